This design comes from an exercise in tuning for a short achievable clock period and few clock cycles on the open sky130 flow, not from production work. Function was checked by simulation only, so behaviour that the tests miss may differ from the original. Order is by start time. A run may have started before the one above it ended, and the first run may already hold edits. The series may have gaps, and a smaller design here may also do less where the tests do not look. Power and IR drop assume default switching activity.

==> flow/config.mk <==
export PLATFORM = sky130hd
export DESIGN_NAME = mips
export DESIGN_NICKNAME = mips
export VERILOG_FILES = /design/flow/design.v
export SDC_FILE = /design/flow/constraint.sdc
export NUM_CORES = 4
export LEC_CHECK = 0
export CAP_MARGIN = 20
export CORE_MARGIN = 2
export CORE_UTILIZATION = 40
export SLEW_MARGIN = 20
==> flow/design.v <==
module PC_four_adder(input [31:0] PC, output [31:0] incremented_PC);
wire cin = 1'b0;
wire cout;
thirty_two_bit_adder adder1(cout, incremented_PC[31:0], PC[31:0], 32'b00000000000000000000000000000100,cin);
endmodule
module PC_immediate_adder(input [31:0] shift_left_result, 
								  input [31:0] PC_4_add_result, 
								  output [31:0] PC_shift_left_add_result);
wire cin = 1'b0;
wire cout;
thirty_two_bit_adder adder2(cout, PC_shift_left_add_result[31:0], shift_left_result[31:0], PC_4_add_result[31:0], cin);
endmodule
module PC_mux(input [31:0] PC_4_add_result, 
				  input [31:0] PC_shift_left_add_result, 
				  input zero_and_branch, 
				  output [31:0] PC);
  wire [31:0] temp_res1;
  wire [31:0] temp_res2;
  wire zero_and_branch_;
  not not1(zero_and_branch_, zero_and_branch);
  and and1(temp_res1[31], PC_4_add_result[31], zero_and_branch_);
  and and2(temp_res1[30], PC_4_add_result[30], zero_and_branch_);
  and and3(temp_res1[29], PC_4_add_result[29], zero_and_branch_);
  and and4(temp_res1[28], PC_4_add_result[28], zero_and_branch_);
  and and5(temp_res1[27], PC_4_add_result[27], zero_and_branch_);
  and and6(temp_res1[26], PC_4_add_result[26], zero_and_branch_);
  and and7(temp_res1[25], PC_4_add_result[25], zero_and_branch_);
  and and8(temp_res1[24], PC_4_add_result[24], zero_and_branch_);
  and and9(temp_res1[23], PC_4_add_result[23], zero_and_branch_);
  and and10(temp_res1[22], PC_4_add_result[22], zero_and_branch_);
  and and11(temp_res1[21], PC_4_add_result[21], zero_and_branch_);
  and and12(temp_res1[20], PC_4_add_result[20], zero_and_branch_);
  and and13(temp_res1[19], PC_4_add_result[19], zero_and_branch_);
  and and14(temp_res1[18], PC_4_add_result[18], zero_and_branch_);
  and and15(temp_res1[17], PC_4_add_result[17], zero_and_branch_);
  and and16(temp_res1[16], PC_4_add_result[16], zero_and_branch_);
  and and17(temp_res1[15], PC_4_add_result[15], zero_and_branch_);
  and and18(temp_res1[14], PC_4_add_result[14], zero_and_branch_);
  and and19(temp_res1[13], PC_4_add_result[13], zero_and_branch_);
  and and20(temp_res1[12], PC_4_add_result[12], zero_and_branch_);
  and and21(temp_res1[11], PC_4_add_result[11], zero_and_branch_);
  and and22(temp_res1[10], PC_4_add_result[10], zero_and_branch_);
  and and23(temp_res1[9], PC_4_add_result[9], zero_and_branch_);
  and and24(temp_res1[8], PC_4_add_result[8], zero_and_branch_);
  and and25(temp_res1[7], PC_4_add_result[7], zero_and_branch_);
  and and26(temp_res1[6], PC_4_add_result[6], zero_and_branch_);
  and and27(temp_res1[5], PC_4_add_result[5], zero_and_branch_);
  and and28(temp_res1[4], PC_4_add_result[4], zero_and_branch_);
  and and29(temp_res1[3], PC_4_add_result[3], zero_and_branch_);
  and and30(temp_res1[2], PC_4_add_result[2], zero_and_branch_);
  and and31(temp_res1[1], PC_4_add_result[1], zero_and_branch_);
  and and32(temp_res1[0], PC_4_add_result[0], zero_and_branch_);
  and and33(temp_res2[31], PC_shift_left_add_result[31], zero_and_branch);
  and and34(temp_res2[30], PC_shift_left_add_result[30], zero_and_branch);
  and and35(temp_res2[29], PC_shift_left_add_result[29], zero_and_branch);
  and and36(temp_res2[28], PC_shift_left_add_result[28], zero_and_branch);
  and and37(temp_res2[27], PC_shift_left_add_result[27], zero_and_branch);
  and and38(temp_res2[26], PC_shift_left_add_result[26], zero_and_branch);
  and and39(temp_res2[25], PC_shift_left_add_result[25], zero_and_branch);
  and and40(temp_res2[24], PC_shift_left_add_result[24], zero_and_branch);
  and and41(temp_res2[23], PC_shift_left_add_result[23], zero_and_branch);
  and and42(temp_res2[22], PC_shift_left_add_result[22], zero_and_branch);
  and and43(temp_res2[21], PC_shift_left_add_result[21], zero_and_branch);
  and and44(temp_res2[20], PC_shift_left_add_result[20], zero_and_branch);
  and and45(temp_res2[19], PC_shift_left_add_result[19], zero_and_branch);
  and and46(temp_res2[18], PC_shift_left_add_result[18], zero_and_branch);
  and and47(temp_res2[17], PC_shift_left_add_result[17], zero_and_branch);
  and and48(temp_res2[16], PC_shift_left_add_result[16], zero_and_branch);
  and and49(temp_res2[15], PC_shift_left_add_result[15], zero_and_branch);
  and and50(temp_res2[14], PC_shift_left_add_result[14], zero_and_branch);
  and and51(temp_res2[13], PC_shift_left_add_result[13], zero_and_branch);
  and and52(temp_res2[12], PC_shift_left_add_result[12], zero_and_branch);
  and and53(temp_res2[11], PC_shift_left_add_result[11], zero_and_branch);
  and and54(temp_res2[10], PC_shift_left_add_result[10], zero_and_branch);
  and and55(temp_res2[9], PC_shift_left_add_result[9], zero_and_branch);
  and and56(temp_res2[8], PC_shift_left_add_result[8], zero_and_branch);
  and and57(temp_res2[7], PC_shift_left_add_result[7], zero_and_branch);
  and and58(temp_res2[6], PC_shift_left_add_result[6], zero_and_branch);
  and and59(temp_res2[5], PC_shift_left_add_result[5], zero_and_branch);
  and and60(temp_res2[4], PC_shift_left_add_result[4], zero_and_branch);
  and and61(temp_res2[3], PC_shift_left_add_result[3], zero_and_branch);
  and and62(temp_res2[2], PC_shift_left_add_result[2], zero_and_branch);
  and and63(temp_res2[1], PC_shift_left_add_result[1], zero_and_branch);
  and and64(temp_res2[0], PC_shift_left_add_result[0], zero_and_branch);
  or or1(PC[31], temp_res1[31], temp_res2[31]);
  or or2(PC[30], temp_res1[30], temp_res2[30]);
  or or3(PC[29], temp_res1[29], temp_res2[29]);
  or or4(PC[28], temp_res1[28], temp_res2[28]);
  or or5(PC[27], temp_res1[27], temp_res2[27]);
  or or6(PC[26], temp_res1[26], temp_res2[26]);
  or or7(PC[25], temp_res1[25], temp_res2[25]);
  or or8(PC[24], temp_res1[24], temp_res2[24]);
  or or9(PC[23], temp_res1[23], temp_res2[23]);
  or or10(PC[22], temp_res1[22], temp_res2[22]);
  or or11(PC[21], temp_res1[21], temp_res2[21]);
  or or12(PC[20], temp_res1[20], temp_res2[20]);
  or or13(PC[19], temp_res1[19], temp_res2[19]);
  or or14(PC[18], temp_res1[18], temp_res2[18]);
  or or15(PC[17], temp_res1[17], temp_res2[17]);
  or or16(PC[16], temp_res1[16], temp_res2[16]);
  or or17(PC[15], temp_res1[15], temp_res2[15]);
  or or18(PC[14], temp_res1[14], temp_res2[14]);
  or or19(PC[13], temp_res1[13], temp_res2[13]);
  or or20(PC[12], temp_res1[12], temp_res2[12]);
  or or21(PC[11], temp_res1[11], temp_res2[11]);
  or or22(PC[10], temp_res1[10], temp_res2[10]);
  or or23(PC[9], temp_res1[9], temp_res2[9]);
  or or24(PC[8], temp_res1[8], temp_res2[8]);
  or or25(PC[7], temp_res1[7], temp_res2[7]);
  or or26(PC[6], temp_res1[6], temp_res2[6]);
  or or27(PC[5], temp_res1[5], temp_res2[5]);
  or or28(PC[4], temp_res1[4], temp_res2[4]);
  or or29(PC[3], temp_res1[3], temp_res2[3]);
  or or30(PC[2], temp_res1[2], temp_res2[2]);
  or or31(PC[1], temp_res1[1], temp_res2[1]);
  or or32(PC[0], temp_res1[0], temp_res2[0]);
endmodule
module _8x1Mux(res, a, b, c, d, e, f, g, h, s0, s1, s2);
input a, b, c, d, e, f, g, h, s0,s1,s2;
output res;
wire temp0, temp1, temp2, temp3, temp4, temp5, temp6, temp7, s0_, s1_, s2_;
not not1(s0_, s0);
not not2(s1_, s1);
not not3(s2_, s2);
and and1(temp0, s2_, s1_, s0_, a);
and and2(temp1, s2_, s1_, s0, b);
and and3(temp2, s2_, s1, s0_, c);
and and4(temp3, s2_, s1, s0, d);
and and5(temp4, s2, s1_, s0_, e);
and and6(temp5, s2, s1_, s0, f);
and and7(temp6, s2, s1, s0_, g);
and and8(temp7, s2, s1, s0, h);
or or1(res, temp0, temp1, temp2, temp3, temp4, temp5, temp6, temp7);
endmodule
module alu(output [31:0]alu_result, 
				output zero_bit, 
				input [31:0]alu_src1, 
				input [31:0]alu_src2, 
				input [2:0]alu_ctr);
	wire lt,sign,carry_out_sum;
	wire [31:0]R_and, R_or, R_lt, R_xor, R_nor, R_add, R_sub, R_move;
	wire [31:0] alu_result_;
	my_and myand1(R_and[31:0], alu_src1[31:0], alu_src2[31:0]);
	my_or myor1(R_or[31:0], alu_src1[31:0], alu_src2[31:0]);
	is_less_than lt_1(R_lt[0], alu_src1[31:0], alu_src2[31:0]);
	assign R_lt[31:1] = 31'b0;
	my_xor myxor1(R_xor[31:0], alu_src1[31:0], alu_src2[31:0]);
	my_nor mynor1(R_nor[31:0], alu_src1[31:0], alu_src2[31:0]);
	thirty_two_bit_adder adder1(carry_out_sum, R_add[31:0], alu_src1[31:0], alu_src2[31:0], 1'b0);
	thirty_two_bit_subtractor sub1(R_sub[31:0], sign, alu_src1[31:0], alu_src2[31:0]);
	move move1(R_move[31:0], alu_src1[31:0]);
	_8x1Mux mux0 (alu_result[0], R_and[0], R_or[0], R_xor[0], R_nor[0], R_lt[0], R_add[0], R_sub[0], R_move[0], alu_ctr[0], alu_ctr[1], alu_ctr[2]);
	_8x1Mux mux1 (alu_result[1], R_and[1], R_or[1], R_xor[1], R_nor[1], R_lt[1], R_add[1], R_sub[1], R_move[1], alu_ctr[0], alu_ctr[1], alu_ctr[2]);
	_8x1Mux mux2 (alu_result[2], R_and[2], R_or[2], R_xor[2], R_nor[2], R_lt[2], R_add[2], R_sub[2], R_move[2], alu_ctr[0], alu_ctr[1], alu_ctr[2]);
	_8x1Mux mux3 (alu_result[3], R_and[3], R_or[3], R_xor[3], R_nor[3], R_lt[3], R_add[3], R_sub[3], R_move[3], alu_ctr[0], alu_ctr[1], alu_ctr[2]);
	_8x1Mux mux4 (alu_result[4], R_and[4], R_or[4], R_xor[4], R_nor[4], R_lt[4], R_add[4], R_sub[4], R_move[4], alu_ctr[0], alu_ctr[1], alu_ctr[2]);
	_8x1Mux mux5 (alu_result[5], R_and[5], R_or[5], R_xor[5], R_nor[5], R_lt[5], R_add[5], R_sub[5], R_move[5], alu_ctr[0], alu_ctr[1], alu_ctr[2]);
	_8x1Mux mux6 (alu_result[6], R_and[6], R_or[6], R_xor[6], R_nor[6], R_lt[6], R_add[6], R_sub[6], R_move[6], alu_ctr[0], alu_ctr[1], alu_ctr[2]);
	_8x1Mux mux7 (alu_result[7], R_and[7], R_or[7], R_xor[7], R_nor[7], R_lt[7], R_add[7], R_sub[7], R_move[7], alu_ctr[0], alu_ctr[1], alu_ctr[2]);
	_8x1Mux mux8 (alu_result[8], R_and[8], R_or[8], R_xor[8], R_nor[8], R_lt[8], R_add[8], R_sub[8], R_move[8], alu_ctr[0], alu_ctr[1], alu_ctr[2]);
	_8x1Mux mux9 (alu_result[9], R_and[9], R_or[9], R_xor[9], R_nor[9], R_lt[9], R_add[9], R_sub[9], R_move[9], alu_ctr[0], alu_ctr[1], alu_ctr[2]);
	_8x1Mux mux10 (alu_result[10], R_and[10], R_or[10], R_xor[10], R_nor[10], R_lt[10], R_add[10], R_sub[10], R_move[10], alu_ctr[0], alu_ctr[1], alu_ctr[2]);
	_8x1Mux mux11 (alu_result[11], R_and[11], R_or[11], R_xor[11], R_nor[11], R_lt[11], R_add[11], R_sub[11], R_move[11], alu_ctr[0], alu_ctr[1], alu_ctr[2]);
	_8x1Mux mux12 (alu_result[12], R_and[12], R_or[12], R_xor[12], R_nor[12], R_lt[12], R_add[12], R_sub[12], R_move[12], alu_ctr[0], alu_ctr[1], alu_ctr[2]);
	_8x1Mux mux13 (alu_result[13], R_and[13], R_or[13], R_xor[13], R_nor[13], R_lt[13], R_add[13], R_sub[13], R_move[13], alu_ctr[0], alu_ctr[1], alu_ctr[2]);
	_8x1Mux mux14 (alu_result[14], R_and[14], R_or[14], R_xor[14], R_nor[14], R_lt[14], R_add[14], R_sub[14], R_move[14], alu_ctr[0], alu_ctr[1], alu_ctr[2]);
	_8x1Mux mux15 (alu_result[15], R_and[15], R_or[15], R_xor[15], R_nor[15], R_lt[15], R_add[15], R_sub[15], R_move[15], alu_ctr[0], alu_ctr[1], alu_ctr[2]);
	_8x1Mux mux16 (alu_result[16], R_and[16], R_or[16], R_xor[16], R_nor[16], R_lt[16], R_add[16], R_sub[16], R_move[16], alu_ctr[0], alu_ctr[1], alu_ctr[2]);
	_8x1Mux mux17 (alu_result[17], R_and[17], R_or[17], R_xor[17], R_nor[17], R_lt[17], R_add[17], R_sub[17], R_move[17], alu_ctr[0], alu_ctr[1], alu_ctr[2]);
	_8x1Mux mux18 (alu_result[18], R_and[18], R_or[18], R_xor[18], R_nor[18], R_lt[18], R_add[18], R_sub[18], R_move[18], alu_ctr[0], alu_ctr[1], alu_ctr[2]);
	_8x1Mux mux19 (alu_result[19], R_and[19], R_or[19], R_xor[19], R_nor[19], R_lt[19], R_add[19], R_sub[19], R_move[19], alu_ctr[0], alu_ctr[1], alu_ctr[2]);
	_8x1Mux mux20 (alu_result[20], R_and[20], R_or[20], R_xor[20], R_nor[20], R_lt[20], R_add[20], R_sub[20], R_move[20], alu_ctr[0], alu_ctr[1], alu_ctr[2]);
	_8x1Mux mux21 (alu_result[21], R_and[21], R_or[21], R_xor[21], R_nor[21], R_lt[21], R_add[21], R_sub[21], R_move[21], alu_ctr[0], alu_ctr[1], alu_ctr[2]);
	_8x1Mux mux22 (alu_result[22], R_and[22], R_or[22], R_xor[22], R_nor[22], R_lt[22], R_add[22], R_sub[22], R_move[22], alu_ctr[0], alu_ctr[1], alu_ctr[2]);
	_8x1Mux mux23 (alu_result[23], R_and[23], R_or[23], R_xor[23], R_nor[23], R_lt[23], R_add[23], R_sub[23], R_move[23], alu_ctr[0], alu_ctr[1], alu_ctr[2]);
	_8x1Mux mux24 (alu_result[24], R_and[24], R_or[24], R_xor[24], R_nor[24], R_lt[24], R_add[24], R_sub[24], R_move[24], alu_ctr[0], alu_ctr[1], alu_ctr[2]);
	_8x1Mux mux25 (alu_result[25], R_and[25], R_or[25], R_xor[25], R_nor[25], R_lt[25], R_add[25], R_sub[25], R_move[25], alu_ctr[0], alu_ctr[1], alu_ctr[2]);
	_8x1Mux mux26 (alu_result[26], R_and[26], R_or[26], R_xor[26], R_nor[26], R_lt[26], R_add[26], R_sub[26], R_move[26], alu_ctr[0], alu_ctr[1], alu_ctr[2]);
	_8x1Mux mux27 (alu_result[27], R_and[27], R_or[27], R_xor[27], R_nor[27], R_lt[27], R_add[27], R_sub[27], R_move[27], alu_ctr[0], alu_ctr[1], alu_ctr[2]);
	_8x1Mux mux28 (alu_result[28], R_and[28], R_or[28], R_xor[28], R_nor[28], R_lt[28], R_add[28], R_sub[28], R_move[28], alu_ctr[0], alu_ctr[1], alu_ctr[2]);
	_8x1Mux mux29 (alu_result[29], R_and[29], R_or[29], R_xor[29], R_nor[29], R_lt[29], R_add[29], R_sub[29], R_move[29], alu_ctr[0], alu_ctr[1], alu_ctr[2]);
	_8x1Mux mux30 (alu_result[30], R_and[30], R_or[30], R_xor[30], R_nor[30], R_lt[30], R_add[30], R_sub[30], R_move[30], alu_ctr[0], alu_ctr[1], alu_ctr[2]);
	_8x1Mux mux31 (alu_result[31], R_and[31], R_or[31], R_xor[31], R_nor[31], R_lt[31], R_add[31], R_sub[31], R_move[31], alu_ctr[0], alu_ctr[1], alu_ctr[2]);
  not not1(alu_result_[31], alu_result[31]);
  not not2(alu_result_[30], alu_result[30]);
  not not3(alu_result_[29], alu_result[29]);
  not not4(alu_result_[28], alu_result[28]);
  not not5(alu_result_[27], alu_result[27]);
  not not6(alu_result_[26], alu_result[26]);
  not not7(alu_result_[25], alu_result[25]);
  not not8(alu_result_[24], alu_result[24]);
  not not9(alu_result_[23], alu_result[23]);
  not not10(alu_result_[22], alu_result[22]);
  not not11(alu_result_[21], alu_result[21]);
  not not12(alu_result_[20], alu_result[20]);
  not not13(alu_result_[19], alu_result[19]);
  not not14(alu_result_[18], alu_result[18]);
  not not15(alu_result_[17], alu_result[17]);
  not not16(alu_result_[16], alu_result[16]);
  not not17(alu_result_[15], alu_result[15]);
  not not18(alu_result_[14], alu_result[14]);
  not not19(alu_result_[13], alu_result[13]);
  not not20(alu_result_[12], alu_result[12]);
  not not21(alu_result_[11], alu_result[11]);
  not not22(alu_result_[10], alu_result[10]);
  not not23(alu_result_[9], alu_result[9]);
  not not24(alu_result_[8], alu_result[8]);
  not not25(alu_result_[7], alu_result[7]);
  not not26(alu_result_[6], alu_result[6]);
  not not27(alu_result_[5], alu_result[5]);
  not not28(alu_result_[4], alu_result[4]);
  not not29(alu_result_[3], alu_result[3]);
  not not30(alu_result_[2], alu_result[2]);
  not not31(alu_result_[1], alu_result[1]);
  not not32(alu_result_[0], alu_result[0]);
  and and1(zero_bit, alu_result_[31], alu_result_[30], alu_result_[29], alu_result_[28], alu_result_[27], alu_result_[26], alu_result_[25], alu_result_[24], alu_result_[23], alu_result_[22], alu_result_[21], alu_result_[20], alu_result_[19], alu_result_[18], alu_result_[17], alu_result_[16], alu_result_[15], alu_result_[14], alu_result_[13], alu_result_[12], alu_result_[11], alu_result_[10], alu_result_[9], alu_result_[8], alu_result_[7], alu_result_[6], alu_result_[5], alu_result_[4], alu_result_[3], alu_result_[2], alu_result_[1], alu_result_[0]);
endmodule
module alu_control(
output [2:0] alu_ctr,
input [5:0] function_code,
input [2:0] ALUop);
wire is_R_type;
wire is_not_R_type;
wire is_move;
wire [5:0] function_code_;
wire [5:0] res;
wire [2:0] can_I_type_op;
not not1(function_code_[5], function_code[5]);
not not2(function_code_[4], function_code[4]);
not not3(function_code_[3], function_code[3]);
not not4(function_code_[2], function_code[2]);
not not5(function_code_[1], function_code[1]);
not not6(function_code_[0], function_code[0]);
not not7(is_not_R_type, is_R_type);
or ALUctr_2(alu_ctr[2], can_I_type_op[2], res[3], res[2], res[1], is_move);
or ALUctr_1(alu_ctr[1], can_I_type_op[1], res[1], is_move);
or ALUctr_0(alu_ctr[0], can_I_type_op[0], res[4], res[2], is_move);
and find_type(is_R_type, ALUop[2], ALUop[1], ALUop[0]);
and find_move(is_move, function_code_[5], function_code_[4], function_code_[3], function_code_[2], function_code_[1], function_code_[0], ALUop[2], ALUop[1], ALUop[0]);
and is_not_R_type_op1(can_I_type_op[2], ALUop[2], is_not_R_type);
and is_not_R_type_op2(can_I_type_op[1], ALUop[1], is_not_R_type);
and is_not_R_type_op3(can_I_type_op[0], ALUop[0], is_not_R_type);
and is_and(res[5], is_R_type, function_code_[5], function_code_[4], function_code_[3], function_code[2], function_code_[1], function_code_[0]);
and is_or(res[4], is_R_type, function_code_[5], function_code_[4], function_code_[3], function_code[2], function_code_[1], function_code[0]);
and is_slt(res[3], is_R_type, function_code_[5], function_code_[4], function_code_[3], function_code[2], function_code[1], function_code[0]);
and is_add(res[2], is_R_type, function_code_[5], function_code_[4], function_code_[3], function_code_[2], function_code[1], function_code_[0]);
and is_sub(res[1], is_R_type, function_code_[5], function_code_[4], function_code_[3], function_code_[2], function_code[1], function_code[0]);
and is_jr(res[0], is_R_type, function_code_[5], function_code_[4], function_code[3], function_code_[2], function_code_[1], function_code_[0]);
endmodule
module alu_input_mux(
  input [31:0] read_data2,
  input [31:0] sign_extended,
  input ALUsrc,
  output [31:0] res
);
  wire [31:0] temp_res1;
  wire [31:0] temp_res2;
  wire ALUsrc_;
  not not1(ALUsrc_, ALUsrc);
  and and1(temp_res1[31], read_data2[31], ALUsrc_);
  and and2(temp_res1[30], read_data2[30], ALUsrc_);
  and and3(temp_res1[29], read_data2[29], ALUsrc_);
  and and4(temp_res1[28], read_data2[28], ALUsrc_);
  and and5(temp_res1[27], read_data2[27], ALUsrc_);
  and and6(temp_res1[26], read_data2[26], ALUsrc_);
  and and7(temp_res1[25], read_data2[25], ALUsrc_);
  and and8(temp_res1[24], read_data2[24], ALUsrc_);
  and and9(temp_res1[23], read_data2[23], ALUsrc_);
  and and10(temp_res1[22], read_data2[22], ALUsrc_);
  and and11(temp_res1[21], read_data2[21], ALUsrc_);
  and and12(temp_res1[20], read_data2[20], ALUsrc_);
  and and13(temp_res1[19], read_data2[19], ALUsrc_);
  and and14(temp_res1[18], read_data2[18], ALUsrc_);
  and and15(temp_res1[17], read_data2[17], ALUsrc_);
  and and16(temp_res1[16], read_data2[16], ALUsrc_);
  and and17(temp_res1[15], read_data2[15], ALUsrc_);
  and and18(temp_res1[14], read_data2[14], ALUsrc_);
  and and19(temp_res1[13], read_data2[13], ALUsrc_);
  and and20(temp_res1[12], read_data2[12], ALUsrc_);
  and and21(temp_res1[11], read_data2[11], ALUsrc_);
  and and22(temp_res1[10], read_data2[10], ALUsrc_);
  and and23(temp_res1[9], read_data2[9], ALUsrc_);
  and and24(temp_res1[8], read_data2[8], ALUsrc_);
  and and25(temp_res1[7], read_data2[7], ALUsrc_);
  and and26(temp_res1[6], read_data2[6], ALUsrc_);
  and and27(temp_res1[5], read_data2[5], ALUsrc_);
  and and28(temp_res1[4], read_data2[4], ALUsrc_);
  and and29(temp_res1[3], read_data2[3], ALUsrc_);
  and and30(temp_res1[2], read_data2[2], ALUsrc_);
  and and31(temp_res1[1], read_data2[1], ALUsrc_);
  and and32(temp_res1[0], read_data2[0], ALUsrc_);
  and and33(temp_res2[31], sign_extended[31], ALUsrc);
  and and34(temp_res2[30], sign_extended[30], ALUsrc);
  and and35(temp_res2[29], sign_extended[29], ALUsrc);
  and and36(temp_res2[28], sign_extended[28], ALUsrc);
  and and37(temp_res2[27], sign_extended[27], ALUsrc);
  and and38(temp_res2[26], sign_extended[26], ALUsrc);
  and and39(temp_res2[25], sign_extended[25], ALUsrc);
  and and40(temp_res2[24], sign_extended[24], ALUsrc);
  and and41(temp_res2[23], sign_extended[23], ALUsrc);
  and and42(temp_res2[22], sign_extended[22], ALUsrc);
  and and43(temp_res2[21], sign_extended[21], ALUsrc);
  and and44(temp_res2[20], sign_extended[20], ALUsrc);
  and and45(temp_res2[19], sign_extended[19], ALUsrc);
  and and46(temp_res2[18], sign_extended[18], ALUsrc);
  and and47(temp_res2[17], sign_extended[17], ALUsrc);
  and and48(temp_res2[16], sign_extended[16], ALUsrc);
  and and49(temp_res2[15], sign_extended[15], ALUsrc);
  and and50(temp_res2[14], sign_extended[14], ALUsrc);
  and and51(temp_res2[13], sign_extended[13], ALUsrc);
  and and52(temp_res2[12], sign_extended[12], ALUsrc);
  and and53(temp_res2[11], sign_extended[11], ALUsrc);
  and and54(temp_res2[10], sign_extended[10], ALUsrc);
  and and55(temp_res2[9], sign_extended[9], ALUsrc);
  and and56(temp_res2[8], sign_extended[8], ALUsrc);
  and and57(temp_res2[7], sign_extended[7], ALUsrc);
  and and58(temp_res2[6], sign_extended[6], ALUsrc);
  and and59(temp_res2[5], sign_extended[5], ALUsrc);
  and and60(temp_res2[4], sign_extended[4], ALUsrc);
  and and61(temp_res2[3], sign_extended[3], ALUsrc);
  and and62(temp_res2[2], sign_extended[2], ALUsrc);
  and and63(temp_res2[1], sign_extended[1], ALUsrc);
  and and64(temp_res2[0], sign_extended[0], ALUsrc);
  or or1(res[31], temp_res1[31], temp_res2[31]);
  or or2(res[30], temp_res1[30], temp_res2[30]);
  or or3(res[29], temp_res1[29], temp_res2[29]);
  or or4(res[28], temp_res1[28], temp_res2[28]);
  or or5(res[27], temp_res1[27], temp_res2[27]);
  or or6(res[26], temp_res1[26], temp_res2[26]);
  or or7(res[25], temp_res1[25], temp_res2[25]);
  or or8(res[24], temp_res1[24], temp_res2[24]);
  or or9(res[23], temp_res1[23], temp_res2[23]);
  or or10(res[22], temp_res1[22], temp_res2[22]);
  or or11(res[21], temp_res1[21], temp_res2[21]);
  or or12(res[20], temp_res1[20], temp_res2[20]);
  or or13(res[19], temp_res1[19], temp_res2[19]);
  or or14(res[18], temp_res1[18], temp_res2[18]);
  or or15(res[17], temp_res1[17], temp_res2[17]);
  or or16(res[16], temp_res1[16], temp_res2[16]);
  or or17(res[15], temp_res1[15], temp_res2[15]);
  or or18(res[14], temp_res1[14], temp_res2[14]);
  or or19(res[13], temp_res1[13], temp_res2[13]);
  or or20(res[12], temp_res1[12], temp_res2[12]);
  or or21(res[11], temp_res1[11], temp_res2[11]);
  or or22(res[10], temp_res1[10], temp_res2[10]);
  or or23(res[9], temp_res1[9], temp_res2[9]);
  or or24(res[8], temp_res1[8], temp_res2[8]);
  or or25(res[7], temp_res1[7], temp_res2[7]);
  or or26(res[6], temp_res1[6], temp_res2[6]);
  or or27(res[5], temp_res1[5], temp_res2[5]);
  or or28(res[4], temp_res1[4], temp_res2[4]);
  or or29(res[3], temp_res1[3], temp_res2[3]);
  or or30(res[2], temp_res1[2], temp_res2[2]);
  or or31(res[1], temp_res1[1], temp_res2[1]);
  or or32(res[0], temp_res1[0], temp_res2[0]);
endmodule
module control_unit(
output regDst,
output branch,
output memRead,
output memWrite,
output [2:0] ALUop,
output ALUsrc,
output regWrite,
output jump,
output byteOperations,
output move,
input [5:0] opcode
);
wire [5:0] opcode_;
wire [1:0] store_;
wire [6:0] res;
wire [4:0] temp_res_1;
wire [2:0] temp_res_2;
wire [2:0] temp_res_3;
wire is_move_op;
wire temp_regWrite;
not(opcode_[0], opcode[0]);
not(opcode_[1], opcode[1]);
not(opcode_[2], opcode[2]);
not(opcode_[3], opcode[3]);
not(opcode_[4], opcode[4]);
not(opcode_[5], opcode[5]);
wire move_;
not(move_, move);
not(store_[1], temp_res_1[2]);  
not(store_[0], temp_res_1[0]); 
and is_111(res[5], opcode_[5], opcode_[4], opcode_[3], opcode_[2], opcode_[1], opcode_[0]);
and is_000(res[4], opcode_[5], opcode_[4], opcode_[3], opcode[2], opcode_[1], opcode_[0]);
and is_001(res[3], opcode_[5], opcode_[4], opcode_[3], opcode[2], opcode_[1], opcode[0]);
and is_100(res[2], opcode_[5], opcode_[4], opcode_[3], opcode[2], opcode[1], opcode[0]);
or  is_101(res[1], temp_res_1[0], temp_res_1[1], temp_res_1[2], temp_res_1[3], temp_res_1[4]);
or is_110(res[0], temp_res_2[2], temp_res_2[1], temp_res_2[0]);
or is_111_or_move(res[6], res[5], temp_res_3[2]);
or ALUop_2(ALUop[2], res[2], res[1], res[0], res[6]);
or ALUop_1(ALUop[1], res[0], res[6]);
or ALUop_0(ALUop[0], res[3], res[1], res[6]);
and regDst_is(regDst, res[5], move_);  
or branch_is(branch, temp_res_2[1], temp_res_2[0], temp_res_3[1], temp_res_3[0]);  
or memRead_is(memRead, temp_res_1[3], temp_res_1[1]);  
or memWrite_is(memWrite, temp_res_1[2], temp_res_1[0]);  
or ALUsrc_is(ALUsrc, res[1], res[4], res[3], res[2], temp_res_2[2]);  
and temp_regWrite_is(temp_regWrite, store_[0], store_[1]);
or regWrite_is(regWrite, temp_regWrite, temp_res_3[2]);
or jump_is(jump, temp_res_3[1], temp_res_3[0]);
or byteOperation_is(byteOperations, temp_res_1[1], temp_res_1[0]);
and move_is(move, temp_res_3[2], 1'b1);
and is_addi(temp_res_1[4], opcode_[5], opcode_[4], opcode_[3], opcode_[2], opcode[1], opcode_[0]);
and is_lw(temp_res_1[3], opcode_[5], opcode_[4], opcode[3], opcode_[2], opcode_[1], opcode_[0]);
and is_sw(temp_res_1[2], opcode_[5], opcode[4], opcode_[3], opcode_[2], opcode_[1], opcode_[0]);
and is_lb(temp_res_1[1], opcode_[5], opcode_[4], opcode[3], opcode_[2], opcode_[1], opcode[0]);
and is_sb(temp_res_1[0], opcode_[5], opcode[4], opcode_[3], opcode_[2], opcode_[1], opcode[0]);
and is_subi(temp_res_2[2], opcode_[5], opcode_[4], opcode_[3], opcode_[2], opcode[1], opcode[0]);
and is_beq(temp_res_2[1], opcode[5], opcode_[4], opcode_[3], opcode_[2], opcode[1], opcode[0]);
and is_bne(temp_res_2[0], opcode[5], opcode_[4], opcode_[3], opcode[2], opcode[1], opcode[0]);
and is_move(temp_res_3[2], opcode[5], opcode_[4], opcode_[3], opcode_[2], opcode_[1], opcode_[0]);
and is_j(temp_res_3[1], opcode[5], opcode[4], opcode[3], opcode_[2], opcode_[1], opcode_[0]);
and is_jal(temp_res_3[0], opcode[5], opcode[4], opcode[3], opcode_[2], opcode_[1], opcode[0]);
endmodule
module four_bit_CLA(output [3:0]r, output P, output G, input [3:0]a, input [3:0]b, input cin);
	wire [2:0]w;
	wire [3:0]p;
	wire [3:0]g;
	wire [3:0]c;  
	one_bit_adder add1(p[0], g[0], r[0], a[0], b[0], cin);
	one_bit_adder add2(p[1], g[1], r[1], a[1], b[1], c[0]);
	one_bit_adder add3(p[2], g[2], r[2], a[2], b[2], c[1]);
	one_bit_adder add4(p[3], g[3], r[3], a[3], b[3], c[2]);
	four_bit_CLL CLL1(c[3:0], p[3:0], g[3:0], cin);
	and and2(w[0], p[3], g[2]);
	and and3(w[1], p[3], p[2], g[1]);
	and and4(w[2], p[3], p[2], p[1], g[0]);
	or	 or1(G, g[3], w[2], w[1], w[0]);
	and and5(P, p[3], p[2], p[1], p[0]);
endmodule
module four_bit_CLL(output [3:0]cout, input [3:0]p, input [3:0]g, input cin);
	wire [3:0]w;
	and and1(w[0], p[0], cin);
	or or1(cout[0], g[0], w[0]);			 
	and and2(w[1], p[1], cout[0]);
	or or2(cout[1], g[1], w[1]);			 
	and and3(w[2], p[2], cout[1]);
	or or3(cout[2], g[2], w[2]);			 
	and and4(w[3], p[3], cout[2]);
	or or4(cout[3], g[3], w[3]);			 
endmodule
module is_less_than(output lt, input [31:0] A, input [31:0] B);
	wire sign;
	wire [31:0]res;
	thirty_two_bit_subtractor sub(res, sign, A[31:0], B[31:0]);
	not not1(lt, sign);
endmodule
module jump_mux(
			input [25:0] jump_address, 
			input [31:0] PC, 
			input jump, 
			output [31:0] selected_PC);
  wire [31:0] temp_res1;
  wire [31:0] temp_res2;
  wire jump_;
  not not1(jump_, jump);
  and and1(temp_res1[31], 1'b0, jump);
  and and2(temp_res1[30], 1'b0, jump);
  and and3(temp_res1[29], 1'b0, jump);
  and and4(temp_res1[28], 1'b0, jump);
  and and5(temp_res1[27], 1'b0, jump);
  and and6(temp_res1[26], 1'b0, jump);
  and and7(temp_res1[25], jump_address[25], jump);
  and and8(temp_res1[24], jump_address[24], jump);
  and and9(temp_res1[23], jump_address[23], jump);
  and and10(temp_res1[22], jump_address[22], jump);
  and and11(temp_res1[21], jump_address[21], jump);
  and and12(temp_res1[20], jump_address[20], jump);
  and and13(temp_res1[19], jump_address[19], jump);
  and and14(temp_res1[18], jump_address[18], jump);
  and and15(temp_res1[17], jump_address[17], jump);
  and and16(temp_res1[16], jump_address[16], jump);
  and and17(temp_res1[15], jump_address[15], jump);
  and and18(temp_res1[14], jump_address[14], jump);
  and and19(temp_res1[13], jump_address[13], jump);
  and and20(temp_res1[12], jump_address[12], jump);
  and and21(temp_res1[11], jump_address[11], jump);
  and and22(temp_res1[10], jump_address[10], jump);
  and and23(temp_res1[9], jump_address[9], jump);
  and and24(temp_res1[8], jump_address[8], jump);
  and and25(temp_res1[7], jump_address[7], jump);
  and and26(temp_res1[6], jump_address[6], jump);
  and and27(temp_res1[5], jump_address[5], jump);
  and and28(temp_res1[4], jump_address[4], jump);
  and and29(temp_res1[3], jump_address[3], jump);
  and and30(temp_res1[2], jump_address[2], jump);
  and and31(temp_res1[1], jump_address[1], jump);
  and and32(temp_res1[0], jump_address[0], jump);
  and and33(temp_res2[31], PC[31], jump_);
  and and34(temp_res2[30], PC[30], jump_);
  and and35(temp_res2[29], PC[29], jump_);
  and and36(temp_res2[28], PC[28], jump_);
  and and37(temp_res2[27], PC[27], jump_);
  and and38(temp_res2[26], PC[26], jump_);
  and and39(temp_res2[25], PC[25], jump_);
  and and40(temp_res2[24], PC[24], jump_);
  and and41(temp_res2[23], PC[23], jump_);
  and and42(temp_res2[22], PC[22], jump_);
  and and43(temp_res2[21], PC[21], jump_);
  and and44(temp_res2[20], PC[20], jump_);
  and and45(temp_res2[19], PC[19], jump_);
  and and46(temp_res2[18], PC[18], jump_);
  and and47(temp_res2[17], PC[17], jump_);
  and and48(temp_res2[16], PC[16], jump_);
  and and49(temp_res2[15], PC[15], jump_);
  and and50(temp_res2[14], PC[14], jump_);
  and and51(temp_res2[13], PC[13], jump_);
  and and52(temp_res2[12], PC[12], jump_);
  and and53(temp_res2[11], PC[11], jump_);
  and and54(temp_res2[10], PC[10], jump_);
  and and55(temp_res2[9], PC[9], jump_);
  and and56(temp_res2[8], PC[8], jump_);
  and and57(temp_res2[7], PC[7], jump_);
  and and58(temp_res2[6], PC[6], jump_);
  and and59(temp_res2[5], PC[5], jump_);
  and and60(temp_res2[4], PC[4], jump_);
  and and61(temp_res2[3], PC[3], jump_);
  and and62(temp_res2[2], PC[2], jump_);
  and and63(temp_res2[1], PC[1], jump_);
  and and64(temp_res2[0], PC[0], jump_);
  or or1(selected_PC[31], temp_res1[31], temp_res2[31]);
  or or2(selected_PC[30], temp_res1[30], temp_res2[30]);
  or or3(selected_PC[29], temp_res1[29], temp_res2[29]);
  or or4(selected_PC[28], temp_res1[28], temp_res2[28]);
  or or5(selected_PC[27], temp_res1[27], temp_res2[27]);
  or or6(selected_PC[26], temp_res1[26], temp_res2[26]);
  or or7(selected_PC[25], temp_res1[25], temp_res2[25]);
  or or8(selected_PC[24], temp_res1[24], temp_res2[24]);
  or or9(selected_PC[23], temp_res1[23], temp_res2[23]);
  or or10(selected_PC[22], temp_res1[22], temp_res2[22]);
  or or11(selected_PC[21], temp_res1[21], temp_res2[21]);
  or or12(selected_PC[20], temp_res1[20], temp_res2[20]);
  or or13(selected_PC[19], temp_res1[19], temp_res2[19]);
  or or14(selected_PC[18], temp_res1[18], temp_res2[18]);
  or or15(selected_PC[17], temp_res1[17], temp_res2[17]);
  or or16(selected_PC[16], temp_res1[16], temp_res2[16]);
  or or17(selected_PC[15], temp_res1[15], temp_res2[15]);
  or or18(selected_PC[14], temp_res1[14], temp_res2[14]);
  or or19(selected_PC[13], temp_res1[13], temp_res2[13]);
  or or20(selected_PC[12], temp_res1[12], temp_res2[12]);
  or or21(selected_PC[11], temp_res1[11], temp_res2[11]);
  or or22(selected_PC[10], temp_res1[10], temp_res2[10]);
  or or23(selected_PC[9], temp_res1[9], temp_res2[9]);
  or or24(selected_PC[8], temp_res1[8], temp_res2[8]);
  or or25(selected_PC[7], temp_res1[7], temp_res2[7]);
  or or26(selected_PC[6], temp_res1[6], temp_res2[6]);
  or or27(selected_PC[5], temp_res1[5], temp_res2[5]);
  or or28(selected_PC[4], temp_res1[4], temp_res2[4]);
  or or29(selected_PC[3], temp_res1[3], temp_res2[3]);
  or or30(selected_PC[2], temp_res1[2], temp_res2[2]);
  or or31(selected_PC[1], temp_res1[1], temp_res2[1]);
  or or32(selected_PC[0], temp_res1[0], temp_res2[0]);
endmodule
module move(output [31:0] moved_rt, input [31:0] rs);
  and and1(moved_rt[0], rs[0], 1'b1);
  and and2(moved_rt[1], rs[1], 1'b1);
  and and3(moved_rt[2], rs[2], 1'b1);
  and and4(moved_rt[3], rs[3], 1'b1);
  and and5(moved_rt[4], rs[4], 1'b1);
  and and6(moved_rt[5], rs[5], 1'b1);
  and and7(moved_rt[6], rs[6], 1'b1);
  and and8(moved_rt[7], rs[7], 1'b1);
  and and9(moved_rt[8], rs[8], 1'b1);
  and and10(moved_rt[9], rs[9], 1'b1);
  and and11(moved_rt[10], rs[10], 1'b1);
  and and12(moved_rt[11], rs[11], 1'b1);
  and and13(moved_rt[12], rs[12], 1'b1);
  and and14(moved_rt[13], rs[13], 1'b1);
  and and15(moved_rt[14], rs[14], 1'b1);
  and and16(moved_rt[15], rs[15], 1'b1);
  and and17(moved_rt[16], rs[16], 1'b1);
  and and18(moved_rt[17], rs[17], 1'b1);
  and and19(moved_rt[18], rs[18], 1'b1);
  and and20(moved_rt[19], rs[19], 1'b1);
  and and21(moved_rt[20], rs[20], 1'b1);
  and and22(moved_rt[21], rs[21], 1'b1);
  and and23(moved_rt[22], rs[22], 1'b1);
  and and24(moved_rt[23], rs[23], 1'b1);
  and and25(moved_rt[24], rs[24], 1'b1);
  and and26(moved_rt[25], rs[25], 1'b1);
  and and27(moved_rt[26], rs[26], 1'b1);
  and and28(moved_rt[27], rs[27], 1'b1);
  and and29(moved_rt[28], rs[28], 1'b1);
  and and30(moved_rt[29], rs[29], 1'b1);
  and and31(moved_rt[30], rs[30], 1'b1);
  and and32(moved_rt[31], rs[31], 1'b1);
endmodule
module my_and(output [31:0] R, input [31:0] A, input [31:0] B);
    and and1(R[0], A[0], B[0]);
    and and2(R[1], A[1], B[1]);
    and and3(R[2], A[2], B[2]);
    and and4(R[3], A[3], B[3]);
    and and5(R[4], A[4], B[4]);
    and and6(R[5], A[5], B[5]);
    and and7(R[6], A[6], B[6]);
    and and8(R[7], A[7], B[7]);
    and and9(R[8], A[8], B[8]);
    and and10(R[9], A[9], B[9]);
    and and11(R[10], A[10], B[10]);
    and and12(R[11], A[11], B[11]);
    and and13(R[12], A[12], B[12]);
    and and14(R[13], A[13], B[13]);
    and and15(R[14], A[14], B[14]);
    and and16(R[15], A[15], B[15]);
    and and17(R[16], A[16], B[16]);
    and and18(R[17], A[17], B[17]);
    and and19(R[18], A[18], B[18]);
    and and20(R[19], A[19], B[19]);
    and and21(R[20], A[20], B[20]);
    and and22(R[21], A[21], B[21]);
    and and23(R[22], A[22], B[22]);
    and and24(R[23], A[23], B[23]);
    and and25(R[24], A[24], B[24]);
    and and26(R[25], A[25], B[25]);
    and and27(R[26], A[26], B[26]);
    and and28(R[27], A[27], B[27]);
    and and29(R[28], A[28], B[28]);
    and and30(R[29], A[29], B[29]);
    and and31(R[30], A[30], B[30]);
    and and32(R[31], A[31], B[31]);
endmodule
module my_nor(output [31:0] R, input [31:0] A, input [31:0] B);
    nor nor1(R[0], A[0], B[0]);
    nor nor2(R[1], A[1], B[1]);
    nor nor3(R[2], A[2], B[2]);
    nor nor4(R[3], A[3], B[3]);
    nor nor5(R[4], A[4], B[4]);
    nor nor6(R[5], A[5], B[5]);
    nor nor7(R[6], A[6], B[6]);
    nor nor8(R[7], A[7], B[7]);
    nor nor9(R[8], A[8], B[8]);
    nor nor10(R[9], A[9], B[9]);
    nor nor11(R[10], A[10], B[10]);
    nor nor12(R[11], A[11], B[11]);
    nor nor13(R[12], A[12], B[12]);
    nor nor14(R[13], A[13], B[13]);
    nor nor15(R[14], A[14], B[14]);
    nor nor16(R[15], A[15], B[15]);
    nor nor17(R[16], A[16], B[16]);
    nor nor18(R[17], A[17], B[17]);
    nor nor19(R[18], A[18], B[18]);
    nor nor20(R[19], A[19], B[19]);
    nor nor21(R[20], A[20], B[20]);
    nor nor22(R[21], A[21], B[21]);
    nor nor23(R[22], A[22], B[22]);
    nor nor24(R[23], A[23], B[23]);
    nor nor25(R[24], A[24], B[24]);
    nor nor26(R[25], A[25], B[25]);
    nor nor27(R[26], A[26], B[26]);
    nor nor28(R[27], A[27], B[27]);
    nor nor29(R[28], A[28], B[28]);
    nor nor30(R[29], A[29], B[29]);
    nor nor31(R[30], A[30], B[30]);
    nor nor32(R[31], A[31], B[31]);
endmodule
module my_or(output [31:0] R, input [31:0] A, input [31:0] B);
    or or1(R[0], A[0], B[0]);
    or or2(R[1], A[1], B[1]);
    or or3(R[2], A[2], B[2]);
    or or4(R[3], A[3], B[3]);
    or or5(R[4], A[4], B[4]);
    or or6(R[5], A[5], B[5]);
    or or7(R[6], A[6], B[6]);
    or or8(R[7], A[7], B[7]);
    or or9(R[8], A[8], B[8]);
    or or10(R[9], A[9], B[9]);
    or or11(R[10], A[10], B[10]);
    or or12(R[11], A[11], B[11]);
    or or13(R[12], A[12], B[12]);
    or or14(R[13], A[13], B[13]);
    or or15(R[14], A[14], B[14]);
    or or16(R[15], A[15], B[15]);
    or or17(R[16], A[16], B[16]);
    or or18(R[17], A[17], B[17]);
    or or19(R[18], A[18], B[18]);
    or or20(R[19], A[19], B[19]);
    or or21(R[20], A[20], B[20]);
    or or22(R[21], A[21], B[21]);
    or or23(R[22], A[22], B[22]);
    or or24(R[23], A[23], B[23]);
    or or25(R[24], A[24], B[24]);
    or or26(R[25], A[25], B[25]);
    or or27(R[26], A[26], B[26]);
    or or28(R[27], A[27], B[27]);
    or or29(R[28], A[28], B[28]);
    or or30(R[29], A[29], B[29]);
    or or31(R[30], A[30], B[30]);
    or or32(R[31], A[31], B[31]);
endmodule
module my_twos_complement(output [31:0] T, input [31:0] A);
	 wire [31:0]R;
	 wire overflow;
    not not1(R[0], A[0]);
    not not2(R[1], A[1]);
    not not3(R[2], A[2]);
    not not4(R[3], A[3]);
    not not5(R[4], A[4]);
    not not6(R[5], A[5]);
    not not7(R[6], A[6]);
    not not8(R[7], A[7]);
    not not9(R[8], A[8]);
    not not10(R[9], A[9]);
    not not11(R[10], A[10]);
    not not12(R[11], A[11]);
    not not13(R[12], A[12]);
    not not14(R[13], A[13]);
    not not15(R[14], A[14]);
    not not16(R[15], A[15]);
    not not17(R[16], A[16]);
    not not18(R[17], A[17]);
    not not19(R[18], A[18]);
    not not20(R[19], A[19]);
    not not21(R[20], A[20]);
    not not22(R[21], A[21]);
    not not23(R[22], A[22]);
    not not24(R[23], A[23]);
    not not25(R[24], A[24]);
    not not26(R[25], A[25]);
    not not27(R[26], A[26]);
    not not28(R[27], A[27]);
    not not29(R[28], A[28]);
    not not30(R[29], A[29]);
    not not31(R[30], A[30]);
    not not32(R[31], A[31]);
	 thirty_two_bit_adder adder1(overflow, T[31:0], R[31:0], 32'b00000000000000000000000000000001, 1'b0);
endmodule
module my_xor(output [31:0] R, input [31:0] A, input [31:0] B);
    xor xor1(R[0], A[0], B[0]);
    xor xor2(R[1], A[1], B[1]);
    xor xor3(R[2], A[2], B[2]);
    xor xor4(R[3], A[3], B[3]);
    xor xor5(R[4], A[4], B[4]);
    xor xor6(R[5], A[5], B[5]);
    xor xor7(R[6], A[6], B[6]);
    xor xor8(R[7], A[7], B[7]);
    xor xor9(R[8], A[8], B[8]);
    xor xor10(R[9], A[9], B[9]);
    xor xor11(R[10], A[10], B[10]);
    xor xor12(R[11], A[11], B[11]);
    xor xor13(R[12], A[12], B[12]);
    xor xor14(R[13], A[13], B[13]);
    xor xor15(R[14], A[14], B[14]);
    xor xor16(R[15], A[15], B[15]);
    xor xor17(R[16], A[16], B[16]);
    xor xor18(R[17], A[17], B[17]);
    xor xor19(R[18], A[18], B[18]);
    xor xor20(R[19], A[19], B[19]);
    xor xor21(R[20], A[20], B[20]);
    xor xor22(R[21], A[21], B[21]);
    xor xor23(R[22], A[22], B[22]);
    xor xor24(R[23], A[23], B[23]);
    xor xor25(R[24], A[24], B[24]);
    xor xor26(R[25], A[25], B[25]);
    xor xor27(R[26], A[26], B[26]);
    xor xor28(R[27], A[27], B[27]);
    xor xor29(R[28], A[28], B[28]);
    xor xor30(R[29], A[29], B[29]);
    xor xor31(R[30], A[30], B[30]);
    xor xor32(R[31], A[31], B[31]);
endmodule
module one_bit_adder (output p, output g, output r, input a, input b, input cin);
    wire w1, w2;
    and and1(g, a, b);			 
    or or1(p, a, b);				 
    xor xor1(r, a, b, cin);	 
endmodule
module register_block (
    output [31:0] read_data1,
    output [31:0] read_data2,
    input clk,
    input byteOperations,
    input [31:0] write_data,
    input [4:0] read_reg1,
    input [4:0] read_reg2,
    input [4:0] write_reg,
    input regWrite
);
	reg [31:0] registers [31:0];
    assign read_data1 = registers[read_reg1];
    assign read_data2 = registers[read_reg2];
    always @(posedge clk) begin
        if (regWrite) begin
            if (byteOperations) begin
                registers[write_reg] <= {24'b000000000000000000000000, write_data[7:0]};
            end else begin
                registers[write_reg] <= write_data;
            end
        end
    end
endmodule
module second_level_CLL(output [7:0]cout, input [7:0]P, input [7:0]G, input cin);
	wire w[7:0];
	and and1(w[0], P[0], cin);
	or or1(cout[0], G[0], w[0]);			 
	and and2(w[1], P[1], cout[0]);
	or or2(cout[1], G[1], w[1]);			 
	and and3(w[2], P[2], cout[1]);
	or or3(cout[2], G[2], w[2]);			 
	and and4(w[3], P[3], cout[2]);
	or or4(cout[3], G[3], w[3]);			 
	and and5(w[4], P[4], cout[3]);
	or or5(cout[4], G[4], w[4]);			 
	and and6(w[5], P[5], cout[4]);
	or or6(cout[5], G[5], w[5]);			 
	and and7(w[6], P[6], cout[5]);
	or or7(cout[6], G[6], w[6]);			 
	and and8(w[7], P[7], cout[6]);
	or or8(cout[7], G[7], w[7]);			 
endmodule
module shift_left_2 (
    output [31:0] shifted_address,
    input [31:0] address
);
    and and1(shifted_address[31], address[29], 1'b1);
    and and2(shifted_address[30], address[28], 1'b1);
    and and3(shifted_address[29], address[27], 1'b1);
    and and4(shifted_address[28], address[26], 1'b1);
    and and5(shifted_address[27], address[25], 1'b1);
    and and6(shifted_address[26], address[24], 1'b1);
    and and7(shifted_address[25], address[23], 1'b1);
    and and8(shifted_address[24], address[22], 1'b1);
    and and9(shifted_address[23], address[21], 1'b1);
    and and10(shifted_address[22], address[20], 1'b1);
    and and11(shifted_address[21], address[19], 1'b1);
    and and12(shifted_address[20], address[18], 1'b1);
    and and13(shifted_address[19], address[17], 1'b1);
    and and14(shifted_address[18], address[16], 1'b1);
    and and15(shifted_address[17], address[15], 1'b1);
    and and16(shifted_address[16], address[14], 1'b1);
    and and17(shifted_address[15], address[13], 1'b1);
    and and18(shifted_address[14], address[12], 1'b1);
    and and19(shifted_address[13], address[11], 1'b1);
    and and20(shifted_address[12], address[10], 1'b1);
    and and21(shifted_address[11], address[9], 1'b1);
    and and22(shifted_address[10], address[8], 1'b1);
    and and23(shifted_address[9], address[7], 1'b1);
    and and24(shifted_address[8], address[6], 1'b1);
    and and25(shifted_address[7], address[5], 1'b1);
    and and26(shifted_address[6], address[4], 1'b1);
    and and27(shifted_address[5], address[3], 1'b1);
    and and28(shifted_address[4], address[2], 1'b1);
    and and29(shifted_address[3], address[1], 1'b1);
    and and30(shifted_address[2], address[0], 1'b1);
    and and31(shifted_address[1], 1'b0, 1'b1);
    and and32(shifted_address[0], 1'b0, 1'b1);
endmodule
module sign_extend(
output wire [31:0] sign_ext_imm,
input [15:0] imm);
    and and1(sign_ext_imm[31], 1'b1, 1'b0);
    and and2(sign_ext_imm[30], 1'b1, 1'b0);
    and and3(sign_ext_imm[29], 1'b1, 1'b0);
    and and4(sign_ext_imm[28], 1'b1, 1'b0);
    and and5(sign_ext_imm[27], 1'b1, 1'b0);
    and and6(sign_ext_imm[26], 1'b1, 1'b0);
    and and7(sign_ext_imm[25], 1'b1, 1'b0);
    and and8(sign_ext_imm[24], 1'b1, 1'b0);
    and and9(sign_ext_imm[23], 1'b1, 1'b0);
    and and10(sign_ext_imm[22], 1'b1, 1'b0);
    and and11(sign_ext_imm[21], 1'b1, 1'b0);
    and and12(sign_ext_imm[20], 1'b1, 1'b0);
    and and13(sign_ext_imm[19], 1'b1, 1'b0);
    and and14(sign_ext_imm[18], 1'b1, 1'b0);
    and and15(sign_ext_imm[17], 1'b1, 1'b0);
    and and16(sign_ext_imm[16], 1'b1, 1'b0);
    and and17(sign_ext_imm[15], imm[15], 1'b1);
    and and18(sign_ext_imm[14], imm[14], 1'b1);
    and and19(sign_ext_imm[13], imm[13], 1'b1);
    and and20(sign_ext_imm[12], imm[12], 1'b1);
    and and21(sign_ext_imm[11], imm[11], 1'b1);
    and and22(sign_ext_imm[10], imm[10], 1'b1);
    and and23(sign_ext_imm[9], imm[9], 1'b1);
    and and24(sign_ext_imm[8], imm[8], 1'b1);
    and and25(sign_ext_imm[7], imm[7], 1'b1);
    and and26(sign_ext_imm[6], imm[6], 1'b1);
    and and27(sign_ext_imm[5], imm[5], 1'b1);
    and and28(sign_ext_imm[4], imm[4], 1'b1);
    and and29(sign_ext_imm[3], imm[3], 1'b1);
    and and30(sign_ext_imm[2], imm[2], 1'b1);
    and and31(sign_ext_imm[1], imm[1], 1'b1);
    and and32(sign_ext_imm[0], imm[0], 1'b1);
endmodule
module thirty_two_bit_adder(
output cout, 
output [31:0] R, 
input [31:0] A, 
input [31:0] B, 
input cin);
	wire [7:0]P;
	wire [7:0]G;
	wire [7:0]c;
	four_bit_CLA CLA1(R[3:0], P[0], G[0], A[3:0], B[3:0], cin);
	four_bit_CLA CLA2(R[7:4], P[1], G[1], A[7:4], B[7:4], c[0]);
	four_bit_CLA CLA3(R[11:8], P[2], G[2], A[11:8], B[11:8], c[1]);
	four_bit_CLA CLA4(R[15:12], P[3], G[3], A[15:12], B[15:12], c[2]);
	four_bit_CLA CLA5(R[19:16], P[4], G[4], A[19:16], B[19:16], c[3]);
	four_bit_CLA CLA6(R[23:20], P[5], G[5], A[23:20], B[23:20], c[4]);
	four_bit_CLA CLA7(R[27:24], P[6], G[6], A[27:24], B[27:24], c[5]);
	four_bit_CLA CLA8(R[31:28], P[7], G[7], A[31:28], B[31:28], c[6]);
	second_level_CLL CLL1(c[7:0], P[7:0], G[7:0], cin);
	and and1(cout, c[7], 1);
endmodule
module thirty_two_bit_subtractor(output [31:0] R, output sign, input [31:0] A, input [31:0] B);
	wire [31:0] B_TC;
	my_twos_complement tws1(B_TC[31:0], B[31:0]);
	thirty_two_bit_adder adder1(sign, R[31:0], A[31:0], B_TC[31:0], 1'b0);
endmodule
module write_data_mux(input [31:0] read_data, 
                      input [31:0] ALU_result, 
							 input memRead, 
							 output [31:0] write_data);
  wire [31:0] temp_res1;
  wire [31:0] temp_res2;
  wire memRead_;
  not not1(memRead_, memRead);
  and and1(temp_res1[31], ALU_result[31], memRead_);
  and and2(temp_res1[30], ALU_result[30], memRead_);
  and and3(temp_res1[29], ALU_result[29], memRead_);
  and and4(temp_res1[28], ALU_result[28], memRead_);
  and and5(temp_res1[27], ALU_result[27], memRead_);
  and and6(temp_res1[26], ALU_result[26], memRead_);
  and and7(temp_res1[25], ALU_result[25], memRead_);
  and and8(temp_res1[24], ALU_result[24], memRead_);
  and and9(temp_res1[23], ALU_result[23], memRead_);
  and and10(temp_res1[22], ALU_result[22], memRead_);
  and and11(temp_res1[21], ALU_result[21], memRead_);
  and and12(temp_res1[20], ALU_result[20], memRead_);
  and and13(temp_res1[19], ALU_result[19], memRead_);
  and and14(temp_res1[18], ALU_result[18], memRead_);
  and and15(temp_res1[17], ALU_result[17], memRead_);
  and and16(temp_res1[16], ALU_result[16], memRead_);
  and and17(temp_res1[15], ALU_result[15], memRead_);
  and and18(temp_res1[14], ALU_result[14], memRead_);
  and and19(temp_res1[13], ALU_result[13], memRead_);
  and and20(temp_res1[12], ALU_result[12], memRead_);
  and and21(temp_res1[11], ALU_result[11], memRead_);
  and and22(temp_res1[10], ALU_result[10], memRead_);
  and and23(temp_res1[9], ALU_result[9], memRead_);
  and and24(temp_res1[8], ALU_result[8], memRead_);
  and and25(temp_res1[7], ALU_result[7], memRead_);
  and and26(temp_res1[6], ALU_result[6], memRead_);
  and and27(temp_res1[5], ALU_result[5], memRead_);
  and and28(temp_res1[4], ALU_result[4], memRead_);
  and and29(temp_res1[3], ALU_result[3], memRead_);
  and and30(temp_res1[2], ALU_result[2], memRead_);
  and and31(temp_res1[1], ALU_result[1], memRead_);
  and and32(temp_res1[0], ALU_result[0], memRead_);
  and and33(temp_res2[31], read_data[31], memRead);
  and and34(temp_res2[30], read_data[30], memRead);
  and and35(temp_res2[29], read_data[29], memRead);
  and and36(temp_res2[28], read_data[28], memRead);
  and and37(temp_res2[27], read_data[27], memRead);
  and and38(temp_res2[26], read_data[26], memRead);
  and and39(temp_res2[25], read_data[25], memRead);
  and and40(temp_res2[24], read_data[24], memRead);
  and and41(temp_res2[23], read_data[23], memRead);
  and and42(temp_res2[22], read_data[22], memRead);
  and and43(temp_res2[21], read_data[21], memRead);
  and and44(temp_res2[20], read_data[20], memRead);
  and and45(temp_res2[19], read_data[19], memRead);
  and and46(temp_res2[18], read_data[18], memRead);
  and and47(temp_res2[17], read_data[17], memRead);
  and and48(temp_res2[16], read_data[16], memRead);
  and and49(temp_res2[15], read_data[15], memRead);
  and and50(temp_res2[14], read_data[14], memRead);
  and and51(temp_res2[13], read_data[13], memRead);
  and and52(temp_res2[12], read_data[12], memRead);
  and and53(temp_res2[11], read_data[11], memRead);
  and and54(temp_res2[10], read_data[10], memRead);
  and and55(temp_res2[9], read_data[9], memRead);
  and and56(temp_res2[8], read_data[8], memRead);
  and and57(temp_res2[7], read_data[7], memRead);
  and and58(temp_res2[6], read_data[6], memRead);
  and and59(temp_res2[5], read_data[5], memRead);
  and and60(temp_res2[4], read_data[4], memRead);
  and and61(temp_res2[3], read_data[3], memRead);
  and and62(temp_res2[2], read_data[2], memRead);
  and and63(temp_res2[1], read_data[1], memRead);
  and and64(temp_res2[0], read_data[0], memRead);
  or or1(write_data[31], temp_res1[31], temp_res2[31]);
  or or2(write_data[30], temp_res1[30], temp_res2[30]);
  or or3(write_data[29], temp_res1[29], temp_res2[29]);
  or or4(write_data[28], temp_res1[28], temp_res2[28]);
  or or5(write_data[27], temp_res1[27], temp_res2[27]);
  or or6(write_data[26], temp_res1[26], temp_res2[26]);
  or or7(write_data[25], temp_res1[25], temp_res2[25]);
  or or8(write_data[24], temp_res1[24], temp_res2[24]);
  or or9(write_data[23], temp_res1[23], temp_res2[23]);
  or or10(write_data[22], temp_res1[22], temp_res2[22]);
  or or11(write_data[21], temp_res1[21], temp_res2[21]);
  or or12(write_data[20], temp_res1[20], temp_res2[20]);
  or or13(write_data[19], temp_res1[19], temp_res2[19]);
  or or14(write_data[18], temp_res1[18], temp_res2[18]);
  or or15(write_data[17], temp_res1[17], temp_res2[17]);
  or or16(write_data[16], temp_res1[16], temp_res2[16]);
  or or17(write_data[15], temp_res1[15], temp_res2[15]);
  or or18(write_data[14], temp_res1[14], temp_res2[14]);
  or or19(write_data[13], temp_res1[13], temp_res2[13]);
  or or20(write_data[12], temp_res1[12], temp_res2[12]);
  or or21(write_data[11], temp_res1[11], temp_res2[11]);
  or or22(write_data[10], temp_res1[10], temp_res2[10]);
  or or23(write_data[9], temp_res1[9], temp_res2[9]);
  or or24(write_data[8], temp_res1[8], temp_res2[8]);
  or or25(write_data[7], temp_res1[7], temp_res2[7]);
  or or26(write_data[6], temp_res1[6], temp_res2[6]);
  or or27(write_data[5], temp_res1[5], temp_res2[5]);
  or or28(write_data[4], temp_res1[4], temp_res2[4]);
  or or29(write_data[3], temp_res1[3], temp_res2[3]);
  or or30(write_data[2], temp_res1[2], temp_res2[2]);
  or or31(write_data[1], temp_res1[1], temp_res2[1]);
  or or32(write_data[0], temp_res1[0], temp_res2[0]);
endmodule
module write_reg_input_mux(input [4:0] write_reg_1, input [4:0] write_reg_2, input regDst, output [4:0] selected_write_reg);
wire [4:0] temp_res_1;
wire [4:0] temp_res_2;
wire regDst_;
not not1(regDst_, regDst);
and and1(temp_res_1[4], write_reg_1[4], regDst_);
and and2(temp_res_1[3], write_reg_1[3], regDst_);
and and3(temp_res_1[2], write_reg_1[2], regDst_);
and and4(temp_res_1[1], write_reg_1[1], regDst_);
and and5(temp_res_1[0], write_reg_1[0], regDst_);
and and6(temp_res_2[4], write_reg_2[4], regDst);
and and7(temp_res_2[3], write_reg_2[3], regDst);
and and8(temp_res_2[2], write_reg_2[2], regDst);
and and9(temp_res_2[1], write_reg_2[1], regDst);
and and0(temp_res_2[0], write_reg_2[0], regDst);
or or1(selected_write_reg[4], temp_res_1[4], temp_res_2[4]);
or or2(selected_write_reg[3], temp_res_1[3], temp_res_2[3]);
or or3(selected_write_reg[2], temp_res_1[2], temp_res_2[2]);
or or4(selected_write_reg[1], temp_res_1[1], temp_res_2[1]);
or or5(selected_write_reg[0], temp_res_1[0], temp_res_2[0]);
endmodule
module zero_bit_branch_operations(input [5:0] opcode, input zero_bit, input jump, output zero_bit_result);
wire [5:0] opcode_;
wire zero_bit_;
not not7(zero_bit_, zero_bit);
wire [1:0] temp_res;
not not1(opcode_[5], opcode[5]);
not not2(opcode_[4], opcode[4]);
not not3(opcode_[3], opcode[3]);
not not4(opcode_[2], opcode[2]);
not not5(opcode_[1], opcode[1]);
not not6(opcode_[0], opcode[0]);
and and1(temp_res[1], opcode[5], opcode_[4], opcode_[3], opcode_[2], opcode[1], opcode[0], zero_bit);
and and2(temp_res[0], opcode[5], opcode_[4], opcode_[3], opcode[2], opcode[1], opcode[0], zero_bit_);
or(zero_bit_result, temp_res[1], temp_res[0], jump);
endmodule
module mips(
	input clk,
	input rst,
	output [31:0] imem_addr,
	input  [31:0] imem_rdata,
	output [31:0] dmem_addr,
	output [31:0] dmem_wdata,
	output dmem_we,
	output dmem_byte,
	input  [31:0] dmem_rdata
);
reg  [31:0] PC_next;
wire [31:0] PC;
wire [31:0] PC_mux_out;
wire [31:0] instruction;
wire [31:0] sign_extended;
wire [31:0] PC_4_add_result;
wire [31:0] PC_shift_left_add_result;
wire [31:0] shift_left_result;
wire [31:0] ALU_result;
wire [31:0] read_data1;
wire [31:0] read_data2;
wire [31:0] write_data;
wire [4:0]  write_reg;
wire [31:0] mem_read_data;
wire [2:0]  alu_ctr;
wire [31:0] selected_PC_to_jump_or_four_added_pc;
wire regDst;
wire branch;
wire memRead;
wire memWrite;
wire [2:0] ALUop;
wire ALUsrc;
wire regWrite;
wire jump;
wire byteOperations;
wire move;
wire zero_bit;
wire [31:0] alu_input_mux_result;
wire branch_and_zero;
wire zero_bit_result;
  always @(posedge clk) begin
		if (rst)
			PC_next <= 32'b00000000000000000000000000000000;
		else
			PC_next <= selected_PC_to_jump_or_four_added_pc;
  end
  assign PC = PC_next;
  assign imem_addr = PC;
  assign instruction = imem_rdata;
  assign mem_read_data = dmem_rdata;
  assign dmem_addr = ALU_result;
  assign dmem_wdata = read_data2;
  assign dmem_we = memWrite & ~rst;
  assign dmem_byte = byteOperations;
and pc_mux_and(branch_and_zero, branch, zero_bit_result);
control_unit cu(regDst, branch, memRead, memWrite, ALUop[2:0], ALUsrc, regWrite, jump, byteOperations, move, instruction[31:26]);
write_reg_input_mux mux1(instruction[20:16], instruction[15:11], regDst, write_reg[4:0]);
register_block rb(read_data1[31:0], read_data2[31:0], clk, byteOperations, write_data[31:0], instruction[25:21], instruction[20:16], write_reg[4:0], regWrite);
sign_extend se(sign_extended[31:0], instruction[15:0]);
alu_control ac(alu_ctr[2:0], instruction[5:0], ALUop[2:0]);
alu_input_mux mux2(read_data2[31:0], sign_extended[31:0], ALUsrc, alu_input_mux_result[31:0]);
alu alu1(ALU_result[31:0], zero_bit, read_data1[31:0], alu_input_mux_result[31:0], alu_ctr[2:0]);
shift_left_2 sl(shift_left_result[31:0], sign_extended[31:0]);
PC_four_adder pfa(PC[31:0], PC_4_add_result[31:0]);
PC_immediate_adder pia(shift_left_result[31:0], PC_4_add_result[31:0], PC_shift_left_add_result[31:0]);
zero_bit_branch_operations zbb(instruction[31:26], zero_bit, jump, zero_bit_result);
PC_mux pm(PC_4_add_result[31:0], PC_shift_left_add_result[31:0], branch_and_zero, PC_mux_out[31:0]);
jump_mux jm(instruction[25:0], PC_mux_out[31:0], jump, selected_PC_to_jump_or_four_added_pc[31:0]);
write_data_mux wdm(mem_read_data[31:0], ALU_result[31:0], memRead, write_data[31:0]);
endmodule
==> flow/run.sh <==
#!/bin/bash
# synth_recipe.tcl (not shown) runs the flow's synth.tcl, then flattens the netlist and writes it again
# the make line also repeats each setting of config.mk as NAME=value (left out here)
make -C /OpenROAD-flow-scripts/flow DESIGN_CONFIG=/design/flow/config.mk WORK_HOME=/design/flow/orfs CLKGATE_MAP_FILE= SYNTH_SCRIPT=/design/flow/synth_recipe.tcl finish
==> flow/constraint.sdc <==
create_clock -name core_clock -period 18.0 [get_ports {clk}]
set_input_delay 3.6000 -clock core_clock [delete_from_list [all_inputs] [get_ports {clk}]]
set_output_delay 3.6000 -clock core_clock [all_outputs]
set_load 0.01 [all_outputs]
==> flow_metrics.tcl, run 1 <==
set metrics [dict create \
    status "complete, no violations" \
    cp_common_cell "ha_1" \
    setup_viol 0 \
    pwr-share-comb 0.173 \
    clock_skew_ns 0.0282 \
    netlist_area_mm2 0.0573 \
    htree_num_levels 3 \
    r2r_slack_ns 7.77 \
    async_reset_ff_frac 0 \
    ys_warn_count 3 \
    ios 164 \
    yosys.area.top_type_share 0.537 \
    setup_ws_ns 1.82 \
    grt_max_degree 89 \
    vias_per_cell 6.48 \
    cp_slowest_cell "buf_4" \
    cts_buffers 106 \
    wirelength_um 195000 \
    die_h_um 383 \
    grt_overflow 0 \
    dr.first_iter.drc_count 5201 \
    p_leak_nw 22.4 \
    cpPeakStageDelay_ns 0.81 \
    syn_nets 3885 \
    path_max_fanout 88 \
    worst_pin_slew_ns 1.18 \
    syn_to_final_growth_pct 13.1 \
    route.detailed.drc 0 \
    die_width_um 383 \
    maxCapViolCount 0 \
    syn_area_per_cell_um2 16.1 \
    cts_tree "built" \
    drtPass1Iterations 5 \
    port_buffers 163 \
    endpoint_kind "primary output" \
    initial_core_util 0.404 \
    synth.area.top_cells "edfxtp_1 54%, mux4_2 21%, ha_1 4.6%" \
    synth_top_area_cell "edfxtp_1" \
    core.rowCount 138 \
    rsz0062_at_grt "no" \
    clock-sinks 1056 \
    syn_inst 3551 \
    critical_path_class "primary input to primary output" \
    seq_power_share 0.462 \
    max_freq_ghz 0.0618 \
    setup.worst_path.start_class "primary input" \
    ys_top_cells_by_count "1024 x edfxtp_1, 534 x mux4_2, 210 x ha_1, 203 x inv_1, 196 x nand2_1" \
    slew_headroom 0.209 \
    p_switching_w 0.00166 \
    nNetsFinal 3991 \
    n_antenna_cell 0 \
    cts_root_buf "clkbuf_16" \
    synth_seq_cells 1056 \
    min_period_ns 16.18 \
    worst_skew_pair.late_latency_ns 0.74 \
    final.setup.tns_ns 0 \
    hold_path_depth 2 \
    p_clk_frac 0.365 \
    synth_most_common_cell "edfxtp_1" \
    hold_buffers 0 \
    powerDensity_mw_per_mm2 95.7 \
    p_sw_frac 0.267 \
    synth_cell_types 87 \
    vias 36500 \
    path_clk_slew_ns 0.06 \
    hold_path_class "flip-flop to flip-flop" \
    grt_first_pass_wirelength_um 272000 \
    grt_pass1_vias 35400 \
    die_area_mm2 0.146 \
    detail_route.wl_per_cell_um 34.6 \
    synth_ff_type "edfxtp_1" \
    fin_util 0.457 \
    rr_worst_depth 31 \
    cp.required_ns 14.40 \
    finalCritPeriodShare 0.899 \
    core_area_mm2 0.142 \
    synth_edf_count 1024 \
    peakVddDrop_mv 0.0737 \
    power.internal_w 0.00455 \
    cts_resized 0 \
    antenna_found_initial 7 \
    detailedPlace.worstSlack_ns 1.83 \
    ant_nets 0 \
    hold_viol 0 \
    slew_viol_final 0 \
    post_cts_buffers 0 \
    hpwl_um 120000 \
    grt_usage 0.264 \
    clockBufferDepth 3 \
    arrival_ns 12.58 \
    gp_congestion 0.970 \
    yosysSeqAreaShare 0.548 \
    drive_gt1_frac 0.251 \
]
## cell families after synthesis
| kind of cell | after synthesis | share of synthesized area |
|---|---|---|
| AO/OA/AOI/OAI | 424 | 0.0558 |
| XOR/XNOR | 37 | 0.00565 |
| AND/OR/NAND/NOR | 587 | 0.0497 |
| buffers and inverters | 504 | 0.0405 |
| adder cells (fa/ha/maj) | 268 | 0.0661 |
| multiplexers | 675 | 0.235 |
| flip-flops | 1056 | 0.548 |
## registers in the layout, summed over array words and instances (netlist names), named ones only
name and cells:
PC_next 30, rb.registers 1024
## cell usage in the layout, fill, tap and decap left out, types with 10 or more instances in the layout
cell and instances:
nand2_1 195, bufinv_16 12, clkinv_1 20, o21ai_0 38, o2111ai_1 13, nand2b_1 22
nor2_1 130, and4_1 16, clkinv_2 15, and3b_1 10, nor2_4 33, a21oi_1 54
nor3_1 23, a211o_1 12, nor4_1 16, nand3_1 27, a2111oi_0 19, a221oi_1 31
ha_1 210, inv_1 200, xor2_1 21, clkbuf_16 111, a22oi_1 72, edfxtp_1 1024
a31oi_1 14, mux2i_1 138, o211ai_1 40, fa_1 58, buf_4 135, a211oi_1 14
clkdlybuf4s50_1 154, nor2b_1 10, nand4_1 15, xnor2_1 16, nor3_2 18, clkbuf_1 25
dfxtp_1 32, mux4_2 534
## routing by layer
metal  track usage  vias to the layer above  wire [µm]
met2         0.407                     2324      89200
met1         0.371                    19300      77400
met3        0.0555                      387      20700
met5             0                        -         17
li1              -                    14500          -
met4        0.0966                        4       7720
## final cells by class
cell class | instances | area (µm²)
multi-input combinational | 1991 | 24100
clock buffer | 136 | 2870
inverter | 203 | 767
fill | 12300 | 77100
timing repair buffer | 299 | 2700
tap | 1890 | 2360
sequential | 1056 | 31400
clock inverter | 59 | 651
## final timing paths
path | start | end
worst max-delay path | imem_rdata[16] | dmem_addr[31]
worst min-delay path | flip-flop | flip-flop
worst max register to register | rb.registers[30][2] | PC_next[21]
worst min register to register | flip-flop | flip-flop
## through the flow
stage          std cells  instance area (µm²)  power [W]  hold slack, ns
4_1_cts             5634                64800    0.00622           0.456
6_report            5634                64800    0.00620           0.456
3_3_place_gp        5438                61300    0.00397           0.446
2_1_floorplan       3551                57300    0.00357           0.437
5_1_grt             5634                64800    0.00640           0.475
3_5_place_dp        5439                61300    0.00398           0.448
## worst max-delay path, delay by kind of cell
family,cells,cell delay [ns]
buffers and inverters,7,2.87
XOR/XNOR,1,0.17
AND/OR/NAND/NOR,8,1.81
multiplexers,3,1.44
adder cells (fa/ha/maj),7,1.95
AO/OA/AOI/OAI,3,0.52
## power by group through the flow
stage / clock network [W] / registers [W] / logic [W]
floorplan: 0 / 0.00291 / 0.000660
global placement: 0 / 0.00292 / 0.00105
detailed placement: 0 / 0.00292 / 0.00106
CTS: 0.00229 / 0.00286 / 0.00106
global route: 0.00239 / 0.00287 / 0.00115
finish: 0.00226 / 0.00287 / 0.00107
Testbench counts, summed over its fixed seeds: cycles 39,283.
==> inputs of run 2 (changes only) <==
--- a/flow/design.v
+++ b/flow/design.v
@@ -1064,61 +1064,101 @@
 );
-reg  [31:0] PC_next;
-wire [31:0] PC;
-wire [31:0] PC_mux_out;
-wire [31:0] instruction;
-wire [31:0] sign_extended;
-wire [31:0] PC_4_add_result;
-wire [31:0] PC_shift_left_add_result;
-wire [31:0] shift_left_result;
-wire [31:0] ALU_result;
-wire [31:0] read_data1;
-wire [31:0] read_data2;
-wire [31:0] write_data;
-wire [4:0]  write_reg;
-wire [31:0] mem_read_data;
-wire [2:0]  alu_ctr;
-wire [31:0] selected_PC_to_jump_or_four_added_pc;
-wire regDst;
-wire branch;
-wire memRead;
-wire memWrite;
-wire [2:0] ALUop;
-wire ALUsrc;
-wire regWrite;
-wire jump;
-wire byteOperations;
-wire move;
-wire zero_bit;
-wire [31:0] alu_input_mux_result;
-wire branch_and_zero;
-wire zero_bit_result;
-  always @(posedge clk) begin
-		if (rst)
-			PC_next <= 32'b00000000000000000000000000000000;
-		else
-			PC_next <= selected_PC_to_jump_or_four_added_pc;
-  end
-  assign PC = PC_next;
-  assign imem_addr = PC;
-  assign instruction = imem_rdata;
-  assign mem_read_data = dmem_rdata;
-  assign dmem_addr = ALU_result;
-  assign dmem_wdata = read_data2;
-  assign dmem_we = memWrite & ~rst;
-  assign dmem_byte = byteOperations;
-and pc_mux_and(branch_and_zero, branch, zero_bit_result);
-control_unit cu(regDst, branch, memRead, memWrite, ALUop[2:0], ALUsrc, regWrite, jump, byteOperations, move, instruction[31:26]);
-write_reg_input_mux mux1(instruction[20:16], instruction[15:11], regDst, write_reg[4:0]);
-register_block rb(read_data1[31:0], read_data2[31:0], clk, byteOperations, write_data[31:0], instruction[25:21], instruction[20:16], write_reg[4:0], regWrite);
-sign_extend se(sign_extended[31:0], instruction[15:0]);
-alu_control ac(alu_ctr[2:0], instruction[5:0], ALUop[2:0]);
-alu_input_mux mux2(read_data2[31:0], sign_extended[31:0], ALUsrc, alu_input_mux_result[31:0]);
-alu alu1(ALU_result[31:0], zero_bit, read_data1[31:0], alu_input_mux_result[31:0], alu_ctr[2:0]);
-shift_left_2 sl(shift_left_result[31:0], sign_extended[31:0]);
-PC_four_adder pfa(PC[31:0], PC_4_add_result[31:0]);
-PC_immediate_adder pia(shift_left_result[31:0], PC_4_add_result[31:0], PC_shift_left_add_result[31:0]);
-zero_bit_branch_operations zbb(instruction[31:26], zero_bit, jump, zero_bit_result);
-PC_mux pm(PC_4_add_result[31:0], PC_shift_left_add_result[31:0], branch_and_zero, PC_mux_out[31:0]);
-jump_mux jm(instruction[25:0], PC_mux_out[31:0], jump, selected_PC_to_jump_or_four_added_pc[31:0]);
-write_data_mux wdm(mem_read_data[31:0], ALU_result[31:0], memRead, write_data[31:0]);
+localparam [2:0] ALU_AND = 3'd0, ALU_OR = 3'd1, ALU_LT = 3'd4,
+                 ALU_ADD = 3'd5, ALU_SUB = 3'd6, ALU_MOVE = 3'd7;
+reg [31:0] registers [0:31];
+reg [31:0] pc_r;
+reg        vE, wrE, ldE, byE, stE, beqE, bneE;
+reg [4:0]  wdE;
+reg [2:0]  opE;
+reg [31:0] aE, bE, rtE, btE;
+wire eqE    = (aE == bE);
+wire takenE = vE & ((beqE & eqE) | (bneE & ~eqE));
+reg [31:0] alu_res;
+always @(*) begin
+	case (opE)
+		ALU_OR:   alu_res = aE | bE;
+		ALU_LT:   alu_res = {31'b0, (bE == 32'b0) | (aE < bE)};
+		ALU_ADD:  alu_res = aE + bE;
+		ALU_SUB:  alu_res = aE - bE;
+		ALU_MOVE: alu_res = aE;
+		default:  alu_res = aE & bE;
+	endcase
+end
+wire [31:0] resE = ldE ? (byE ? {24'b0, dmem_rdata[7:0]} : dmem_rdata) : alu_res;
+assign dmem_addr  = aE + bE;
+assign dmem_wdata = rtE;
+assign dmem_byte  = byE;
+assign dmem_we    = vE & stE & ~rst;
+always @(posedge clk) begin
+	if (vE & wrE)
+		registers[wdE] <= resE;
+end
+wire [31:0] fa  = takenE ? btE : pc_r;
+wire [31:0] fa4 = takenE ? (btE + 32'd4) : (pc_r + 32'd4);
+assign imem_addr = fa;
+wire [31:0] ins = imem_rdata;
+wire [5:0]  op  = ins[31:26];
+wire [5:0]  fn  = ins[5:0];
+wire [4:0]  rs  = ins[25:21];
+wire [4:0]  rt  = ins[20:16];
+wire [4:0]  rd  = ins[15:11];
+wire [31:0] zimm = {16'b0, ins[15:0]};
+wire is_r     = (op == 6'b000000);
+wire is_move  = (op == 6'b100000);
+wire is_andi  = (op == 6'b000100);
+wire is_ori   = (op == 6'b000101);
+wire is_slti  = (op == 6'b000111);
+wire is_addi  = (op == 6'b000010);
+wire is_subi  = (op == 6'b000011);
+wire is_lw    = (op == 6'b001000);
+wire is_lb    = (op == 6'b001001);
+wire is_sw    = (op == 6'b010000);
+wire is_sb    = (op == 6'b010001);
+wire is_beq   = (op == 6'b100011);
+wire is_bne   = (op == 6'b100111);
+wire is_jump  = (op == 6'b111000) | (op == 6'b111001);
+reg [2:0] fn_op;
+always @(*) begin
+	case (fn)
+		6'b000100: fn_op = ALU_AND;
+		6'b000101: fn_op = ALU_OR;
+		6'b000111: fn_op = ALU_LT;
+		6'b000010: fn_op = ALU_ADD;
+		6'b000011: fn_op = ALU_SUB;
+		6'b000000: fn_op = ALU_MOVE;
+		default:   fn_op = ALU_AND;
+	endcase
+end
+wire mem_op  = is_lw | is_lb | is_sw | is_sb;
+wire use_imm = is_andi | is_ori | is_slti | is_addi | is_subi | mem_op;
+wire [2:0] alu_op = (is_r | is_move)       ? fn_op   :
+                    is_ori                 ? ALU_OR  :
+                    is_slti                ? ALU_LT  :
+                    (is_addi | mem_op)     ? ALU_ADD :
+                    (is_subi | is_beq | is_bne) ? ALU_SUB :
+                                             ALU_AND;
+wire fwd_rs = vE & wrE & (wdE == rs);
+wire fwd_rt = vE & wrE & (wdE == rt);
+wire [31:0] rs_val = fwd_rs ? resE : registers[rs];
+wire [31:0] rt_val = fwd_rt ? resE : registers[rt];
+always @(posedge clk) begin
+	if (rst) begin
+		pc_r <= 32'b0;
+		vE   <= 1'b0;
+	end else begin
+		pc_r <= is_jump ? {6'b0, ins[25:0]} : fa4;
+		vE   <= 1'b1;
+	end
+	wrE  <= ~(is_sw | is_sb);
+	ldE  <= is_lw | is_lb;
+	byE  <= is_lb | is_sb;
+	stE  <= is_sw | is_sb;
+	beqE <= is_beq;
+	bneE <= is_bne;
+	wdE  <= is_r ? rd : rt;
+	opE  <= alu_op;
+	aE   <= rs_val;
+	bE   <= use_imm ? zimm : rt_val;
+	rtE  <= rt_val;
+	btE  <= fa4 + {14'b0, ins[15:0], 2'b00};
+end
 endmodule
==> flow_metrics.tcl, run 2 <==
set metrics [dict create \
    htree_num_levels 3 \
    min_period_ns 12.16 \
    hold_path_class "flip-flop to flip-flop" \
    synth_ff_type "edfxtp_1" \
    detail_route.wl_per_cell_um 32.7 \
    port_buffers 163 \
    setup_viol 0 \
    holdCritStartpoint "btE[0]" \
    core_area_mm2 0.149 \
    die_area_mm2 0.153 \
    worst_skew_pair.late_latency_ns 0.78 \
    fin_util 0.456 \
    async_reset_ff_frac 0 \
    synth.area.top_cells "edfxtp_1 51%, mux4_2 24%, dfxtp_1 4.9%" \
    grt_first_pass_wirelength_um 278000 \
    post_cts_buffers 0 \
    nNetsFinal 4045 \
    vias 37900 \
    cp_common_cell "buf_4" \
    synth_edf_count 1024 \
    detailedPlace.worstSlack_ns 6.58 \
    setup.worst_path.start_class "flip-flop" \
    p_leak_nw 22.4 \
    peakVddDrop_mv 0.0981 \
    cts_resized 0 \
    powerDensity_mw_per_mm2 103 \
    ios 164 \
    cts_buffers 119 \
    critical_path_class "flip-flop to primary output" \
    hold_viol 0 \
    cp_cell_sequence "buf_4 -> buf_4 -> mux4_2 -> mux4_2 -> mux2_2 -> inv_1 -> ha_1 -> or4_4 -> or3_4 -> o31a_1 -> o21ai_4 -> buf_4 -> mux2i_1 -> inv_1 -> clkdlybuf4s50_1" \
    die_h_um 391 \
    worst_pin_slew_ns 1.17 \
    setup_ws_ns 5.84 \
    hold_buffers 0 \
    dp.cells 5755 \
    ant_nets 0 \
    cts_root_buf "clkbuf_16" \
    status "complete, no violations" \
    syn_to_final_growth_pct 13.7 \
    top_register "registers" \
    path_clk_slew_ns 0.06 \
    slew_headroom 0.201 \
    gp_congestion 0.961 \
    clock-sinks 1172 \
    initial_core_util 0.401 \
    wirelength_um 196000 \
    hpwl_um 122000 \
    cpPeakStageDelay_ns 0.83 \
    mostFrequentLayoutCells "1024 x edfxtp_1, 640 x mux4_2, 183 x nand2_1" \
    cts_tree "built" \
    fin_hold_ws_ns 0.520 \
    synth_cell_types 86 \
    grt_max_degree 127 \
    vias_per_cell 6.34 \
    cp_slowest_cell "buf_4" \
    syn_area_per_cell_um2 16.1 \
    grt_pass1_vias 37300 \
    largest_reg_flops 1024 \
    synth_seq_cells 1172 \
    yosys.area.top_type_share 0.513 \
    cp.required_ns 14.40 \
    grt_usage 0.255 \
    stdcell_count 5979 \
    dr.first_iter.drc_count 4981 \
    n_fill_cell 12900 \
    drive_gt1_frac 0.271 \
    yosysSeqAreaShare 0.562 \
    maxCapViolCount 0 \
    n_antenna_cell 0 \
    rsz0062_at_grt "no" \
    slew_viol_final 0 \
    netlist_area_mm2 0.0600 \
    drtPass1Iterations 6 \
    grt_overflow 0 \
    antenna_found_initial 1 \
    max_freq_ghz 0.0823 \
    ys_warn_count 1 \
    ys_top_cells_by_count "1024 x edfxtp_1, 640 x mux4_2, 185 x nand2_1, 177 x nor2_1, 159 x a21oi_1" \
    core.rowCount 142 \
    synth_top_area_cell "edfxtp_1" \
    synth_most_common_cell "edfxtp_1" \
    clockBufferDepth 3 \
    syn_inst 3726 \
    route.detailed.drc 0 \
    die_width_um 391 \
    arrival_ns 8.56 \
    path_max_fanout 76 \
    clock_skew_ns 0.0564 \
    syn_nets 3909 \
    final.setup.tns_ns 0 \
    final_common_cell "edfxtp_1" \
    endpoint_kind "primary output" \
    finalCritPeriodShare 0.675 \
]
run 2: critical path: cells and delay by family (launching register included):
family,cells,cell delay (ns)
AOI/OAI and AO/OA,2,0.62
adders and majority gates,1,0.41
buffers and inverters,6,2.95
muxes,4,1.89
DFF,1,0.76
and+or+nand+nor,2,0.94
run 2: stage by stage:
stage | cell area [µm²] | power [W]
2_1_floorplan | 60000 | 0.00400
3_3_place_gp | 64200 | 0.00453
3_5_place_dp | 64200 | 0.00454
4_1_cts | 68200 | 0.00703
5_1_grt | 68200 | 0.00724
6_report | 68200 | 0.00701
run 2: final timing paths:
| check | endpoint | slack (ns) | cells past startpoint |
|---|---|---|---|
| max | imem_addr[4] | 5.84 | 15 |
| min | btE[0] | 0.52 | 1 |
| max reg2reg | btE[30] | 7.26 | 29 |
| min reg2reg | btE[0] | 0.52 | 1 |
run 2: logic make-up (layout without fill, tap and decap cells):
family | Yosys count | count (layout) | synth area share
flip-flops | 1172 | 1172 | 0.562
multiplexers | 756 | 756 | 0.261
AND/OR/NAND/NOR | 666 | 666 | 0.0540
AO/OA/AOI/OAI | 525 | 525 | 0.0563
buffers and inverters | 384 | 621 | 0.0259
adder cells (fa/ha/maj) | 117 | 117 | 0.0248
XOR/XNOR | 106 | 106 | 0.0156
run 2: cell type report:
class,instances,area (µm²),area share
sequential,1172,33700,0.495
multi-input combinational,2170,25100,0.367
clock buffer,140,3080,0.0451
tap,2016,2520,0.0370
timing repair buffer,264,2440,0.0358
clock inverter,82,861,0.0126
inverter,135,507,0.00743
run 2: routing by layer:
metal	wire length [µm]	track usage	vias up
li1	-	-	15500
met5	0	0	-
met4	7400	0.0954	0
met3	18900	0.0452	327
met2	90700	0.396	2125
met1	78700	0.359	20000
run 2: power by group:
group / internal [W] / total, W / leakage (nW) / switching [W]
registers: 0.00313 / 0.00319 / 10.6 / 0.0000574
clock network: 0.00140 / 0.00251 / 1.89 / 0.00111
logic: 0.000502 / 0.00131 / 9.93 / 0.000813
total: 0.00503 / 0.00701 / 22.4 / 0.00198
Testbench counts for the RTL of run 2, summed over its fixed seeds: cycles 39,411.
==> inputs of run 3 (changes only) <==
--- a/flow/design.v
+++ b/flow/design.v
@@ -1066,10 +1066,9 @@
                  ALU_ADD = 3'd5, ALU_SUB = 3'd6, ALU_MOVE = 3'd7;
-reg [31:0] registers [0:31];
+reg        rst_q;
 reg [31:0] pc_r;
-reg        vE, wrE, ldE, byE, stE, beqE, bneE;
+reg        wrE, ldE, byE, weE;
 reg [4:0]  wdE;
 reg [2:0]  opE;
-reg [31:0] aE, bE, rtE, btE;
-wire eqE    = (aE == bE);
-wire takenE = vE & ((beqE & eqE) | (bneE & ~eqE));
+reg [31:0] aE, bE, rtE, addrE;
+wire vE = ~rst_q;
 reg [31:0] alu_res;
@@ -1086,12 +1085,20 @@
 wire [31:0] resE = ldE ? (byE ? {24'b0, dmem_rdata[7:0]} : dmem_rdata) : alu_res;
-assign dmem_addr  = aE + bE;
+wire        wbE  = vE & wrE;
+assign dmem_addr  = addrE;
 assign dmem_wdata = rtE;
 assign dmem_byte  = byE;
-assign dmem_we    = vE & stE & ~rst;
-always @(posedge clk) begin
-	if (vE & wrE)
-		registers[wdE] <= resE;
-end
-wire [31:0] fa  = takenE ? btE : pc_r;
-wire [31:0] fa4 = takenE ? (btE + 32'd4) : (pc_r + 32'd4);
+assign dmem_we    = weE & ~rst;
+wire [1023:0] rf;
+genvar gi;
+generate
+	for (gi = 0; gi < 32; gi = gi + 1) begin : g_rf
+		reg [31:0] r;
+		always @(posedge clk)
+			if (wbE && wdE == gi)
+				r <= resE;
+		assign rf[gi*32 +: 32] = r;
+	end
+endgenerate
+wire [31:0] fa  = rst_q ? 32'b0 : pc_r;
+wire [31:0] fa4 = fa + 32'd4;
 assign imem_addr = fa;
@@ -1132,32 +1139,28 @@
 wire use_imm = is_andi | is_ori | is_slti | is_addi | is_subi | mem_op;
-wire [2:0] alu_op = (is_r | is_move)       ? fn_op   :
-                    is_ori                 ? ALU_OR  :
-                    is_slti                ? ALU_LT  :
-                    (is_addi | mem_op)     ? ALU_ADD :
+wire [2:0] alu_op = (is_r | is_move)            ? fn_op   :
+                    is_ori                      ? ALU_OR  :
+                    is_slti                     ? ALU_LT  :
+                    (is_addi | mem_op)          ? ALU_ADD :
                     (is_subi | is_beq | is_bne) ? ALU_SUB :
-                                             ALU_AND;
-wire fwd_rs = vE & wrE & (wdE == rs);
-wire fwd_rt = vE & wrE & (wdE == rt);
-wire [31:0] rs_val = fwd_rs ? resE : registers[rs];
-wire [31:0] rt_val = fwd_rt ? resE : registers[rt];
+                                                  ALU_AND;
+wire fwd_rs = wbE & (wdE == rs);
+wire fwd_rt = wbE & (wdE == rt);
+wire [31:0] rs_val = fwd_rs ? resE : rf[rs*32 +: 32];
+wire [31:0] rt_val = fwd_rt ? resE : rf[rt*32 +: 32];
+wire        eq    = (rs_val == rt_val);
+wire        taken = (is_beq & eq) | (is_bne & ~eq);
+wire [31:0] btgt  = fa4 + {14'b0, ins[15:0], 2'b00};
 always @(posedge clk) begin
-	if (rst) begin
-		pc_r <= 32'b0;
-		vE   <= 1'b0;
-	end else begin
-		pc_r <= is_jump ? {6'b0, ins[25:0]} : fa4;
-		vE   <= 1'b1;
-	end
-	wrE  <= ~(is_sw | is_sb);
-	ldE  <= is_lw | is_lb;
-	byE  <= is_lb | is_sb;
-	stE  <= is_sw | is_sb;
-	beqE <= is_beq;
-	bneE <= is_bne;
-	wdE  <= is_r ? rd : rt;
-	opE  <= alu_op;
-	aE   <= rs_val;
-	bE   <= use_imm ? zimm : rt_val;
-	rtE  <= rt_val;
-	btE  <= fa4 + {14'b0, ins[15:0], 2'b00};
+	rst_q <= rst;
+	pc_r  <= is_jump ? {6'b0, ins[25:0]} : taken ? btgt : fa4;
+	wrE   <= ~(is_sw | is_sb);
+	ldE   <= is_lw | is_lb;
+	byE   <= is_lb | is_sb;
+	weE   <= ~rst & (is_sw | is_sb);
+	wdE   <= is_r ? rd : rt;
+	opE   <= alu_op;
+	aE    <= rs_val;
+	bE    <= use_imm ? zimm : rt_val;
+	rtE   <= rt_val;
+	addrE <= rs_val + zimm;
 end
==> flow_metrics.tcl, run 3 <==
set metrics [dict create \
    grt_overflow 0 \
    yosys.area.top_type_share 0.484 \
    grt_usage 0.268 \
    cts_root_buf "clkbuf_16" \
    cts_tree "built" \
    top_layer "met5" \
    grt_max_degree 120 \
    fin_util 0.456 \
    ant_nets 0 \
    worst_pin_slew_ns 1.16 \
    yosysSeqAreaShare 0.538 \
    n_fill_cell 14000 \
    grt_first_pass_wirelength_um 312000 \
    die_area_mm2 0.162 \
    hold_end "pc_r[1]" \
    holdCritStartpoint "pc_r[1]" \
    clock_skew_ns 0.0327 \
    synth_seq_cells 1197 \
    largest_reg_flops 1024 \
    route.detailed.drc 0 \
    gp_congestion 0.962 \
    wl_met1_um 87500 \
    nNetsFinal 4832 \
    worstReg2RegEnd "addrE[28]" \
    synth_cell_types 100 \
    path_clk_slew_ns 0.06 \
    slew_viol_final 0 \
    dr_wl_met3_um 20300 \
    htree_num_levels 4 \
    syn_to_final_growth_pct 13.4 \
    synth_most_common_cell "edfxtp_1" \
    ios 164 \
    final_common_cell "edfxtp_1" \
    critical_path_class "primary input to flip-flop" \
    final.setup.tns_ns 0 \
    drive_gt1_frac 0.201 \
    async_reset_ff_frac 0 \
    multi_input_area_mm2 0.0277 \
    cp_cell_sequence "buf_6 -> buf_4 -> xor2_1 -> nor4_1 -> and2_2 -> buf_4 -> nor2_1 -> a221oi_1 -> o32ai_1 -> or4b_1 -> nor4_1 -> nand4_1 -> or3_1 -> or4_4 -> nor4_4 -> mux2_4 -> or4_1 -> and3_1" \
    cts_resized 0 \
    hold_path_class "flip-flop to flip-flop" \
    crit_start "imem_rdata[23]" \
    cp.required_ns 18.68 \
    top_register "g_rf.r" \
    slew_headroom 0.228 \
    vias 43900 \
    r2r_slack_ns 9.84 \
    seq_area_mm2 0.0342 \
    hold_path_depth 2 \
    netlist_area_mm2 0.0636 \
    route.met2.wl_um 103000 \
    hpwl_um 140000 \
    max_freq_ghz 0.0957 \
    setup_viol 0 \
    dr.first_iter.drc_count 5941 \
    syn_area_per_cell_um2 14.1 \
    detail_route.wl_per_cell_um 32.2 \
    port_buffers 163 \
    drtPass1Iterations 5 \
    synth.area.top_cells "edfxtp_1 48%, mux4_2 17%, dfxtp_1 5.4%" \
    power.total_w 0.00748 \
    antenna_found_initial 9 \
    ys_warn_count 1 \
    min_period_ns 10.45 \
    hold_buffers 0 \
    endpoint_kind "flip-flop" \
    initial_core_util 0.402 \
    rsz0062_at_grt "no" \
    peakVddDrop_mv 0.113 \
    synth_edf_count 1024 \
    cts_buffers 132 \
    finalCritPeriodShare 0.580 \
    synth_ff_type "edfxtp_1" \
    die_h_um 403 \
    maxCapViolCount 0 \
    clockBufferDepth 3 \
    grt_pass1_vias 42500 \
    die_width_um 403 \
    path_max_fanout 56 \
    hold_viol 0 \
    setup_ws_ns 7.55 \
    mostFrequentLayoutCells "1024 x edfxtp_1, 487 x mux4_2, 246 x nand2_1" \
    rr_worst_depth 28 \
    syn_nets 4705 \
    cp_slowest_cell "a221oi_1" \
    clock-sinks 1197 \
    ys_top_cells_by_count "1024 x edfxtp_1, 487 x mux4_2, 251 x nor2_1, 250 x nand2_1, 235 x mux2i_1" \
    critical_path_buf_inv_count 3 \
    vias_per_cell 6.44 \
    synth_top_area_cell "edfxtp_1" \
    status "complete, no violations" \
    r2r-start "bE[7]" \
    arrival_ns 11.12 \
    syn_inst 4503 \
    setup.worst_path.start_class "primary input" \
    crit_family "simple AND/OR/NAND/NOR gates" \
    p_leak_nw 24.5 \
    post_cts_buffers 0 \
    cpPeakStageDelay_ns 0.73 \
    detailedPlace.worstSlack_ns 6.28 \
    powerDensity_mw_per_mm2 104 \
    worst_skew_pair.late_latency_ns 0.80 \
    core_area_mm2 0.158 \
    core.rowCount 146 \
    wirelength_um 220000 \
]
## run 3: per-layer routing
layer / up-vias / GRT usage
met5: - / 0
met4: 2 / 0.107
met3: 473 / 0.0456
met2: 2434 / 0.424
met1: 22700 / 0.367
li1: 18300 / -
## run 3: how the worst max path moves through the flow
stage,slack (ns),depth (start not counted),to
final,7.55,18,pc_r[30]
after global routing,7.13,17,pc_r[30]
after CTS,7.11,18,pc_r[18]
after global placement,6.34,18,pc_r[18]
after detailed placement,6.28,18,pc_r[18]
after floorplan,9.17,24,addrE[28]
## run 3: logic make-up after synthesis
group | Yosys count | share of synthesized area
adder cells (fa/ha/maj) | 136 | 0.0272
AND/OR/NAND/NOR | 1025 | 0.0802
AO/OA/AOI/OAI | 819 | 0.0880
flip-flops | 1197 | 0.538
multiplexers | 764 | 0.217
XOR/XNOR | 123 | 0.0169
buffers and inverters | 439 | 0.0324
## run 3: worst reg2reg max path: cells and delay by family, from the launching register on
family / cells / cell delay, ns
AO/OA/AOI/OAI: 14 / 3.77
AND/OR/NAND/NOR: 7 / 1.88
adder cells (fa/ha/maj): 3 / 1.24
buffers and inverters: 3 / 0.55
flip-flops: 1 / 0.44
XOR/XNOR: 1 / 0.14
## run 3: report_power, final
group          switching [W]  total [W]  leakage [nW]  internal [W]
clock                0.00117    0.00275          2.10       0.00157
combinational       0.000938    0.00144          11.6      0.000504
sequential         0.0000668    0.00329          10.8       0.00322
## run 3: final cells by class
class	instances	area share
Inverter	145	0.00755
Clock inverter	87	0.0132
Clock buffer	155	0.0471
Timing Repair Buffer	287	0.0367
Tap cell	2072	0.0360
Antenna cell	5	0.000174
Multi-Input combinational cell	2867	0.385
Sequential cell	1197	0.475
## run 3: metrics by stage
stage / std cells / area (µm²) / hold slack [ns]
after floorplan: 4503 / 63600 / 0.619
after CTS: 6805 / 72000 / 0.659
after detailed placement: 6563 / 67600 / 0.645
final: 6815 / 72100 / 0.653
after global placement: 6563 / 67600 / 0.608
after global routing: 6813 / 72100 / 0.723
Testbench counts for the RTL of run 3, summed over its fixed seeds: cycles 39,411.
==> inputs of run 4 (changes only) <==
--- a/flow/config.mk
+++ b/flow/config.mk
@@ -7,2 +7,3 @@
 export LEC_CHECK = 0
+export ABC_CLOCK_PERIOD_IN_PS = 3000
 export CAP_MARGIN = 20
@@ -10,2 +11,3 @@
 export CORE_UTILIZATION = 40
+export SETUP_SLACK_MARGIN = 5
 export SLEW_MARGIN = 20
==> flow_metrics.tcl, run 4 <==
set metrics [dict create \
    drive_gt1_frac 0.201 \
    cp_cell_sequence "buf_6 -> buf_4 -> xor2_1 -> nor4_1 -> and2_2 -> buf_4 -> nor2_1 -> a221oi_1 -> o32ai_1 -> or4b_1 -> nor4_1 -> nand4_1 -> or3_1 -> or4_4 -> nor4_4 -> mux2_4 -> or4_1 -> and3_1" \
    htree_num_levels 4 \
    port_buffers 163 \
    syn_inst 4503 \
    hold_path_depth 2 \
    hold_buffers 0 \
    syn_area_per_cell_um2 14.1 \
    holdCritStartpoint "pc_r[1]" \
    setup_viol 0 \
    grt_max_degree 120 \
    antenna_found_initial 9 \
    peakVddDrop_mv 0.113 \
    detailedPlace.worstSlack_ns 6.28 \
    r2r-start "bE[7]" \
    async_reset_ff_frac 0 \
    synth_most_common_cell "edfxtp_1" \
    cts_root_buf "clkbuf_16" \
    route.detailed.drc 0 \
    powerDensity_mw_per_mm2 104 \
    slew_viol_final 0 \
    grt_usage 0.268 \
    dpl_cell_area_mm2 0.0676 \
    clock_skew_ns 0.0327 \
    synth_top_area_cell "edfxtp_1" \
    post_cts_buffers 0 \
    dp.cells 6563 \
    finalCritPeriodShare 0.580 \
    final.setup.tns_ns 0 \
    synth_seq_cells 1197 \
    final_common_cell "edfxtp_1" \
    synth_edf_count 1024 \
    gr-usage-met2 0.424 \
    synth_cell_types 100 \
    clockBufferDepth 3 \
    worst_skew_pair.late_latency_ns 0.80 \
    die_area_mm2 0.162 \
    die_h_um 403 \
    cp_slowest_cell "a221oi_1" \
    ys_top_cells_by_count "1024 x edfxtp_1, 487 x mux4_2, 251 x nor2_1, 250 x nand2_1, 235 x mux2i_1" \
    rr_worst_depth 28 \
    cts_buffers 132 \
    worst_pin_slew_ns 1.16 \
    grt-busiest-layer "met2" \
    fin_hold_ws_ns 0.653 \
    cp.required_ns 18.68 \
    syn_nets 4705 \
    critical_path_class "primary input to flip-flop" \
    stdcell_count 6815 \
    synth_ff_type "edfxtp_1" \
    status "complete, no violations" \
    yosysSeqAreaShare 0.538 \
    vias 43900 \
    min_period_ns 10.45 \
    wirelength_um 220000 \
    fin_area_mm2 0.0721 \
    setup.worst_path.start_class "primary input" \
    hpwl_um 140000 \
    cts_tree "built" \
    grt_pass1_vias 42500 \
    initial_core_util 0.402 \
    vias_per_cell 6.44 \
    mostFrequentLayoutCells "1024 x edfxtp_1, 487 x mux4_2, 246 x nand2_1" \
    cpPeakStageDelay_ns 0.73 \
    core_area_mm2 0.158 \
    slew_headroom 0.228 \
    ant_nets 0 \
    grt_overflow 0 \
    critical_path_buf_inv_count 3 \
    detail_route.wl_per_cell_um 32.2 \
    p_leak_nw 24.5 \
    dr.first_iter.drc_count 5941 \
    hold_path_class "flip-flop to flip-flop" \
    crit_family "simple AND/OR/NAND/NOR gates" \
    setup_ws_ns 7.55 \
    crit_start "imem_rdata[23]" \
    endpoint_kind "flip-flop" \
    grt_use_met1 0.367 \
    syn_to_final_growth_pct 13.4 \
    max_freq_ghz 0.0957 \
    path_depth 18 \
    rsz0062_at_grt "no" \
    cts_resized 0 \
    path_max_fanout 56 \
    synth.area.top_cells "edfxtp_1 48%, mux4_2 17%, dfxtp_1 5.4%" \
    yosys.area.top_type_share 0.484 \
    path_clk_slew_ns 0.06 \
    hold_viol 0 \
    grt_first_pass_wirelength_um 312000 \
    ys_warn_count 1 \
    die_width_um 403 \
    largest_reg_flops 1024 \
    clock-sinks 1197 \
    maxCapViolCount 0 \
    gp_congestion 0.962 \
    arrival_ns 11.12 \
    top_register "g_rf.r" \
    ios 164 \
    gr-usage-met3 0.0456 \
    nNetsFinal 4832 \
    drtPass1Iterations 5 \
    netlist_area_mm2 0.0636 \
    core.rowCount 146 \
]
run 4: worst reg2reg max path, delay by kind of cell, from the launching register on:
kind,cells,cell delay [ns]
buf+inv,3,0.55
simple gates,7,1.88
compound gates,14,3.77
flops,1,0.44
fa+ha+maj,3,1.24
xor+xnor,1,0.14
run 4: area by class of cell:
cell class                 instances  area (µm²)
multi-input combinational       2867       27700
timing repair buffer             287        2650
clock inverter                    87         951
tap                             2072        2590
clock buffer                     155        3400
fill                           14000       86100
sequential                      1197       34200
inverter                         145         544
antenna                            5        12.5
run 4: final timing paths:
| check | to | slack [ns] |
|---|---|---|
| setup / recovery | pc_r[30] | 7.55 |
| hold / removal | pc_r[1] | 0.65 |
| setup reg to reg | addrE[28] | 9.84 |
| hold reg to reg | pc_r[1] | 0.65 |
run 4: kinds of logic after synthesis:
family | Yosys count | share of synthesized area
AOI/OAI and AO/OA | 819 | 0.0880
xor gates and xnor gates | 123 | 0.0169
adders and majority gates | 136 | 0.0272
buffers and inverters | 439 | 0.0324
DFF | 1197 | 0.538
muxes | 764 | 0.217
and+or+nand+nor | 1025 | 0.0802
run 4: routing by layer:
metal / share of wire / wire, µm / vias up
met5: 0.000091 / 20 / -
met3: 0.092 / 20300 / 473
met2: 0.47 / 103000 / 2434
met4: 0.042 / 9230 / 2
met1: 0.40 / 87500 / 22700
li1: - / - / 18300
run 4: metrics by stage:
step                      power (W)   util
after floorplan             0.00420      -
after global placement      0.00474  0.427
after detailed placement    0.00475  0.428
after CTS                   0.00748  0.455
after global routing        0.00771  0.456
final                       0.00748  0.456
run 4: report_power, final:
part	switching (W)	internal, W
Clock	0.00117	0.00157
Combinational	0.000938	0.000504
Sequential	0.0000668	0.00322
Total	0.00218	0.00530
==> inputs of run 5 (changes only) <==
==> flow/flow/run.sh (new file) <==
#!/bin/bash
# Own flow: the standard layout (standard.sh, unchanged synthesis), with
#  - the timing repair asked to leave SETUP_SLACK_MARGIN ns of setup slack on
#    the 18 ns clock, so that it shortens the critical paths instead of
#    stopping as soon as the 18 ns clock is met;
#  - the rst input and dmem_we output pins placed side by side.
# Each tool's output goes to a log file in this folder (ORFS's own logs stay
# under orfs/logs).
set -euo pipefail
here=$(pwd)
margin=${SETUP_MARGIN_NS:-10.5}
bash standard.sh \
  SETUP_SLACK_MARGIN=$margin \
  IO_CONSTRAINTS=$here/flow/io.tcl \
  finish > $here/orfs_make.log 2>&1
==> flow/flow/io.tcl (new file) <==
# Keep the reset input next to the store-enable output: dmem_we = weE & ~rst
# is the only path from an input straight to an output.
set_io_pin_constraint -group -order -pin_names {rst dmem_we}
==> flow/standard.sh (new file) <==
#!/bin/bash
# synth_recipe.tcl (not shown) runs the flow's synth.tcl, then flattens the netlist and writes it again
# the make line also repeats each setting of config.mk as NAME=value (left out here)
make -C /OpenROAD-flow-scripts/flow DESIGN_CONFIG=/design/flow/config.mk WORK_HOME=/design/flow/orfs CLKGATE_MAP_FILE= SYNTH_SCRIPT=/design/flow/synth_recipe.tcl "${@:-finish}"
--- a/flow/config.mk
+++ b/flow/config.mk
@@ -11,3 +11,2 @@
 export CORE_UTILIZATION = 40
-export SETUP_SLACK_MARGIN = 5
 export SLEW_MARGIN = 20
removed: flow/run.sh
==> flow_metrics.tcl, run 5 <==
set metrics [dict create \
    path_max_fanout 7 \
    worst_skew_pair.late_latency_ns 0.80 \
    path_clk_slew_ns 0.06 \
    die_h_um 403 \
    die_width_um 403 \
    nNetsFinal 5019 \
    final_common_cell "edfxtp_1" \
    clock_skew_ns 0.0363 \
    gp_congestion 0.957 \
    synth_cell_types 100 \
    htree_num_levels 4 \
    cts_tree "built" \
    drtPass1Iterations 7 \
    yosysSeqAreaShare 0.538 \
    worst_pin_slew_ns 1.20 \
    p_leak_nw 26.6 \
    yosys.area.top_type_share 0.484 \
    antenna_found_initial 9 \
    power.internal_w 0.00536 \
    p_switching_w 0.00224 \
    route.detailed.drc 0 \
    syn_nets 4705 \
    slew_headroom 0.201 \
    async_reset_ff_frac 0 \
    cts_buffers 132 \
    setup.worst_path.start_class "primary input" \
    grt_usage 0.297 \
    cp.required_ns 18.72 \
    core_area_mm2 0.158 \
    die_area_mm2 0.162 \
    synth_ff_type "edfxtp_1" \
    hpwl_um 142000 \
    grt_first_pass_wirelength_um 340000 \
    critical_path_class "primary input to flip-flop" \
    endpoint_kind "flip-flop" \
    grt_overflow 0 \
    max_freq_ghz 0.126 \
    p_clk_frac 0.352 \
    maxCapViolCount 0 \
    pwr-share-comb 0.216 \
    setup_viol 0 \
    vias 45800 \
    syn_to_final_growth_pct 20.4 \
    syn_inst 4503 \
    synth.area.top_cells "edfxtp_1 48%, mux4_2 17%, dfxtp_1 5.4%" \
    ys_warn_count 1 \
    finalCritPeriodShare 0.441 \
    cp_cell_sequence "buf_16 -> buf_16 -> buf_4 -> buf_12 -> mux4_2 -> mux4_2 -> mux2i_1 -> a21oi_1 -> a21o_1 -> xor2_1 -> or4_1 -> or4_4 -> nor4_4 -> buf_6 -> mux2_4 -> or4_1 -> a21oi_1" \
    slew_viol_final 0 \
    final.setup.tns_ns 0 \
    cpPeakStageDelay_ns 0.60 \
    top_register "g_rf.r" \
    synth_most_common_cell "edfxtp_1" \
    detail_route.wl_per_cell_um 35.2 \
    rsz0062_at_grt "yes" \
    grt_max_degree 69 \
    port_buffers 163 \
    netlist_area_mm2 0.0636 \
    hold_path_class "flip-flop to flip-flop" \
    mostFrequentLayoutCells "1024 x edfxtp_1, 487 x mux4_2, 240 x nand2_1" \
    p_sw_frac 0.295 \
    ant_nets 0 \
    arrival_ns 8.66 \
    powerDensity_mw_per_mm2 99.4 \
    core.rowCount 146 \
    vias_per_cell 6.54 \
    status "complete, no violations" \
    peakVddDrop_mv 0.107 \
    ys_top_cells_by_count "1024 x edfxtp_1, 487 x mux4_2, 251 x nor2_1, 250 x nand2_1, 235 x mux2i_1" \
    dr.first_iter.drc_count 6584 \
    syn_area_per_cell_um2 14.1 \
    cts_root_buf "clkbuf_16" \
    min_period_ns 7.94 \
    seq_power_share 0.432 \
    synth_seq_cells 1197 \
    synth_edf_count 1024 \
    largest_reg_flops 1024 \
    hold_buffers 0 \
    initial_core_util 0.402 \
    drive_gt1_frac 0.259 \
    cp_slowest_cell "or4_4" \
    clock-sinks 1197 \
    hold_viol 0 \
    synth_top_area_cell "edfxtp_1" \
    wirelength_um 246000 \
    clockBufferDepth 3 \
    grt_pass1_vias 44600 \
    power.total_w 0.00761 \
    ios 164 \
]
[run 5: cell counts after synthesis]
No cell type changed its count.
[run 5: logic make-up (layout without fill, tap and decap cells)]
kind of cell	after synthesis	after routing	synth area share
other	0	1	0
adders and majority gates	136	136	0.0272
and+or+nand+nor	1025	1025	0.0802
buffers and inverters	439	855	0.0324
DFF	1197	1197	0.538
AOI/OAI and AO/OA	819	819	0.0880
muxes	764	766	0.217
xor gates and xnor gates	123	123	0.0169
[run 5: per-stage QoR]
| stage | hold slack (ns) | worst slack [ns] | instance area, µm² | std cells | utilization |
|---|---|---|---|---|---|
| 5_1_grt | 0.693 | 10.04 | 76500 | 6993 | 0.484 |
| 4_1_cts | 0.628 | 10.09 | 75500 | 6939 | 0.477 |
| 3_3_place_gp | 0.602 | 7.34 | 67800 | 6564 | 0.428 |
| 6_report | 0.629 | 10.06 | 76500 | 6994 | 0.484 |
| 3_5_place_dp | 0.618 | 7.35 | 67800 | 6567 | 0.429 |
| 2_1_floorplan | 0.619 | 9.97 | 64000 | 4503 | - |
[run 5: repair_timing]
item / CTS / global route
setup buffers: 82 / 44
pin swaps: 43 / 44
hold endpoints to repair: 0 / 0
setup endpoints to repair: 56 / 49
resized for setup: 247 / 93
gates cloned: 52 / 6
[run 5: power groups by stage]
stage	Sequential, W	Combinational [W]	Clock, W
floorplan	0.00333	0.000882	0
global placement	0.00334	0.00142	0
detailed placement	0.00335	0.00143	0
CTS	0.00329	0.00156	0.00269
global route	0.00329	0.00172	0.00280
finish	0.00329	0.00164	0.00268
[run 5: per-layer routing]
metal / part of all wire / wire [µm] / vias to the layer above / global-route usage
li1: - / - / 18600 / -
met1: 0.36 / 87700 / 23300 / 0.373
met2: 0.47 / 115000 / 3070 / 0.474
met4: 0.069 / 16900 / 8 / 0.171
met3: 0.11 / 26900 / 749 / 0.0675
met5: 0.00021 / 51 / - / 0
[run 5: layout make-up]
type | count | area (µm²)
antenna | 1 | 2.50
clock buffer | 177 | 3670
clock inverter | 61 | 522
fill | 13400 | 81700
inverter | 145 | 553
multi-input combinational | 2869 | 28800
sequential | 1197 | 34200
tap | 2072 | 2590
timing repair buffer | 472 | 6210
[run 5: critical path, delay by kind of cell]
family | cells | cell delay [ns]
AND/OR/NAND/NOR | 4 | 1.77
multiplexers | 4 | 1.76
buffers and inverters | 5 | 0.81
AO/OA/AOI/OAI | 3 | 0.47
XOR/XNOR | 1 | 0.21
[run 5: path summary, 6_finish.rpt]
path | slack (ns) | from | end | depth (start not counted)
setup / recovery | 10.06 | imem_rdata[16] | pc_r[26] | 17
hold / removal | 0.63 | pc_r[1] | pc_r[1] | 2
setup reg to reg | 10.94 | bE[7] | pc_r[26] | 20
hold reg to reg | 0.63 | pc_r[1] | pc_r[1] | 2
==> inputs of run 6 (changes only) <==
--- a/flow/design.v
+++ b/flow/design.v
@@ -1068,7 +1068,10 @@
 reg [31:0] pc_r;
-reg        wrE, ldE, byE, weE;
+reg        wrE, ldE, byE, weE, beqE, bneE, c16E;
 reg [4:0]  wdE;
 reg [2:0]  opE;
-reg [31:0] aE, bE, rtE, addrE;
+reg [31:0] aE, bE, rtE, btE;
+reg [15:0] alo16E, ahi1E;
 wire vE = ~rst_q;
+wire eqE    = (aE == bE);
+wire takenE = vE & ((beqE & eqE) | (bneE & ~eqE));
 reg [31:0] alu_res;
@@ -1086,3 +1089,3 @@
 wire        wbE  = vE & wrE;
-assign dmem_addr  = addrE;
+assign dmem_addr  = {c16E ? ahi1E : aE[31:16], alo16E};
 assign dmem_wdata = rtE;
@@ -1101,3 +1104,3 @@
 endgenerate
-wire [31:0] fa  = rst_q ? 32'b0 : pc_r;
+wire [31:0] fa  = rst_q ? 32'b0 : takenE ? btE : pc_r;
 wire [31:0] fa4 = fa + 32'd4;
@@ -1149,8 +1152,9 @@
 wire [31:0] rt_val = fwd_rt ? resE : rf[rt*32 +: 32];
-wire        eq    = (rs_val == rt_val);
-wire        taken = (is_beq & eq) | (is_bne & ~eq);
-wire [31:0] btgt  = fa4 + {14'b0, ins[15:0], 2'b00};
+wire [16:0] alo = {1'b0, rs_val[15:0]} + {1'b0, ins[15:0]};
 always @(posedge clk) begin
 	rst_q <= rst;
-	pc_r  <= is_jump ? {6'b0, ins[25:0]} : taken ? btgt : fa4;
+	pc_r  <= is_jump ? {6'b0, ins[25:0]} : fa4;
+	btE   <= fa4 + {14'b0, ins[15:0], 2'b00};
+	beqE  <= is_beq;
+	bneE  <= is_bne;
 	wrE   <= ~(is_sw | is_sb);
@@ -1164,3 +1168,5 @@
 	rtE   <= rt_val;
-	addrE <= rs_val + zimm;
+	alo16E <= alo[15:0];
+	c16E   <= alo[16];
+	ahi1E  <= rs_val[31:16] + 16'd1;
 end
==> flow_metrics.tcl, run 6 <==
set metrics [dict create \
    top_register "g_rf.r" \
    syn_inst 4045 \
    gp_congestion 0.914 \
    vias 39700 \
    slew_viol_final 0 \
    setup.worst_path.start_class "primary input" \
    pwr-share-comb 0.188 \
    hold_buffers 0 \
    core_area_mm2 0.154 \
    cts_buffers 134 \
    final.setup.tns_ns 0 \
    hpwl_um 122000 \
    maxCapViolCount 0 \
    power.total_w 0.00754 \
    arrival_ns 3.91 \
    setup_viol 0 \
    die_area_mm2 0.159 \
    cts_root_buf "clkbuf_16" \
    synth_edf_count 1024 \
    ant_nets 0 \
    synth_top_area_cell "edfxtp_1" \
    largest_reg_flops 1024 \
    synth.area.top_cells "edfxtp_1 49%, mux4_2 23%, dfxtp_1 6.7%" \
    seq_power_share 0.449 \
    yosysSeqAreaShare 0.561 \
    grt_pass1_vias 39500 \
    min_period_ns 7.51 \
    synth_seq_cells 1232 \
    grt_first_pass_wirelength_um 283000 \
    p_sw_frac 0.277 \
    peakVddDrop_mv 0.112 \
    dp.cells 6078 \
    fin_util 0.468 \
    async_reset_ff_frac 0 \
    finalCritPeriodShare 0.417 \
    hold_viol 0 \
    grt_overflow 0 \
    p_clk_frac 0.363 \
    critical_path_class "primary input to primary output" \
    netlist_area_mm2 0.0623 \
    core.rowCount 144 \
    drive_gt1_frac 0.300 \
    p_leak_nw 24.3 \
    status "complete, no violations" \
    grt_usage 0.249 \
    route.detailed.drc 0 \
    initial_core_util 0.403 \
    wirelength_um 200000 \
    slew_headroom 0.220 \
    stdcell_count 6396 \
    grt_max_degree 130 \
    syn_area_per_cell_um2 15.4 \
    antenna_found_initial 2 \
    drtPass1Iterations 6 \
    p_switching_w 0.00209 \
    die_h_um 399 \
    syn_to_final_growth_pct 16.2 \
    worst_pin_slew_ns 1.16 \
    synth_ff_type "edfxtp_1" \
    clock_skew_ns 0.0299 \
    yosys.area.top_type_share 0.494 \
    hold_path_class "flip-flop to flip-flop" \
    power.internal_w 0.00545 \
    rsz0062_at_grt "yes" \
    ys_warn_count 1 \
    max_freq_ghz 0.133 \
    cts_tree "built" \
    nNetsFinal 4444 \
    endpoint_kind "primary output" \
    syn_nets 4245 \
    detail_route.wl_per_cell_um 31.3 \
    path_clk_slew_ns 0.06 \
    cp.required_ns 14.40 \
    htree_num_levels 4 \
    synth_most_common_cell "edfxtp_1" \
    clock-sinks 1232 \
    worst_skew_pair.late_latency_ns 0.77 \
    clockBufferDepth 3 \
    dr.first_iter.drc_count 4671 \
    die_width_um 399 \
    synth_cell_types 86 \
    mostFrequentLayoutCells "1024 x edfxtp_1, 640 x mux4_2, 234 x nand2_1" \
    final_common_cell "edfxtp_1" \
    powerDensity_mw_per_mm2 104 \
    port_buffers 163 \
    ios 164 \
    vias_per_cell 6.21 \
    ys_top_cells_by_count "1024 x edfxtp_1, 640 x mux4_2, 248 x nand2_1, 234 x nor2_1, 208 x dfxtp_1" \
    path_max_fanout 2 \
]
run 6: cell count changes after synthesis, sizes merged, moves of 20 or more:
| cell | change |
|---|---|
| mux2i | -186 |
| o31ai | -20 |
| nand3 | -36 |
| mux4 | +153 |
| nor2b | -52 |
| buf | -96 |
| a22oi | -92 |
| o21ai | +33 |
| nand4 | -21 |
| a31oi | -22 |
| clkbuf | +73 |
| and2 | -26 |
| and3 | -31 |
| dfxtp | +35 |
run 6: critical path, stage by stage:
cell and delay (ns):
buf_6 0.09, nor2b_1 0.09, buf_2 0.13
run 6: power groups by stage:
stage / clock network, W / registers (W) / logic (W)
2_1_floorplan: 0 / 0.00343 / 0.000834
3_3_place_gp: 0 / 0.00344 / 0.00133
3_5_place_dp: 0 / 0.00344 / 0.00133
4_1_cts: 0.00278 / 0.00339 / 0.00137
5_1_grt: 0.00288 / 0.00339 / 0.00151
6_report: 0.00274 / 0.00339 / 0.00141
run 6: area by class of cell:
type / instances / area, µm²
diodes: 3 / 7.51
clock inverters: 68 / 589
repair buffers: 334 / 3280
well taps: 2044 / 2560
clock buffers: 173 / 3760
fillers: 13200 / 82100
flip-flops and latches: 1232 / 35000
inverters: 149 / 562
multi-input cells: 2393 / 26600
run 6: path summary, 6_finish.rpt:
path	startpoint	to	slack, ns	cells past startpoint
worst max-delay path	rst	dmem_we	10.49	3
worst min-delay path	pc_r[0]	btE[0]	0.48	2
worst max register to register	aE[21]	alo16E[14]	11.00	28
worst min register to register	pc_r[0]	btE[0]	0.48	2
run 6: metal layers:
layer	track usage	part of all wire
met2	0.407	0.48
met1	0.331	0.39
met3	0.0551	0.090
met5	0	0
met4	0.0827	0.033
run 6: repair_timing:
| action | in CTS | in global routing |
|---|---|---|
| setup endpoints to repair | 63 | 46 |
| cloned | 4 | 7 |
| resized for setup | 215 | 111 |
| pin swaps | 18 | 26 |
| buffers inserted | 31 | 32 |
run 6: logic make-up (layout without fill, tap and decap cells):
logic type	Yosys count	in the layout	synth area share
fa+ha+maj	134	134	0.0274
flops	1232	1232	0.561
simple gates	797	797	0.0603
xor+xnor	105	105	0.0149
mux	746	746	0.250
buf+inv	420	724	0.0260
compound gates	611	611	0.0610
other cells	0	3	0
run 6: metrics by stage:
stage	worst slack [ns]	cell area, µm²	hold WS [ns]
5_1_grt	10.41	72300	0.489
6_report	10.49	72300	0.479
4_1_cts	10.36	71800	0.499
3_5_place_dp	8.90	66500	0.490
2_1_floorplan	10.09	62700	0.454
3_3_place_gp	8.90	66500	0.486
Testbench counts for the RTL of run 6, summed over its fixed seeds: cycles 39,411.
==> inputs of run 7 (changes only) <==
--- a/flow/design.v
+++ b/flow/design.v
@@ -1073,4 +1073,5 @@
 reg [15:0] alo16E, ahi1E;
+reg [7:0]  neE;
 wire vE = ~rst_q;
-wire eqE    = (aE == bE);
+wire eqE    = ~|neE;
 wire takenE = vE & ((beqE & eqE) | (bneE & ~eqE));
@@ -1153,2 +1154,9 @@
 wire [16:0] alo = {1'b0, rs_val[15:0]} + {1'b0, ins[15:0]};
+wire [31:0] dif = rs_val ^ rt_val;
+wire [7:0]  ne;
+generate
+	for (gi = 0; gi < 8; gi = gi + 1) begin : g_ne
+		assign ne[gi] = |dif[gi*4 +: 4];
+	end
+endgenerate
 always @(posedge clk) begin
@@ -1168,2 +1176,3 @@
 	rtE   <= rt_val;
+	neE    <= ne;
 	alo16E <= alo[15:0];
==> flow_metrics.tcl, run 7 <==
set metrics [dict create \
    status "complete, no violations" \
    pwr-share-comb 0.186 \
    slew_headroom 0.217 \
    p_sw_frac 0.285 \
    grt_usage 0.246 \
    dr.first_iter.drc_count 4905 \
    vias 40500 \
    endpoint_kind "primary output" \
    grt_overflow 0 \
    syn_area_per_cell_um2 15.3 \
    worst_skew_pair.late_latency_ns 0.80 \
    synth_top_area_cell "edfxtp_1" \
    clock_skew_ns 0.0392 \
    final_common_cell "edfxtp_1" \
    synthSimpleGateAreaFrac 0.0633 \
    stdcell_count 6413 \
    port_buffers 163 \
    clock-sinks 1240 \
    die_area_mm2 0.161 \
    synth.area.top_cells "edfxtp_1 49%, mux4_2 23%, dfxtp_1 6.9%" \
    powerDensity_mw_per_mm2 104 \
    final.setup.tns_ns 0 \
    synth_seq_cells 1240 \
    die_h_um 401 \
    gp_congestion 0.934 \
    arrival_ns 3.90 \
    n_fill_cell 13500 \
    cts_buffers 132 \
    p_switching_w 0.00213 \
    cp_slowest_cell "buf_8" \
    power.internal_w 0.00535 \
    clockBufferDepth 3 \
    setup_ws_ns 10.50 \
    syn_nets 4317 \
    synth_cell_types 99 \
    die_width_um 401 \
    wirelength_um 202000 \
    htree_num_levels 4 \
    peakVddDrop_mv 0.110 \
    endpoint "dmem_we" \
    hold_path_class "flip-flop to flip-flop" \
    r2r-start "neE[5]" \
    muxShareOfSynthArea 0.244 \
    p_leak_nw 24.1 \
    synth_ff_type "edfxtp_1" \
    core.rowCount 145 \
    worst_pin_slew_ns 1.17 \
    ys_top_cells_by_count "1024 x edfxtp_1, 640 x mux4_2, 253 x nor2_1, 240 x nand2_1, 216 x dfxtp_1" \
    drive_gt1_frac 0.251 \
    ant_nets 0 \
    core_area_mm2 0.156 \
    drtPass1Iterations 6 \
    dp.cells 6162 \
    cpPeakStageDelay_ns 0.10 \
    maxCapViolCount 0 \
    syn_to_final_growth_pct 14.1 \
    synth_edf_count 1024 \
    detail_route.wl_per_cell_um 31.4 \
    grt_pass1_vias 39700 \
    vias_per_cell 6.31 \
    max_freq_ghz 0.133 \
    synth-adder-area-share 0.0271 \
    p_clk_frac 0.359 \
    path_max_fanout 2 \
    cp.required_ns 14.40 \
    cts_root_buf "clkbuf_16" \
    ys_warn_count 1 \
    worstReg2RegEnd "btE[29]" \
    rsz0062_at_grt "yes" \
    synth_top_family_by_area "multiplexers" \
    crit_start "rst" \
    crit_family "buffers and inverters" \
    cp_cell_sequence "buf_8 -> nor2b_4 -> buf_6" \
    r2r_slack_ns 11.68 \
    syn_inst 4117 \
    cts_tree "built" \
    synth_most_common_cell "edfxtp_1" \
    rr_worst_depth 24 \
    yosys.area.top_type_share 0.487 \
    hold_viol 0 \
    path_depth 3 \
    largest_reg_flops 1024 \
    finalCritPeriodShare 0.417 \
    grt_first_pass_wirelength_um 286000 \
    setup.worst_path.start_class "primary input" \
    route.detailed.drc 0 \
    path_clk_slew_ns 0.06 \
    netlist_area_mm2 0.0631 \
    setup_viol 0 \
    power.total_w 0.00749 \
    async_reset_ff_frac 0 \
    hpwl_um 123000 \
    ios 164 \
    initial_core_util 0.403 \
    synth-compound-area-share 0.0656 \
    critical_path_buf_inv_count 2 \
    synth_xor_area_frac 0.0176 \
    min_period_ns 7.50 \
    yosysSeqAreaShare 0.556 \
    critical_path_class "primary input to primary output" \
    antenna_found_initial 6 \
    seq_power_share 0.455 \
    mostFrequentLayoutCells "1024 x edfxtp_1, 640 x mux4_2, 237 x nand2_1" \
    grt_max_degree 99 \
    slew_viol_final 0 \
    top_register "g_rf.r" \
    nNetsFinal 4446 \
    detailedPlace.worstSlack_ns 8.66 \
]
[run 7: changes by cell type after synthesis, moves of 18 or more]
cell	change
a21oi_1	-27
and3_1	+20
buf_1	-18
buf_2	+40
clkbuf_1	-23
mux2_2	-25
nor2_1	+19
[run 7: layout make-up]
| type | instances | area [µm²] | area share |
|---|---|---|---|
| diodes | 1 | 2.50 | 0.0000348 |
| clock buffers | 171 | 3580 | 0.0498 |
| clock inverters | 71 | 671 | 0.00931 |
| inverters | 146 | 548 | 0.00761 |
| multi-input cells | 2457 | 26800 | 0.372 |
| flip-flops and latches | 1240 | 35100 | 0.487 |
| well taps | 2058 | 2570 | 0.0358 |
| repair buffers | 269 | 2770 | 0.0384 |
[run 7: what timing repair did]
item / in CTS / in global routing
setup endpoints to repair: 73 / 31
gates resized for setup: 34 / 23
gates cloned: 1 / 6
hold buffers: 0 / 0
endpoints found under the hold margin: 0 / 0
buffers inserted: 1 / 0
[run 7: power by group through the flow]
stage	sequential, W	combinational (W)	clock, W
finish	0.00340	0.00140	0.00269
global route	0.00341	0.00149	0.00283
CTS	0.00340	0.00137	0.00273
detailed placement	0.00346	0.00136	0
global placement	0.00346	0.00135	0
floorplan	0.00344	0.000850	0
[run 7: metrics by stage]
| step | cell area, µm² | hold WS, ns | utilization |
|---|---|---|---|
| 2_1_floorplan | 63400 | 0.454 | - |
| 3_3_place_gp | 67300 | 0.469 | 0.430 |
| 3_5_place_dp | 67300 | 0.468 | 0.431 |
| 4_1_cts | 71800 | 0.478 | 0.459 |
| 5_1_grt | 72000 | 0.497 | 0.460 |
| 6_report | 72000 | 0.477 | 0.460 |
[run 7: tightest hold or removal path: cells and delay by family, from the launching register on]
kind	cells	cell delay (ns)
compound gates	1	0.08
simple gates	1	0.04
flops	1	0.29
[run 7: per-layer routing]
| layer | up-vias | wire length, µm | global-route usage |
|---|---|---|---|
| li1 | 16800 | - | - |
| met1 | 21300 | 79400 | 0.331 |
| met2 | 2024 | 96400 | 0.397 |
| met3 | 393 | 17600 | 0.0444 |
| met4 | 2 | 8110 | 0.0957 |
| met5 | - | 11 | 0 |
[run 7: how the worst min path moves through the flow]
stage / slack [ns] / cells after the start / endpoint / from
6_report: 0.48 / 2 / btE[1] / pc_r[1]
3_5_place_dp: 0.47 / 2 / btE[1] / pc_r[1]
2_1_floorplan: 0.45 / 2 / btE[0] / pc_r[0]
4_1_cts: 0.48 / 2 / btE[1] / pc_r[1]
5_1_grt: 0.50 / 2 / btE[1] / pc_r[1]
3_3_place_gp: 0.47 / 2 / btE[1] / pc_r[1]
[run 7: cells by family after synthesis]
family | Yosys count
simple gates | 829
mux | 732
buf+inv | 420
xor+xnor | 127
compound gates | 635
flops | 1240
fa+ha+maj | 134
Testbench counts for the RTL of run 7, summed over its fixed seeds: cycles 39,411.

afterwards: timing with drivers on the ports:
The results above use ideal ports. As a check the final layouts listed here were re-extracted and re-timed, cells and wires unchanged. Step 1: set_driving_cell puts a clkbuf_16 on clk and a buf_2 on each other input, an assumption about the parent block. Step 2 adds t to the input delays and takes it off the output delays; t is the mean of the earliest and latest rising clock arrival at the registers after step 1. Input paths then give back, and output paths get back, about the clock's delay inside the block. Three values: no drivers, after step 1, after step 2; two values: the first two.
run	t (ns)	setup slack, ns	worst hold slack (ns)	cell pins on the clock port's net
run 1	0.809	1.818 / 1.772 / 1.772	0.456 / 0.456 / 0.456	1
run 2	0.832	5.843 / 5.758 / 6.590	0.520 / 0.520 / 0.520	1
run 3	0.857	7.551 / 7.593 / 6.735	0.653 / 0.653 / 0.653	1
run 4	0.857	7.551 / 7.593 / 6.735	0.653 / 0.653 / 0.653	1
run 5	0.867	10.061 / 9.744 / 8.877	0.629 / 0.629 / 0.629	1
run 6	0.839	10.491 / 10.414 / 9.701	0.479 / 0.479 / 0.479	1
run 7	0.863	10.501 / 10.460 / 9.729	0.477 / 0.477 / 0.477	1
After both steps every run listed still meets setup and hold. The setup slack of run 5, which loses most, moves by -0.317 ns with the drivers and by -1.184 ns with both steps.
